Context: an optimization exercise on an open-source flow, tuned for small area, a short achievable clock period and few clock cycles per item. The choices shown serve that exercise and are no tape-out recipe.
In this exercise RTL edits were held to simulation tests only and were not proved equivalent to the original.
Order is by start time. A run may have started before the one above it ended, and the first run may already hold edits.
Not every run is shown, and edits may drop behaviour that the tests do not exercise.

==> flow/design.v <==
module add(
    input [31:0] A_in,
    input [31:0] B_in,
    input Ctr_in,  
    input en,
    input clk,
    output [31:0] S,
    output Cout,
    output reg done,
    output reg [3:0] flag
);  
    parameter OVERFLOW=3;
    parameter ZERO=2;
    parameter SIGN=1;
    parameter CARRY=0;
    reg [31:0] A;
    reg [31:0] B;
    reg Ctr;
    reg counter;
    always @(posedge clk) begin
        if(en) begin
            if(counter == 0) begin
                A <= A_in;
                Ctr <= Ctr_in;
                if(Ctr_in) begin
                    B <= ~B_in;
                end else begin
                    B <= B_in;
                end
                done <= 0;
                counter <= 1;
            end else begin
                if(Cout) begin
                    flag[CARRY] <= 1;
                    flag[OVERFLOW] <= 1;
                end else begin
                    flag[CARRY] <= 0;
                    flag[OVERFLOW] <= 0;
                end
                if(S[31]) begin
                    flag[SIGN] <= 1;
                end else begin
                    flag[SIGN] <= 0;
                end
                if(S == 0) begin
                    flag[ZERO] <= 1;
                end else begin
                    flag[ZERO] <= 0;
                end
                done <= 1;
                counter <= 0;
            end
        end else begin
            done <= 0;
            counter <= 0;
        end
    end
    genvar i;
    wire [6:0] Cout_temp;
    generate
        for(i = 0; i < 7; i = i + 1) begin : CLA_i_gen
            CLA CLA_i(
                .A(A[4*i+3:4*i]),
                .B(B[4*i+3:4*i]),
                .Cin(i == 0 ? Ctr : Cout_temp[i-1]),
                .S(S[4*i+3:4*i]),
                .Cout(Cout_temp[i])
            );
        end
        CLA CLA_7(
            .A(A[31:28]),
            .B(B[31:28]),
            .Cin(Cout_temp[6]),
            .S(S[31:28])
        );
    endgenerate
    assign Cout = A[31]&B[31]&(~S[31]) | (~A[31])&(~B[31])&S[31];
endmodule
module CLA(
    input [3:0] A,
    input [3:0] B,
    input Cin,
    output [3:0] S,
    output Cout
);  
    wire [3:0] G;
    wire [3:0] P;
    genvar i;
    generate
        for(i = 0; i < 4; i = i + 1) begin : P_G_gen
            assign G[i] = A[i] & B[i];  
            assign P[i] = A[i] | B[i];  
        end
    endgenerate
    wire [3:0] Gi_0;
    wire P3_0 = P[3] & P[2] & P[1] & P[0];
    genvar j;
    generate
        assign Gi_0[0] = G[0];
        for(j = 1; j < 4; j = j + 1) begin : Gi_gen
            assign Gi_0[j] = G[j] | (P[j] & Gi_0[j-1]);
        end
    endgenerate
    assign Cout = Gi_0[3] | (P3_0 & Cin);
    wire [2:0] Cout_temp;
    genvar k;
    generate
        FA Sum_0(
            .A(A[0]),
            .B(B[0]),
            .Cin(Cin),
            .S(S[0]),
            .Cout(Cout_temp[0])
        );
        for(k = 1; k < 3; k = k + 1) begin : Sum_gen
            FA Sum_i(
                .A(A[k]),
                .B(B[k]),
                .Cin(Cout_temp[k-1]),  
                .S(S[k]),
                .Cout(Cout_temp[k])
            );
        end
        FA Sum_3(
            .A(A[3]),
            .B(B[3]),
            .Cin(Cout_temp[2]),
            .S(S[3])
        );
    endgenerate
endmodule  
module FA(
    input A,
    input B,
    input Cin,
    output S,
    output Cout
);
    assign S = A ^ B ^ Cin;
    assign Cout = (A & B) | (A & Cin) | (B & Cin); 
endmodule
module mul(
    input [31:0] M_in,
    input [31:0] Q_in,
    input clk,
    input reset,
    input en,
    output reg done,
    output [63:0] A_out,  
    output reg [3:0] flag  
);
    parameter OVERFLOW=3;
    parameter ZERO=2;
    parameter SIGN=1;
    parameter CARRY=0;
reg [5:0] counter;
reg signed [31:0] M;
reg signed [31:0] Q;
reg signed [66:0] temp;  
wire signed [1:0] temp_s = {temp[66], temp[66]};  
assign A_out = temp[64:1];
wire signed [33:0] b_M;
wire signed [33:0] b_2M;
wire signed [33:0] b_M_in;
wire signed [33:0] b_2M_in;
assign b_2M = -(M<<1);  
assign b_M = - M;  
assign b_2M_in = -(M_in<<1);  
assign b_M_in = - M_in;  
reg signed [33:0] booth_p;  
always @(*) begin  
    if((counter == 0)) begin
        case ({Q_in[1:0],1'b0})  
            3'b000: booth_p <= 0;
            3'b001: booth_p <= {M_in[31], M_in[31], M_in};  
            3'b010: booth_p <= {M_in[31], M_in[31], M_in};
            3'b011: booth_p <= {M_in[31],M_in, 1'b0};  
            3'b100: booth_p <= b_2M_in; 
            3'b101: booth_p <= {b_M_in};  
            3'b110: booth_p <= b_M_in;
            3'b111: booth_p <= 0;
        endcase
    end else begin  
        case (temp[2:0])  
            3'b000: booth_p <= 0;
            3'b001: booth_p <= {M[31], M[31], M};  
            3'b010: booth_p <= {M[31], M[31], M};
            3'b011: booth_p <= {M[31], M, 1'b0};  
            3'b100: booth_p <= b_2M;
            3'b101: booth_p <= b_M;
            3'b110: booth_p <= b_M;
            3'b111: booth_p <= 0;
        endcase
    end
end
parameter MUL_CYCLE = 17;
always @(posedge clk) begin
    if(reset) begin
        M <= 0;
        Q <= 0;
        temp <= 0;
        counter <= 0;
        done <= 0;
    end else begin
        if(en) begin
            if(counter == 0) begin
                M <= M_in;
                Q <= Q_in;
                temp[66:35] <= 0;
                temp[34:0] <= {Q_in[31], Q_in[31],Q_in, 1'b0}; 
                done <= 0;
                counter <= counter + 1;
            end else if(counter == MUL_CYCLE) begin
                temp[66:33] <= {temp_s, temp[66:35]} + booth_p;  
                temp[32:0] <= temp[34:2];
                counter <= 0;
                done <= 1;
            end else begin
                temp[66:33] <= {temp_s, temp[66:35]} + booth_p;
                temp[32:0] <= temp[34:2];
                done <= 0;
                counter <= counter + 1;
            end
        end else begin
            temp <= temp;
            M <= M;
            Q <= Q;
            counter <= 0;
            done <= 0;
        end
    end
end
always @(*) begin
    flag[OVERFLOW] = 0;
    flag[CARRY] = 0;
    if(A_out == 0) begin
        flag[ZERO] = 1;
    end else begin
        flag[ZERO] = 0;
    end
    if(A_out[63]) begin
        flag[SIGN] = 1;
    end else begin
        flag[SIGN] = 0;
    end
end
endmodule
module div #(
        parameter WIDTH = 32
    )(
    input [2*WIDTH-1:0] Z_in,
    input [WIDTH-1:0] D_in,
    input clk,
    input reset,
    input en,
    output reg [WIDTH-1:0] Q,
    output reg [WIDTH-1:0] R,
    output reg done,
    output reg [3:0] flag  
);
    parameter OVERFLOW=3;
    parameter ZERO=2;
    parameter SIGN=1;
    parameter CARRY=0;
    parameter MAX_DIV_CYCLE = WIDTH+1;
    parameter MAX_CORRECT_CYCLE = 2;
    parameter CHECK_OVERFLOW = 2;
    reg [6:0] div_counter;  
    reg [4:0] correct_counter;  
    reg signed [2*WIDTH:0] S;  
    reg signed [WIDTH:0] D;  
    reg signed [WIDTH:0] Q_t;  
    reg signed [WIDTH:0] D_c;  
    reg Z_in_sign;    
    reg overflow;
    wire signed [WIDTH:0] D_abs = (D_in[WIDTH-1] == 1) ? D_c : D;
    wire signed [WIDTH:0] S_abs = (S[2*WIDTH] == 1) ? (~S[2*WIDTH:WIDTH] + 1) : S[2*WIDTH:WIDTH];
    always @(posedge clk) begin
        if(div_counter == 0) begin
            D_c <= ~{D_in[WIDTH-1],D_in}+1;
        end else begin
            D_c <= ~D + 1;
        end
        if(div_counter == 0) begin
            Z_in_sign <= Z_in[2*WIDTH-1];
        end else begin
            Z_in_sign <= Z_in_sign;
        end
    end
    always @(posedge clk) begin
        if(reset) begin
            S <= 0;
            D <= 0;
            Q_t <= 0;
            div_counter <= 0;
            correct_counter <= 0;
            Q <= 0;
            R <= 0;
            done <= 0;
            overflow <= 0;
        end else begin
            if(en) begin
                if(div_counter == 0) begin
                    S <= {Z_in[2*WIDTH-1], Z_in};  
                    D <= {D_in[WIDTH-1], D_in};  
                    Q_t <= 0;
                    div_counter <= div_counter + 1;
                    correct_counter <= 0;
                    Q <= 0;
                    R <= 0;
                    done <= 0;
                    overflow <= 0;
                end else if(correct_counter == MAX_CORRECT_CYCLE) begin  
                    S <= 0;
                    D <= 0;
                    Q_t <= 0;
                    div_counter <= 0;
                    correct_counter <= 0;
                    Q <= Q_t[WIDTH-1:0];
                    R <= S[2*WIDTH-1:WIDTH];
                    done <= 1;
                    overflow <= 0;
                end else if((div_counter == MAX_DIV_CYCLE) && (correct_counter != 0) && (correct_counter != MAX_CORRECT_CYCLE)) begin  
                    if(S[2*WIDTH] ^ D[WIDTH]) begin  
                        Q_t <= Q_t - 1;
                        S[2*WIDTH:WIDTH] <= S[2*WIDTH:WIDTH] + D;
                    end else begin  
                        Q_t <= Q_t + 1;
                        S[2*WIDTH:WIDTH] <= S[2*WIDTH:WIDTH] + D_c;
                    end
                    div_counter <= div_counter;
                    correct_counter <= correct_counter + 1;  
                    Q <= 0;
                    R <= 0;
                    done <= 0;
                    overflow <= 0;
                end else if((div_counter == MAX_DIV_CYCLE) && (correct_counter == 0)) begin  
                    if((S_abs >= D_abs)||(Z_in_sign ^ S[2*WIDTH])) begin  
                        S <= S;
                        D <= D;
                        Q_t[WIDTH] <= ~Q_t[WIDTH-1];  
                        Q_t[WIDTH-1:1] <= Q_t[WIDTH-2:0];  
                        Q_t[0] <= 1;  
                        div_counter <= div_counter;
                        correct_counter <= correct_counter + 1;  
                        Q <= 0;
                        R <= 0;
                        done <= 0;
                        overflow <= 0;  
                    end else begin  
                        S <= S;
                        D <= D;
                        Q_t <= 0;
                        div_counter <= 0;
                        correct_counter <= correct_counter + 1;  
                        Q[WIDTH-1:1] <= Q_t[WIDTH-2:0];  
                        Q[0] <= 1;  
                        R <= S[2*WIDTH-1:WIDTH];
                        done <= 1;
                        overflow <= 0;   
                    end 
                end else if(div_counter == CHECK_OVERFLOW )begin  
                    if(Z_in_sign == S[2*WIDTH]) begin  
                        S <= 0;
                        D <= 0;
                        Q_t <= 0;
                        div_counter <= 0;
                        correct_counter <= 0;
                        Q <= 0;
                        R <= 0;
                        done <= 1;
                        overflow <= 1;
                    end else begin
                        if(S[2*WIDTH] ^ D[WIDTH]) begin  
                            S[2*WIDTH:WIDTH] <= S[2*WIDTH-1:WIDTH-1] + D;  
                            Q_t[0] <= 0; 
                        end else begin
                            S[2*WIDTH:WIDTH] <= S[2*WIDTH-1:WIDTH-1] + D_c;  
                            Q_t[0] <= 1; 
                        end
                        S[WIDTH-1:0] <= {S[WIDTH-2:0],1'b0};  
                        Q_t[WIDTH:1] <= Q_t[WIDTH-1:0];  
                        D <= D; 
                        div_counter <= div_counter + 1;
                        correct_counter <= 0;
                        Q <= 0;
                        R <= 0;
                        done <= 0;
                        overflow <= 0;
                    end
                end else begin  
                    if(S[2*WIDTH] ^ D[WIDTH]) begin  
                        S[2*WIDTH:WIDTH] <= S[2*WIDTH-1:WIDTH-1] + D;  
                        Q_t[0] <= 0; 
                    end else begin
                        S[2*WIDTH:WIDTH] <= S[2*WIDTH-1:WIDTH-1] + D_c;  
                        Q_t[0] <= 1; 
                    end
                    S[WIDTH-1:0] <= {S[WIDTH-2:0],1'b0};  
                    Q_t[WIDTH:1] <= Q_t[WIDTH-1:0];  
                    D <= D; 
                    div_counter <= div_counter + 1;
                    correct_counter <= 0;
                    Q <= 0;
                    R <= 0;
                    done <= 0;
                    overflow <= 0;
                end
            end else begin
                    S <= 0;
                    D <= 0;
                    Q_t <= 0;
                    div_counter <= 0;
                    correct_counter <= 0;
                    Q <= 0;
                    R <= 0;
                    done <= 0;
                    overflow <= 0;
            end
        end
    end
    always @(*) begin
        flag[OVERFLOW] = overflow;
        if(Q[WIDTH-1] == 1) begin
            flag[SIGN] = 1;
        end else begin
            flag[SIGN] = 0;
        end
        if(Q == 0) begin
            flag[ZERO] = 1;
        end else begin
            flag[ZERO] = 0;
        end
        flag[CARRY] = 0;
    end
endmodule
module ALU #(
    parameter WIDTH = 32
)(
    input [WIDTH-1:0] num_1,
    input [WIDTH-1:0] num_2,
    input [WIDTH-1:0] sub_reg_input,
    input [3:0] opcode,  
    input clk,
    output reg [WIDTH-1:0] result,
    output reg [WIDTH-1:0] sub_reg_result,
    output reg done,
    output reg [3:0] flag  
);
    parameter OVERFLOW=3;
    parameter ZERO=2;
    parameter SIGN=1;
    parameter CARRY=0;
    parameter ADD = 4'b0000;
    parameter SUB = 4'b0001;
    parameter MUL = 4'b0010;
    parameter DIV = 4'b0011;  
    parameter NEG = 4'b0100;  
    parameter AND = 4'b0101;
    parameter OR  = 4'b0110;
    parameter XOR = 4'b0111;
    parameter NOT = 4'b1000;  
    parameter ADD_CTR = 1'b0;
    parameter SUB_CTR = 1'b1;
    reg ADD_input_en;
    reg ADD_input_Ctr;
    wire signed [WIDTH-1:0] ADD_output_S;
    wire ADD_output_Cout;
    wire ADD_output_done;
    wire [3:0] ADD_output_flag;
    reg SUB_input_en;
    reg SUB_input_Ctr;
    wire signed [WIDTH-1:0] SUB_output_S;
    wire SUB_output_Cout;
    wire SUB_output_done;
    wire [3:0] SUB_output_flag;
    reg NEG_input_en;
    reg NEG_input_Ctr;
    wire signed [WIDTH-1:0] NEG_output_S;
    wire NEG_output_Cout;
    wire NEG_output_done;
    wire [3:0] NEG_output_flag;
    reg MUL_input_en;
    reg MUL_input_reset;
    wire signed [WIDTH*2-1:0] MUL_output_A;
    wire [3:0] MUL_output_flag;
    wire MUL_done;
    reg DIV_input_en;
    wire signed [WIDTH-1:0] DIV_output_Q;
    wire signed [WIDTH-1:0] DIV_output_R;
    wire DIV_done;
    wire [3:0] DIV_flag;
    reg AND_en;
    reg [WIDTH-1:0] AND_output;
    reg [3:0] AND_flag;
    reg OR_en;
    reg [WIDTH-1:0] OR_output;
    reg [3:0] OR_flag;
    reg XOR_en;
    reg [WIDTH-1:0] XOR_output;
    reg [3:0] XOR_flag;
    reg NOT_en;
    reg [WIDTH-1:0] NOT_output;
    reg [3:0] NOT_flag;
    add ALU_ADD(
        .A_in(num_1),
        .B_in(num_2),
        .Ctr_in(ADD_CTR),
        .en(ADD_input_en),
        .clk(clk),
        .S(ADD_output_S),
        .Cout(ADD_output_Cout),
        .done(ADD_output_done),
        .flag(ADD_output_flag)
    );
    add ALU_SUB(
        .A_in(num_1),
        .B_in(num_2),
        .Ctr_in(SUB_CTR),
        .en(SUB_input_en),
        .clk(clk),
        .S(SUB_output_S),
        .Cout(SUB_output_Cout),
        .done(SUB_output_done),
        .flag(SUB_output_flag)
    );
    add ALU_NEG(
        .A_in(0),
        .B_in(num_1),
        .Ctr_in(SUB_CTR),
        .en(NEG_input_en),
        .clk(clk),
        .S(NEG_output_S),
        .Cout(NEG_output_Cout),
        .done(NEG_output_done),
        .flag(NEG_output_flag)
    );
    mul ALU_MUL(
        .M_in(num_1),
        .Q_in(num_2),
        .clk(clk),
        .reset(0),
        .en(MUL_input_en),
        .done(MUL_done),
        .A_out(MUL_output_A),
        .flag(MUL_output_flag)
    );
    div #(.WIDTH(WIDTH)) ALU_DIV(
        .Z_in({sub_reg_input, num_1}),
        .D_in(num_2),
        .clk(clk),
        .reset(1'b0),
        .en(DIV_input_en),
        .done(DIV_done),
        .Q(DIV_output_Q),
        .R(DIV_output_R),
        .flag(DIV_flag)
    );
    always @(AND_en, num_1, num_2, AND_output) begin : AND_module
        if(AND_en) begin
            AND_output = num_1 & num_2;
            if(AND_output == 0) begin
                AND_flag[ZERO] = 1;  
            end else begin
                AND_flag[ZERO] = 0;
            end
            AND_flag[OVERFLOW] = 0;
            AND_flag[SIGN] = AND_output[WIDTH-1];
            AND_flag[CARRY] = 0;
        end else begin
            AND_flag = 4'b0000;
            AND_output = 0;
        end
    end
    always @(OR_en, num_1, num_2, OR_output) begin : OR_module
        if(OR_en) begin
            OR_output = num_1 | num_2;
            if(OR_output == 0) begin
                OR_flag[ZERO] = 1;  
            end else begin
                OR_flag[ZERO] = 0;
            end
            OR_flag[OVERFLOW] = 0;
            OR_flag[SIGN] = OR_output[WIDTH-1];
            OR_flag[CARRY] = 0;
        end else begin
            OR_flag = 4'b0000;
            OR_output = 0;
        end
    end
    always @(XOR_en, num_1, num_2, XOR_output) begin : XOR_module
        if(XOR_en) begin
            XOR_output = num_1 ^ num_2;
            if(XOR_output == 0) begin
                XOR_flag[ZERO] = 1;  
            end else begin
                XOR_flag[ZERO] = 0;
            end
            XOR_flag[OVERFLOW] = 0;
            XOR_flag[SIGN] = XOR_output[WIDTH-1];
            XOR_flag[CARRY] = 0;
        end else begin
            XOR_flag = 4'b0000;
            XOR_output = 0;
        end
    end
    always @(NOT_en, num_1, NOT_output) begin : NOT_module
        if(NOT_en) begin
            NOT_output = ~num_1;
            if(NOT_output == 0) begin
                NOT_flag[ZERO] = 1;  
            end else begin
                NOT_flag[ZERO] = 0;
            end
            NOT_flag[OVERFLOW] = 0;
            NOT_flag[SIGN] = NOT_output[WIDTH-1];
            NOT_flag[CARRY] = 0;
        end else begin
            NOT_flag = 4'b0000;
            NOT_output = 0;
        end
    end
    always @(*) begin : EN_decode
        ADD_input_en = (opcode == ADD);
        SUB_input_en = (opcode == SUB);
        NEG_input_en = (opcode == NEG);
        MUL_input_en = (opcode == MUL);
        DIV_input_en = (opcode == DIV);
        AND_en = (opcode == AND);
        OR_en  = (opcode == OR);
        XOR_en = (opcode == XOR);
        NOT_en = (opcode == NOT);
    end
    always @(*) begin : OPCODE_drive_output
        sub_reg_result =  0;
        case(opcode)
            ADD: begin
                flag =  ADD_output_flag;
                result =  ADD_output_S;
                done =  ADD_output_done;
            end
            SUB: begin
                flag =  SUB_output_flag;
                result =  SUB_output_S;
                done =  SUB_output_done;
            end
            NEG: begin
                flag =  NEG_output_flag;
                result =  NEG_output_S;
                done =  NEG_output_done;
            end
            MUL: begin
                flag =  MUL_output_flag;
                {sub_reg_result, result} =  MUL_output_A;
                done =  MUL_done;
            end
            DIV: begin
                flag =  DIV_flag;
                result =  DIV_output_Q;
                sub_reg_result =  DIV_output_R;
                done =  DIV_done;
            end
            AND: begin
                flag =  AND_flag;
                result =  AND_output;
                done =  1;
            end
            OR: begin
                flag =  OR_flag;
                result =  OR_output;
                done =  1;
            end
            XOR: begin
                flag =  XOR_flag;
                result =  XOR_output;
                done =  1;
            end
            NOT: begin
                flag =  NOT_flag;
                result =  NOT_output;
                done =  1;
            end 
            default: begin
                result =  0;
                flag =  4'b1111;
                sub_reg_result =  0;
                done =  0;
            end
        endcase
    end
endmodule
==> flow/run.sh <==
#!/bin/bash
# synth_recipe.tcl (not shown) runs the flow's synth.tcl, then flattens the netlist and writes it again
# the make line also repeats each setting of config.mk as NAME=value (left out here)
make -C /OpenROAD-flow-scripts/flow DESIGN_CONFIG=/design/flow/config.mk WORK_HOME=/design/flow/orfs CLKGATE_MAP_FILE= SYNTH_SCRIPT=/design/flow/synth_recipe.tcl finish
==> flow/config.mk <==
export PLATFORM = sky130hd
export DESIGN_NAME = ALU
export DESIGN_NICKNAME = ALU
export VERILOG_FILES = /design/flow/design.v
export SDC_FILE = /design/flow/constraint.sdc
export NUM_CORES = 4
export LEC_CHECK = 0
export CAP_MARGIN = 20
export CORE_MARGIN = 2
export CORE_UTILIZATION = 40
export PLACE_DENSITY = 0.6
export SLEW_MARGIN = 20
==> flow/constraint.sdc <==
create_clock -name core_clock -period 10.0 [get_ports {clk}]
set_input_delay 2.0000 -clock core_clock [delete_from_list [all_inputs] [get_ports {clk}]]
set_output_delay 2.0000 -clock core_clock [all_outputs]
set_load 0.01 [all_outputs]
==> results.toml, run 1 <==
[run_status]
status = "finished clean"

[cells_and_area]
drive_above_1_share_pct = 5.68
fin_util_pct = 46.0
final_nets = 4768
layoutNonFillerInstCount = 5573
nFillCells = 9049
areaGrowthSynthToFinish_pct = 14.1

[critical_path]
path_cells = "ha_1, inv_1, fa_1, o21ba_2, o211ai_1, o211ai_1, nor4_1, nor4_1, nor2_1, a21oi_1, o41a_1, o41a_1, fa_1, fa_1, fa_1, xor2_1, o311ai_0, clkdlybuf4s50_1"
cp.depth = 18
path_buf_inv = 2
cp.arrival_ps = 6960
cp_data_required_time_ps = 8000
slowest_stage = "o311ai_0"
crit_type = "flop to output pin"
startpoint_type = "flop"
cpMostUsedCell = "fa_1"
path_max_fanout = 4
r2r_cells = 19
critPathTopFamily = "compound AO/OA/AOI/OAI gates"
critPathMaxStageDelay_ps = 740
worst_setup_path_end_kind = "output pin"

[grt]
antenna_found_initial = 14
grt_max_degree = 101
grt_pass1_wl_um = 221000
track_usage_pct = 31.5
use_met2_pct = 48.5
grt_most_used_layer = "met2"
grtUsageMet1_pct = 41.8
grt_pass1_vias = 32345
met3_usage_pct = 6.00
overflow = 0

[yosys]
async_flop_share_pct = 0
ys_ff_latch = 522
ys_warn_count = 5
netlist-cell-type-count = 80
syn_nets = 4690
synthFlopType = "edfxtp_1"
synth_seq_area_share_pct = 35.1
synth.top_cells.by_count = "nand2_1, ha_1, nor2_1"
yosys-top-cells-area = "edfxtp_1, dfxtp_1, ha_1"
synth_enable_flop_cells = 269
yosysMostFrequentCell = "nand2_1"
synth_top_area_share_pct = 21.5
yosys.area.top_type = "edfxtp_1"
syn_area_per_cell_um2 = 8.95
syn_inst = 4188
synth_area_um2 = 37500

[placement]
pre_cts_slack_ps = 1910
place_inst = 5452
port_buffers = 169
hpwl_um = 116000
place_congestion = 1.05

[clock_tree]
cts_setup_buffers = 0
root_buffer = "clkbuf_16"
cts_buffers = 66
tritoncts = "built"
h-tree-depth = 3
insertion_delay_ps = 640
clk_path_buf_depth = 3
path_clk_slew_ps = 60
hold_buffers = 0
ctsResizeCount = 0
cts_num_sinks = 522

[floorplan]
die_w_um = 310
rows = 112
start_util_pct = 40.3
die_h_um = 310
die-area_um2 = 96200
core_um2 = 93000
pin_count = 170

[sta]
hold_viol_final = 0
max_freq_mhz = 112
slew_headroom_pct = 18.2
rsz0062_at_grt = "false"
fin_setup_tns_ps = 0
fin_ws_ps = 1040
worst_pin_slew_ps = 1220
fin_crit_sh_pct = 89.6
fin_skew_ps = 20.7
setup_violations = 0
drv_slew = 0
period_minus_slack_ps = 8960

[route]
antenna_left = 0
routedWlPerCell_um = 27.7
totalWireLength_um = 154000
drcViolationCount = 0
vias = 34384
firstDrtPassIters = 9
drt_iter0_markers = 4521
vias_per_cell = 6.17

[run]
max_cap_viol_count = 0

[hold_path]
hold_path_depth = 1
worst_hold_path_type = "flop to flop"
## sequential cells by signal, indices dropped and copies added (netlist names), 6 cells and up
register	flops
ALU_DIV.Q_t	32
ALU_DIV.div_counter	7
ALU_SUB.B	32
ALU_ADD.B	32
ALU_DIV.Q	32
ALU_DIV.D	32
ALU_ADD.A	32
ALU_DIV.R	32
ALU_MUL.M	32
ALU_MUL.counter	6
ALU_DIV.D_c	33
ALU_SUB.A	32
ALU_MUL.temp	67
ALU_DIV.S	65
ALU_NEG.B	32
## final timing paths
check                        from               to  slack [ps]
setup / recovery     ALU_ADD.B[0]       result[31]        1040
hold / removal    ALU_NEG.counter  ALU_NEG.counter         480
setup reg to reg    ALU_DIV.S[34]     ALU_DIV.Q[0]        4020
hold reg to reg   ALU_NEG.counter  ALU_NEG.counter         480
## layout by cell type, fill, tap and decap left out, drive strengths merged, types with 52 or more instances in the layout
| master | synthesis | final |
|---|---|---|
| nor4 | 96 | 96 |
| nand4 | 79 | 79 |
| xnor2 | 207 | 207 |
| o21ai | 226 | 226 |
| o22ai | 52 | 52 |
| ha | 352 | 352 |
| nor3 | 130 | 130 |
| inv | 268 | 272 |
| clkbuf | 211 | 92 |
| a22oi | 63 | 63 |
| xor2 | 83 | 83 |
| a22o | 97 | 97 |
| nand3 | 89 | 89 |
| mux2i | 63 | 63 |
| nor2 | 323 | 323 |
| edfxtp | 269 | 269 |
| a21oi | 212 | 212 |
| clkdlybuf4s50 | 0 | 167 |
| buf | 33 | 87 |
| a21o | 55 | 55 |
| a221oi | 97 | 97 |
| nand2 | 370 | 370 |
| dfxtp | 253 | 253 |
## metrics by stage
step                hold WS (ps)  cell area, um2
floorplan                    417           37500
global placement             461           40600
detailed placement           458           40600
CTS                          473           42800
global route                 509           42800
finish                       479           42800
## kinds of logic after synthesis
family / synth area share (%)
fa+ha+maj: 14.7
buf+inv: 5.16
compound gates: 19.9
simple gates: 16.7
flops: 35.1
xor+xnor: 6.77
mux: 1.77
## area by class of cell
class / instances / area, um2 / area share [%]
antenna: 2 / 5.00 / 0.0117
clock buffer: 92 / 1860 / 4.36
clock inverter: 27 / 298 / 0.696
inverter: 268 / 1010 / 2.36
multi-input combinational: 3154 / 22600 / 52.7
sequential: 522 / 13100 / 30.7
tap: 1254 / 1570 / 3.67
timing repair buffer: 254 / 2340 / 5.48
## layer usage
metal / vias to the layer above / routed length, um
li1: 15611 / -
met1: 16579 / 62700
met2: 1833 / 67200
met3: 361 / 15400
met4: 0 / 8990
met5: - / 0
Testbench counts, summed over its fixed seeds: cycles 32,496, items 4,800.
Power of run 1 is not shown: the default activity estimate is doubtful for this run.
==> inputs of run 2 (changes only) <==
==> flow/design.v (replaced) <==
module alu_addsub (
    input  [31:0] a,
    input  [31:0] b,       
    input         cin,
    output [31:0] s,
    output [3:0]  flag
);
    assign s = a + b + {31'd0, cin};
    wire ovf = (a[31] == b[31]) & (s[31] != a[31]);
    wire [31:0] cz = {a[30:0] | b[30:0], cin};
    wire zero = ~|((a ^ b) ^ cz);
    assign flag = {ovf, zero, s[31], ovf};
endmodule
module mul_group (
    input  [31:0] m,
    input  [8:0]  q9,      
    input  [31:0] acc,     
    output [39:0] s
);
    wire [39:0] r [0:3];
    wire [3:0] ng;
    genvar t;
    generate
        for (t = 0; t < 4; t = t + 1) begin : row
            wire b0 = q9[2*t], b1 = q9[2*t+1], b2 = q9[2*t+2];
            wire one = b0 ^ b1;
            wire two = (b2 & ~b1 & ~b0) | (~b2 & b1 & b0);
            assign ng[t] = b2 & ~(b1 & b0);
            wire [32:0] mag = one ? {m[31], m} : two ? {m, 1'b0} : 33'd0;
            wire [32:0] x = mag ^ {33{ng[t]}};
            wire [39:0] xe = {{7{x[32]}}, x};
            assign r[t] = xe << (2*t);
        end
    endgenerate
    wire [39:0] nv = {33'd0, ng[3], 1'b0, ng[2], 1'b0, ng[1], 1'b0, ng[0]};
    wire [39:0] av = {{8{acc[31]}}, acc};
    wire [39:0] s1 = r[0] ^ r[1] ^ r[2];
    wire [39:0] c1 = ((r[0] & r[1]) | (r[0] & r[2]) | (r[1] & r[2])) << 1;
    wire [39:0] s2 = r[3] ^ av ^ nv;
    wire [39:0] c2 = ((r[3] & av) | (r[3] & nv) | (av & nv)) << 1;
    wire [39:0] s3 = s1 ^ c1 ^ s2;
    wire [39:0] c3 = ((s1 & c1) | (s1 & s2) | (c1 & s2)) << 1;
    wire [39:0] s4 = s3 ^ c3 ^ c2;
    wire [39:0] c4 = ((s3 & c3) | (s3 & c2) | (c3 & c2)) << 1;
    assign s = s4 + c4;
endmodule
module div_step (
    input  [30:0] r,
    input         b,
    input  [32:0] dx,
    input         c0,
    output [30:0] r_out,
    output        q
);
    wire [31:0] x = {r, b};
    wire [32:0] t = {1'b0, x} + dx + {32'd0, c0};
    assign q = ~t[32];
    assign r_out = q ? t[30:0] : x[30:0];
endmodule
module div_lt (
    input  [30:0] y,
    input  [32:0] dx,
    input         c0,
    output        lt
);
    wire [32:0] t = {2'b0, y} + dx + {32'd0, c0};
    assign lt = t[32];
endmodule
module ALU #(
    parameter WIDTH = 32
)(
    input [WIDTH-1:0] num_1,
    input [WIDTH-1:0] num_2,
    input [WIDTH-1:0] sub_reg_input,
    input [3:0] opcode,
    input clk,
    output reg [WIDTH-1:0] result,
    output reg [WIDTH-1:0] sub_reg_result,
    output reg done,
    output reg [3:0] flag  
);
    wire op_mul = (opcode == 4'd2);
    wire op_div = (opcode == 4'd3);
    wire op_arith = (opcode == 4'd0) | (opcode == 4'd1) | (opcode == 4'd4);
    wire op_logic = (opcode == 4'd5) | (opcode == 4'd6) | (opcode == 4'd7) | (opcode == 4'd8);
    wire is_add = ~opcode[0] & ~opcode[2];
    wire is_neg = opcode[2];
    wire [31:0] aa = is_neg ? 32'd0 : num_1;
    wire [31:0] bb = is_add ? num_2 : ~(is_neg ? num_1 : num_2);
    wire [31:0] ar_s;
    wire [3:0]  ar_f;
    alu_addsub u_add (.a(aa), .b(bb), .cin(~is_add), .s(ar_s), .flag(ar_f));
    reg [31:0] lg;
    always @(*) begin
        case (opcode[1:0])
            2'b01:   lg = num_1 & num_2;
            2'b10:   lg = num_1 | num_2;
            2'b11:   lg = num_1 ^ num_2;
            default: lg = ~num_1;
        endcase
    end
    wire [3:0] lg_f = {1'b0, ~|lg, lg[31], 1'b0};
    reg        act;         
    reg        fin;         
    reg        ovf;         
    reg  [5:0] cnt;         
    reg  [31:0] hi;         
    reg  [31:0] lo;         
    wire [1:0] grp = act ? cnt[1:0] : 2'd0;
    reg  [8:0] q9;
    always @(*) begin
        case (grp)
            2'd0: q9 = {num_2[7:0], 1'b0};
            2'd1: q9 = num_2[15:7];
            2'd2: q9 = num_2[23:15];
            default: q9 = num_2[31:23];
        endcase
    end
    wire [39:0] ms;
    mul_group u_mul (.m(num_1), .q9(q9), .acc(act ? hi : 32'd0), .s(ms));
    wire zs = sub_reg_input[31];
    wire ds = num_2[31];
    wire [32:0] dx = ds ? {num_2[31], num_2} : ~{num_2[31], num_2};    
    wire c0 = ~ds;
    wire [63:0] zm = {sub_reg_input, num_1} ^ {64{zs}};
    wire [30:0] r0 = hi[30:0];
    wire [30:0] r1, r2;
    wire q1, q2;
    div_step u_s1 (.r(r0), .b(lo[31]), .dx(dx), .c0(c0), .r_out(r1), .q(q1));
    div_step u_s2 (.r(r1), .b(lo[30]), .dx(dx), .c0(c0), .r_out(r2), .q(q2));
    wire lt16, lt8;
    div_lt u_l16 (.y({r0[14:0], lo[31:16]}), .dx(dx), .c0(c0), .lt(lt16));
    div_lt u_l8  (.y({r0[22:0], lo[31:24]}), .dx(dx), .c0(c0), .lt(lt8));
    wire sk16 = (cnt >= 6'd16) & ~|r0[30:15] & lt16;
    wire sk8  = (cnt >= 6'd8)  & ~|r0[30:23] & lt8;
    always @(posedge clk) begin
        if (!(op_mul | op_div) | fin) begin
            act <= 1'b0;
            fin <= 1'b0;
        end else if (op_mul) begin
            hi  <= ms[39:8];
            lo  <= {ms[7:0], lo[31:8]};
            cnt <= act ? cnt + 6'd1 : 6'd1;
            act <= 1'b1;
            fin <= act & (cnt[1:0] == 2'd3);
        end else if (!act) begin             
            hi  <= {1'b0, zm[62:32]};
            lo  <= zm[31:0];
            cnt <= 6'd32;
            ovf <= 1'b0;
            act <= 1'b1;
        end else if (sk16) begin
            hi  <= {1'b0, r0[14:0], lo[31:16]};
            lo  <= {lo[15:0], 16'd0};
            cnt <= cnt - 6'd16;
            fin <= (cnt == 6'd16);
        end else if (sk8) begin
            hi  <= {1'b0, r0[22:0], lo[31:24]};
            lo  <= {lo[23:0], 8'd0};
            cnt <= cnt - 6'd8;
            fin <= (cnt == 6'd8);
        end else begin
            hi  <= {1'b0, r2};
            lo  <= {lo[29:0], q1, q2};
            cnt <= cnt - 6'd2;
            ovf <= cnt[5] & q1;
            fin <= (cnt == 6'd2) | (cnt[5] & q1);
        end
    end
    wire [31:0] rp = {1'b0, hi[30:0]};
    wire [31:0] qp = lo;
    wire [31:0] ea = ds ? rp : ~rp;
    wire [31:0] ecz = {ea[30:0] | num_2[30:0], ds};
    wire ex = ~|((ea ^ num_2) ^ ecz);
    wire sadj = zs & ex & qp[0];
    wire dneg = zs ^ ds;
    wire [31:0] dq = (qp ^ {32{dneg}}) + {31'd0, dneg ^ sadj};
    wire [31:0] dr = zs ? (sadj ? 32'd0 : ~rp) : rp;
    always @(*) begin
        result = lg;
        sub_reg_result = 32'd0;
        flag = lg_f;
        done = 1'b0;
        if (op_arith) begin
            result = ar_s;
            flag = ar_f;
            done = 1'b1;
        end else if (op_logic) begin
            done = 1'b1;
        end else if (op_mul) begin
            result = lo;
            sub_reg_result = hi;
            flag = {1'b0, ~|{hi, lo}, hi[31], 1'b0};
            done = fin;
        end else if (op_div) begin
            result = ovf ? 32'd0 : dq;
            sub_reg_result = ovf ? 32'd0 : dr;
            flag = ovf ? 4'b1100 : {1'b0, ~|dq, dq[31], 1'b0};
            done = fin;
        end
    end
endmodule
==> results.toml, run 2 <==
[yosys]
ys_ff_latch = 73
synth_seq_area_share_pct = 7.55
synth.top_cells.by_count = "inv_1, nand2_1, ha_1"
syn_nets = 4498
yosysMostFrequentCell = "inv_1"
yosys-top-cells-area = "ha_1, xnor2_1, fa_1"
synth_enable_flop_cells = 71
synthFlopType = "edfxtp_1"
syn_area_per_cell_um2 = 7.34
netlist-cell-type-count = 84
ys_warn_count = 2
synth_top_area_share_pct = 16.0
async_flop_share_pct = 0
yosys.area.top_type = "ha_1"
syn_inst = 3920
synth_area_um2 = 28800

[clock_tree]
cts_buffers = 9
insertion_delay_ps = 370
cts_setup_buffers = 0
cts_num_sinks = 73
h-tree-depth = 3
tritoncts = "built"
hold_buffers = 0
path_clk_slew_ps = 60
root_buffer = "clkbuf_16"
clk_path_buf_depth = 2

[critical_path]
crit_type = "input pin to output pin"
cp.arrival_ps = 7710
worst_setup_path_end_kind = "output pin"
cp_data_required_time_ps = 8000
path_max_fanout = 4
startpoint_type = "input pin"

[floorplan]
die_w_um = 272
pin_count = 170
start_util_pct = 40.3
die_h_um = 272
core_um2 = 71400
rows = 98
die-area_um2 = 74100

[placement]
hpwl_um = 111000
place_congestion = 1.04
port_buffers = 169
placed_cell_area_um2 = 32300

[route]
drt_iter0_markers = 3788
totalWireLength_um = 140000
vias = 30854
firstDrtPassIters = 6
antenna_left = 0
drcViolationCount = 0
vias_per_cell = 6.21
routedWlPerCell_um = 28.1

[cells_and_area]
most-common-layout-cells = "inv_1, nand2_1, ha_1, xnor2_1, a21oi_1"
final_nets = 4592
areaGrowthSynthToFinish_pct = 13.2
fin_util_pct = 45.7
finish.instance_area_um2 = 32600
largest_registers = "hi x32, lo x32, cnt x6"
drive_above_1_share_pct = 7.51
mostFrequentLayoutCell = "inv_1"

[sta]
worst_pin_slew_ps = 1190
fin_crit_sh_pct = 97.1
fin_skew_ps = 16.5
hold_slack_ps = 802
drv_slew = 0
slew_headroom_pct = 18.6
rsz0062_at_grt = "false"
max_freq_mhz = 103
hold_viol_final = 0
setup_violations = 0
period_minus_slack_ps = 9710
fin_setup_tns_ps = 0

[grt]
track_usage_pct = 36.5
grt_max_degree = 95
overflow = 0
antenna_found_initial = 8
grt_pass1_vias = 28404
grt_pass1_wl_um = 199000

[run]
max_cap_viol_count = 0

[run_status]
status = "finished clean"

[hold_path]
worst_hold_path_type = "flop to flop"
## run 2: critical path: stages
cell	delay (ps)
clkdlybuf4s50_1	530
inv_1	160
ha_1	330
xor2_1	280
nand3_1	160
nor4b_1	370
and4_1	340
and3_1	190
or2_1	130
ha_1	170
inv_1	90
a211oi_4	250
and2_1	260
nand2b_4	90
o21a_1	200
a21oi_4	170
xnor2_1	90
nor4_1	330
o2111ai_1	160
or4_1	530
o31ai_2	270
clkdlybuf4s50_1	590
## run 2: cells by family (layout without fill, tap and decap cells)
| kind of cell | Yosys count | count (layout) | synth area share [%] |
|---|---|---|---|
| flops | 73 | 73 | 7.55 |
| fa+ha+maj | 477 | 477 | 23.6 |
| xor+xnor | 487 | 487 | 14.8 |
| mux | 99 | 99 | 4.56 |
| simple gates | 1060 | 1060 | 17.1 |
| other cells | 0 | 3 | 0 |
| compound gates | 1013 | 1013 | 23.1 |
| buf+inv | 711 | 810 | 9.31 |
## run 2: repair_timing
action / CTS / global route
hold endpoints to repair: 0 / 0
resized for setup: 0 / 1
setup endpoints to repair: 0 / 1
## run 2: per-stage QoR
| stage | instances | setup WS (ps) |
|---|---|---|
| floorplan | 3920 | 812 |
| global placement | 4951 | 321 |
| detailed placement | 4951 | 320 |
| CTS | 4967 | 312 |
| global route | 4969 | 17.4 |
| finish | 4972 | 288 |
## run 2: layer usage
| layer | GRT usage [%] | part of all wire [%] | vias up |
|---|---|---|---|
| met3 | 6.83 | 9.9 | 475 |
| li1 | - | - | 13850 |
| met5 | 0 | 0.059 | - |
| met4 | 25.4 | 8.3 | 14 |
| met1 | 47.5 | 39 | 14644 |
| met2 | 54.6 | 42 | 1871 |
## run 2: worst paths after layout
check / cells after the start / slack [ps] / end / startpoint
max: 22 / 290 / flag[2] / num_2[7]
min: 2 / 800 / cnt[4] / cnt[4]
max reg2reg: 27 / 1740 / hi[24] / cnt[1]
min reg2reg: 2 / 800 / cnt[4] / cnt[4]
## run 2: area by class of cell
class	instances	area, um2
sequential	73	2180
inverter	425	1600
antenna	3	7.51
tap	950	1190
clock inverter	7	61.3
clock buffer	9	225
multi-input combinational	3136	24100
timing repair buffer	369	3250
fill	7347	38800
Testbench counts for the RTL of run 2, summed over its fixed seeds: cycles 9,448, items 4,800.
Power of run 2 is not shown: the default activity estimate is doubtful for this run.
==> inputs of run 3 (changes only) <==
--- a/flow/config.mk
+++ b/flow/config.mk
@@ -5,8 +5,10 @@
 export SDC_FILE = /design/flow/constraint.sdc
 export NUM_CORES = 4
 export LEC_CHECK = 0
+export ABC_CLOCK_PERIOD_IN_PS = 6000
 export CAP_MARGIN = 20
 export CORE_MARGIN = 2
 export CORE_UTILIZATION = 40
 export PLACE_DENSITY = 0.6
+export SETUP_SLACK_MARGIN = 3
 export SLEW_MARGIN = 20
==> results.toml, run 3 <==
[sta]
worst_pin_slew_ps = 1280
fin_crit_sh_pct = 85.5
max_freq_mhz = 117
fin_skew_ps = 9.44
drv_slew = 0
fin_setup_tns_ps = 0
setup_violations = 0
rsz0062_at_grt = "true"
slew_headroom_pct = 13.2
period_minus_slack_ps = 8550
hold_viol_final = 0

[grt]
grt_max_degree = 77
antenna_found_initial = 5
track_usage_pct = 39.8
overflow = 0
grt_pass1_vias = 31352
grt_pass1_wl_um = 217000

[placement]
port_buffers = 169
place_inst = 4933
place_congestion = 1.05
hpwl_um = 111000

[yosys]
async_flop_share_pct = 0
syn_inst = 3920
yosysMostFrequentCell = "inv_1"
syn_area_per_cell_um2 = 7.34
synth_top_area_share_pct = 16.0
yosys.area.top_type = "ha_1"
ys_ff_latch = 73
synth_area_um2 = 28800
ys_warn_count = 2
synth.top_cells.by_count = "inv_1, nand2_1, ha_1"
synth_enable_flop_cells = 71
synth_seq_area_share_pct = 7.55
netlist-cell-type-count = 84
synthFlopType = "edfxtp_1"
yosys-top-cells-area = "ha_1, xnor2_1, fa_1"
syn_nets = 4498

[route]
vias = 33286
totalWireLength_um = 154000
routedWlPerCell_um = 29.2
antenna_left = 0
drt_iter0_markers = 4227
wl_met2_um = 65100
wl_met1_um = 58100
routed-wl-met3_um = 17100
firstDrtPassIters = 8
top_layer_used = "met4"
vias_per_cell = 6.32
drcViolationCount = 0

[critical_path]
slowest_stage = "mux4_2"
path_max_fanout = 3
cp.arrival_ps = 6550
r2r_slack_ps = 2730
cpMostUsedCell = "nand4_1"
crit_type = "input pin to output pin"
worst_setup_path_end_kind = "output pin"
r2r_cells = 29
r2r-end = "hi[30]"
path_cells = "clkdlybuf4s50_1, inv_1, ha_1, mux4_2, nor4b_1, nand4_1, or3_1, o21ai_0, nand4_1, nor4_2, o2111ai_1, or4_4, o31ai_4, buf_2"
r2r_start = "act"
path_buf_inv = 3
cp_data_required_time_ps = 8000
critPathTopFamily = "simple AND/OR/NAND/NOR gates"
startpoint_type = "input pin"
critPathMaxStageDelay_ps = 620

[run_status]
status = "finished clean"

[hold_path]
holdCritStartpoint = "cnt[4]"
worst_hold_path_type = "flop to flop"
holdPathEnd = "cnt[4]"
hold_path_depth = 2

[floorplan]
start_util_pct = 40.3
core_um2 = 71400
pin_count = 170
die_w_um = 272
die-area_um2 = 74100
rows = 98
die_h_um = 272

[cells_and_area]
most-common-layout-cells = "nand2_1, inv_1, buf_4, ha_1, xnor2_1"
areaGrowthSynthToFinish_pct = 39.1
mostFrequentLayoutCell = "nand2_1"
drive_above_1_share_pct = 27.1
layoutNonFillerInstCount = 5269
final_nets = 4888
largest_registers = "hi x32, lo x32, cnt x6"

[run]
max_cap_viol_count = 0

[clock_tree]
cts_buffers = 9
clk_path_buf_depth = 2
root_buffer = "clkbuf_16"
path_clk_slew_ps = 60
h-tree-depth = 3
tritoncts = "built"
cts_num_sinks = 73
insertion_delay_ps = 370
## run 3: cell types whose count changed in the layout (fill, tap and decap cells not counted), moves of 50 or more
cell             delta
buf_4             +129
ha_1               -61
o21ai_0            -53
ha_4               +50
buf_6             +102
clkdlybuf4s50_1    -81
a21oi_1            -62
## run 3: worst max-delay path by stage
| stage | startpoint | to | slack (ps) | cells after the start |
|---|---|---|---|---|
| after floorplan | num_2[31] | flag[2] | 1620 | 25 |
| final | num_1[27] | flag[2] | 1450 | 14 |
| after detailed placement | num_2[3] | flag[2] | 430 | 22 |
| after CTS | num_2[31] | flag[2] | 1510 | 22 |
| after global routing | num_2[31] | flag[2] | 1350 | 22 |
| after global placement | num_2[3] | flag[2] | 440 | 22 |
## run 3: area by class of cell
class | instances | area (um2)
fill | 6545 | 31300
clock inverter | 6 | 65.1
multi-input combinational | 3137 | 28000
inverter | 425 | 1610
tap | 950 | 1190
sequential | 73 | 2180
clock buffer | 10 | 229
timing repair buffer | 664 | 6740
antenna | 4 | 10.0
## run 3: repair_timing
item                                    CTS  global route
setup buffers                           239            52
endpoints found under the hold margin     0             0
pin swaps                               234           150
resized for setup                       958           212
endpoints found under the setup margin  119           114
cloned                                   21             4
hold buffers                              0             0
## run 3: worst min-delay path, delay by kind of cell (launching register included)
family	cells	cell delay, ps
flip-flops	1	410
AO/OA/AOI/OAI	2	250
## run 3: through the flow
step / cell area, um2 / hold slack (ps) / worst slack, ps / utilization (%)
2_1_floorplan: 29300 / 582 / 1620 / -
3_3_place_gp: 32400 / 763 / 440 / 45.4
3_5_place_dp: 32400 / 733 / 429 / 45.4
4_1_cts: 38500 / 777 / 1510 / 54.0
5_1_grt: 40000 / 816 / 1350 / 56.1
6_report: 40000 / 784 / 1450 / 56.1
## run 3: cell families (layout without fill, tap and decap cells)
group | Yosys count | after routing | synth area share (%)
simple gates | 1060 | 1061 | 17.1
compound gates | 1013 | 1013 | 23.1
buf+inv | 711 | 1105 | 9.31
xor+xnor | 487 | 487 | 14.8
fa+ha+maj | 477 | 477 | 23.6
mux | 99 | 99 | 4.56
flops | 73 | 73 | 7.55
other cells | 0 | 4 | 0
## run 3: per-layer routing
metal	global-route usage, %	up-vias
li1	-	14453
met1	50.4	15959
met2	59.6	2222
met3	9.20	652
met4	27.8	0
met5	0	-
Power of run 3 is not shown: the default activity estimate is doubtful for this run.
==> inputs of run 4 (changes only) <==
==> flow/design.v (replaced) <==
module bk_add #(parameter N = 32) (
    input  [N-1:0] a,
    input  [N-1:0] b,
    input          cin,
    output [N-1:0] s,
    output         co
);
    localparam TOP = (N > 64) ? 64 : (N > 32) ? 32 : (N > 16) ? 16 : (N > 8) ? 8 : (N > 4) ? 4 : (N > 2) ? 2 : 1;
    wire [N-1:0] p0 = a ^ b;
    wire [N-1:0] g0 = a & b;
    reg  [N-1:0] G, P;
    integer i, d;
    always @(*) begin
        G = g0;
        P = p0;
        G[0] = g0[0] | (p0[0] & cin);
        for (d = 1; d < N; d = d * 2)
            for (i = 2 * d - 1; i < N; i = i + 2 * d) begin
                G[i] = G[i] | (P[i] & G[i - d]);
                P[i] = P[i] & P[i - d];
            end
        for (d = TOP; d >= 1; d = d / 2)
            for (i = 3 * d - 1; i < N; i = i + 2 * d) begin
                G[i] = G[i] | (P[i] & G[i - d]);
                P[i] = P[i] & P[i - d];
            end
    end
    assign s = p0 ^ {G[N-2:0], cin};
    assign co = G[N-1];
endmodule
module alu_addsub (
    input  [31:0] a,
    input  [31:0] b,       
    input         cin,
    output [31:0] s,
    output [3:0]  flag
);
    wire co;
    bk_add #(32) u_add (.a(a), .b(b), .cin(cin), .s(s), .co(co));
    wire ovf = (a[31] == b[31]) & (s[31] != a[31]);
    wire [31:0] cz = {a[30:0] | b[30:0], cin};
    wire zero = ~|((a ^ b) ^ cz);
    assign flag = {ovf, zero, s[31], ovf};
endmodule
module mul_group (
    input  [31:0] m,
    input  [8:0]  q9,      
    input  [31:0] s_in,    
    input  [31:0] c_in,
    input         cl_in,   
    output [31:0] s_out,
    output [31:0] c_out,
    output        cl_out,
    output [7:0]  p        
);
    wire [39:0] r [0:3];
    wire [3:0] ng;
    genvar t;
    generate
        for (t = 0; t < 4; t = t + 1) begin : row
            wire b0 = q9[2*t], b1 = q9[2*t+1], b2 = q9[2*t+2];
            wire one = b0 ^ b1;
            wire two = (b2 & ~b1 & ~b0) | (~b2 & b1 & b0);
            assign ng[t] = b2 & ~(b1 & b0);
            wire [32:0] mag = one ? {m[31], m} : two ? {m, 1'b0} : 33'd0;
            wire [32:0] x = mag ^ {33{ng[t]}};
            wire [39:0] u = {7'd0, ~x[32], x[31:0]};
            assign r[t] = u << (2*t);
        end
    endgenerate
    wire [39:0] nv = {32'd0, 1'b1, ng[3], 1'b1, ng[2], 1'b1, ng[1], 1'b1, ng[0]} ;
    wire [39:0] av = {8'd0, s_in};
    wire [39:0] bv = {8'd0, c_in[31:1], c_in[0] | 1'b0};
    wire [39:0] s1 = r[0] ^ r[1] ^ r[2];
    wire [39:0] c1 = ((r[0] & r[1]) | (r[0] & r[2]) | (r[1] & r[2])) << 1;
    wire [39:0] s2 = r[3] ^ av ^ bv;
    wire [39:0] c2 = ((r[3] & av) | (r[3] & bv) | (av & bv)) << 1;
    wire [39:0] s3 = s1 ^ c1 ^ s2;
    wire [39:0] c3 = ((s1 & c1) | (s1 & s2) | (c1 & s2)) << 1;
    wire [39:0] c2n = c2 | {39'd0, cl_in};           
    wire [39:0] s4 = s3 ^ c2n ^ nv;
    wire [39:0] c4 = ((s3 & c2n) | (s3 & nv) | (c2n & nv)) << 1;
    wire [39:0] s5 = s4 ^ c4 ^ c3;
    wire [39:0] c5 = ((s4 & c4) | (s4 & c3) | (c4 & c3)) << 1;
    wire [8:0] lo = {1'b0, s5[7:0]} + {1'b0, c5[7:0]};
    assign p = lo[7:0];
    assign cl_out = lo[8];
    assign s_out = s5[39:8];
    assign c_out = c5[39:8];
endmodule
module mul_hi (
    input  [31:0] s,
    input  [31:0] c,
    input         cl,
    output [31:0] h
);
    localparam [31:0] K = 32'haaaaaaaa;
    wire [31:0] x = s ^ c ^ K;
    wire [31:0] y = (s & c) | (s & K) | (c & K);
    wire co;
    bk_add #(32) u_cpa (.a(x), .b({y[30:0], cl}), .cin(1'b0), .s(h), .co(co));
endmodule
module div_step (
    input  [30:0] r,
    input         b,
    input  [32:0] dx,
    input         c0,
    output [30:0] r_out,
    output        q
);
    wire [31:0] x = {r, b};
    wire [32:0] t;
    wire co;
    bk_add #(33) u_sub (.a({1'b0, x}), .b(dx), .cin(c0), .s(t), .co(co));
    assign q = ~t[32];
    assign r_out = q ? t[30:0] : x[30:0];
endmodule
module div_lt (
    input  [30:0] y,
    input  [32:0] dx,
    input         c0,
    output        lt
);
    wire [32:0] t;
    wire co;
    bk_add #(33) u_cmp (.a({2'b0, y}), .b(dx), .cin(c0), .s(t), .co(co));
    assign lt = t[32];
endmodule
module ALU #(
    parameter WIDTH = 32
)(
    input [WIDTH-1:0] num_1,
    input [WIDTH-1:0] num_2,
    input [WIDTH-1:0] sub_reg_input,
    input [3:0] opcode,
    input clk,
    output reg [WIDTH-1:0] result,
    output reg [WIDTH-1:0] sub_reg_result,
    output reg done,
    output reg [3:0] flag  
);
    wire op_mul = (opcode == 4'd2);
    wire op_div = (opcode == 4'd3);
    wire op_arith = (opcode == 4'd0) | (opcode == 4'd1) | (opcode == 4'd4);
    wire op_logic = (opcode == 4'd5) | (opcode == 4'd6) | (opcode == 4'd7) | (opcode == 4'd8);
    wire is_add = ~opcode[0] & ~opcode[2];
    wire is_neg = opcode[2];
    wire [31:0] aa = is_neg ? 32'd0 : num_1;
    wire [31:0] bb = is_add ? num_2 : ~(is_neg ? num_1 : num_2);
    wire [31:0] ar_s;
    wire [3:0]  ar_f;
    alu_addsub u_add (.a(aa), .b(bb), .cin(~is_add), .s(ar_s), .flag(ar_f));
    reg [31:0] lg;
    always @(*) begin
        case (opcode[1:0])
            2'b01:   lg = num_1 & num_2;
            2'b10:   lg = num_1 | num_2;
            2'b11:   lg = num_1 ^ num_2;
            default: lg = ~num_1;
        endcase
    end
    wire [3:0] lg_f = {1'b0, ~|lg, lg[31], 1'b0};
    reg        act;         
    reg        fin;         
    reg        ovf;         
    reg  [5:0] cnt;         
    reg  [31:0] hs;         
    reg  [31:0] hc;         
    reg         mcl;        
    reg  [31:0] lo;         
    reg  [32:0] dxr;        
    reg         c0r;
    wire [1:0] grp = act ? cnt[1:0] : 2'd0;
    reg  [8:0] q9;
    always @(*) begin
        case (grp)
            2'd0: q9 = {num_2[7:0], 1'b0};
            2'd1: q9 = num_2[15:7];
            2'd2: q9 = num_2[23:15];
            default: q9 = num_2[31:23];
        endcase
    end
    wire [31:0] ms_s, ms_c;
    wire ms_cl;
    wire [7:0] ms_p;
    mul_group u_mul (.m(num_1), .q9(q9), .s_in(act ? hs : 32'h55555556), .c_in(act ? hc : 32'd0),
                     .cl_in(act & mcl), .s_out(ms_s), .c_out(ms_c), .cl_out(ms_cl), .p(ms_p));
    wire [31:0] mh;
    mul_hi u_mh (.s(hs), .c(hc), .cl(mcl), .h(mh));
    wire zs = sub_reg_input[31];
    wire ds = num_2[31];
    wire [32:0] dx = ds ? {num_2[31], num_2} : ~{num_2[31], num_2};    
    wire c0 = ~ds;
    wire [63:0] zm = {sub_reg_input, num_1} ^ {64{zs}};
    wire [30:0] r0 = act ? hs[30:0] : zm[62:32];    
    wire [31:0] l0 = act ? lo : zm[31:0];
    wire [5:0]  cn = act ? cnt : 6'd32;
    wire [30:0] r1, r2;
    wire q1, q2;
    div_step u_s1 (.r(hs[30:0]), .b(lo[31]), .dx(dxr), .c0(c0r), .r_out(r1), .q(q1));
    div_step u_s2 (.r(r1), .b(lo[30]), .dx(dxr), .c0(c0r), .r_out(r2), .q(q2));
    wire lt16, lt8;
    div_lt u_l16 (.y({r0[14:0], l0[31:16]}), .dx(dx), .c0(c0), .lt(lt16));
    div_lt u_l8  (.y({r0[22:0], l0[31:24]}), .dx(dx), .c0(c0), .lt(lt8));
    wire sk16 = cn[5] | cn[4];
    wire sk8  = cn[5] | cn[4] | cn[3];
    wire do16 = sk16 & ~|r0[30:15] & lt16;
    wire do8  = sk8 & ~|r0[30:23] & lt8;
    always @(posedge clk) begin
        dxr <= dx;
        c0r <= c0;
        hc  <= ms_c;
        mcl <= ms_cl;
        if (!opcode[0]) begin                
            hs  <= ms_s;
            lo  <= {ms_p, lo[31:8]};
        end else if (do16) begin
            hs  <= {1'b0, r0[14:0], l0[31:16]};
            lo  <= {l0[15:0], 16'd0};
        end else if (do8) begin
            hs  <= {1'b0, r0[22:0], l0[31:24]};
            lo  <= {l0[23:0], 8'd0};
        end else if (!act) begin
            hs  <= {1'b0, r0};
            lo  <= l0;
        end else begin
            hs  <= {1'b0, r2};
            lo  <= {lo[29:0], q1, q2};
        end
        if (!(op_mul | op_div) | fin) begin
            act <= 1'b0;
            fin <= 1'b0;
        end else if (op_mul) begin
            cnt <= act ? cnt + 6'd1 : 6'd1;
            act <= 1'b1;
            fin <= act & (cnt[1:0] == 2'd3);
        end else begin
            act <= 1'b1;
            if (!act) ovf <= 1'b0;
            if (do16) begin
                cnt <= cn - 6'd16;
                fin <= (cn == 6'd16);
            end else if (do8) begin
                cnt <= cn - 6'd8;
                fin <= (cn == 6'd8);
            end else if (!act) begin
                cnt <= 6'd32;
            end else begin
                cnt <= cnt - 6'd2;
                ovf <= cnt[5] & q1;
                fin <= (cnt == 6'd2) | (cnt[5] & q1);
            end
        end
    end
    wire [31:0] rp = {1'b0, hs[30:0]};
    wire [31:0] qp = lo;
    wire [31:0] ea = ds ? rp : ~rp;
    wire [31:0] ecz = {ea[30:0] | num_2[30:0], ds};
    wire ex = ~|((ea ^ num_2) ^ ecz);
    wire sadj = zs & ex & qp[0];
    wire dneg = zs ^ ds;
    wire dcin = dneg ^ sadj;
    wire [31:0] dx_q = qp ^ {32{dneg}};
    reg  [31:0] dpre;                     
    integer k;
    always @(*) begin
        dpre[0] = 1'b1;
        for (k = 1; k < 32; k = k + 1) dpre[k] = dpre[k-1] & dx_q[k-1];
    end
    wire [31:0] dq = dx_q ^ (dpre & {32{dcin}});
    wire [31:0] dr = zs ? (sadj ? 32'd0 : ~rp) : rp;
    wire qz = ~|qp;
    wire dzero = qz;
    wire dsign = dneg ? ~qz : (&qp[30:0] & sadj);
    always @(*) begin
        result = lg;
        sub_reg_result = 32'd0;
        flag = lg_f;
        done = 1'b0;
        if (op_arith) begin
            result = ar_s;
            flag = ar_f;
            done = 1'b1;
        end else if (op_logic) begin
            done = 1'b1;
        end else if (op_mul) begin
            result = lo;
            sub_reg_result = mh;
            flag = {1'b0, ~|{mh, lo}, mh[31], 1'b0};
            done = fin;
        end else if (op_div) begin
            result = ovf ? 32'd0 : dq;
            sub_reg_result = ovf ? 32'd0 : dr;
            flag = ovf ? 4'b1100 : {1'b0, dzero, dsign, 1'b0};
            done = fin;
        end
    end
endmodule
==> flow/config.mk (replaced) <==
export PLATFORM = sky130hd
export DESIGN_NAME = ALU
export DESIGN_NICKNAME = ALU
export VERILOG_FILES = /design/flow/design.v
export SDC_FILE = /design/flow/constraint.sdc
export NUM_CORES = 4
export LEC_CHECK = 0
export ABC_AREA = 1
export CAP_MARGIN = 20
export CORE_MARGIN = 2
export CORE_UTILIZATION = 40
export PLACE_DENSITY = 0.6
export SLEW_MARGIN = 20
==> results.toml, run 4 <==
[run_status]
status = "finished clean"

[route]
totalWireLength_um = 145000
drt_iter0_markers = 3912
drcViolationCount = 0
firstDrtPassIters = 19
antenna_left = 0
vias_per_cell = 5.72
routedWlPerCell_um = 26.4
vias = 31553

[grt]
track_usage_pct = 37.3
grt_pass1_wl_um = 208000
overflow = 0
antenna_found_initial = 11
grt_max_degree = 76
grt_pass1_vias = 29576

[placement]
port_buffers = 169
place_inst = 5479
pre_cts_slack_ps = 463
hpwl_um = 119000
place_congestion = 1.06

[critical_path]
crit_type = "input pin to output pin"
r2r_start = "cnt[0]"
worst_setup_path_end_kind = "output pin"
r2r_slack_ps = 2390
path_max_fanout = 6
r2r_cells = 26
r2r-end = "lo[31]"
startpoint_type = "input pin"
crit_start = "num_2[0]"
cp_data_required_time_ps = 8000
cp.arrival_ps = 7450

[hold_path]
holdCritStartpoint = "fin"
holdPathEnd = "ovf"
hold_path_depth = 1
worst_hold_path_type = "flop to flop"

[clock_tree]
insertion_delay_ps = 460
cts_num_sinks = 136
path_clk_slew_ps = 70
h-tree-depth = 4
cts_buffers = 17
hold_buffers = 0
root_buffer = "clkbuf_16"
tritoncts = "built"
clk_path_buf_depth = 2

[yosys]
synth_seq_area_share_pct = 9.43
netlist-cell-type-count = 63
synthFlopType = "dfxtp_1"
ys_warn_count = 4
syn_area_per_cell_um2 = 6.61
yosys-top-cells-area = "ha_1, nand2_1, fa_1"
async_flop_share_pct = 0
synth_top_area_share_pct = 16.8
yosys.area.top_type = "ha_1"
synth_enable_flop_cells = 7
synth_area_um2 = 29600
syn_nets = 5171
yosysMostFrequentCell = "nand2_1"
syn_inst = 4483
synth.top_cells.by_count = "nand2_1, inv_1, o21ai_0"
ys_ff_latch = 136

[cells_and_area]
ff_latch_area_um2 = 2800
largest_reg_flops = 32
final_nets = 5227
largest-register = "lo"
mostFrequentLayoutCell = "nand2_1"
areaGrowthSynthToFinish_pct = 11.5
fin_util_pct = 45.2
drive_above_1_share_pct = 4.28
most-common-layout-cells = "nand2_1, inv_1, o21ai_0, ha_1, nor2_1"
nFillCells = 7719
layoutNonFillerInstCount = 5516
multi_input_area_um2 = 23500

[sta]
setup_violations = 0
period_minus_slack_ps = 9450
fin_setup_tns_ps = 0
fin_ws_ps = 547
hold_viol_final = 0
slew_headroom_pct = 17.6
rsz0062_at_grt = "false"
fin_skew_ps = 11.4
worst_pin_slew_ps = 1220
max_freq_mhz = 106
drv_slew = 0
fin_crit_sh_pct = 94.5

[floorplan]
die-area_um2 = 76200
rows = 99
die_w_um = 276
start_util_pct = 40.5
core_um2 = 73100
die_h_um = 276
pin_count = 170

[run]
max_cap_viol_count = 0
## run 4: worst max-delay path by stage
| stage | cells past startpoint | endpoint | slack (ps) |
|---|---|---|---|
| CTS | 25 | result[30] | 430 |
| detailed placement | 25 | result[30] | 460 |
| floorplan | 26 | flag[3] | 1750 |
| finish | 25 | result[30] | 550 |
| global placement | 25 | result[30] | 550 |
| global route | 25 | result[30] | 40 |
## run 4: logic make-up after synthesis
kind of cell | Yosys count | synth area share, %
simple gates | 1593 | 22.1
compound gates | 977 | 18.4
buf+inv | 887 | 11.5
fa+ha+maj | 587 | 29.6
xor+xnor | 303 | 8.96
flops | 136 | 9.43
## run 4: final cells by class
type | instances | share of cell area [%]
clock buffers | 22 | 1.50
repair buffers | 272 | 7.41
flip-flops and latches | 136 | 8.47
inverters | 652 | 7.41
well taps | 959 | 3.63
diodes | 6 | 0.0455
multi-input cells | 3460 | 71.1
clock inverters | 9 | 0.421
## run 4: metrics by stage
stage                     cell area, um2  hold slack [ps]
final                              33000              607
after global routing               33000              643
after CTS                          33000              603
after detailed placement           32400              591
after global placement             32400              582
after floorplan                    29600              503
## run 4: layer usage
metal | vias up | GRT usage [%] | part of all wire (%)
met5 | - | 0 | 0.034
met4 | 8 | 22.9 | 7.4
met3 | 425 | 8.15 | 11
met2 | 1837 | 56.3 | 42
met1 | 14666 | 48.5 | 40
li1 | 14617 | - | -
## run 4: what timing repair did
item / 4_1_cts / 5_1_grt
setup endpoints to repair: 0 / 1
buffers inserted: 0 / 0
resized for setup: 0 / 1
## run 4: worst max-delay path, stage by stage
cell and delay, ps:
clkdlybuf4s50_1 610, inv_1 180, o21ai_0 180, nand2_1 60, o21ai_0 120, inv_1 100
fa_1 430, inv_1 90, fa_1 230, inv_1 60, a31oi_1 310, inv_1 110
a221o_1 350, a21oi_1 260, o21a_1 210, o21ai_0 200, nand3_1 120, nand2_1 90
inv_1 110, o21bai_1 90, a21boi_1 220, fa_1 420, or2_2 290, nand2_1 80
clkdlybuf4s50_1 530
Testbench counts for the RTL of run 4, summed over its fixed seeds: cycles 9,075, items 4,800.
Power of run 4 is not shown: the default activity estimate is doubtful for this run.
==> inputs of run 5 (changes only) <==
==> flow/flow/run.sh (new file) <==
#!/bin/bash
set -euo pipefail
export BUFFER_PORTS_ARGS="-buffer_cell sky130_fd_sc_hd__buf_2"
bash standard.sh > flow.log 2>&1
==> flow/standard.sh (new file) <==
#!/bin/bash
# synth_recipe.tcl (not shown) runs the flow's synth.tcl, then flattens the netlist and writes it again
# the make line also repeats each setting of config.mk as NAME=value (left out here)
make -C /OpenROAD-flow-scripts/flow DESIGN_CONFIG=/design/flow/config.mk WORK_HOME=/design/flow/orfs CLKGATE_MAP_FILE= SYNTH_SCRIPT=/design/flow/synth_recipe.tcl "${@:-finish}"
removed: flow/run.sh
==> results.toml, run 5 <==
[floorplan]
die_w_um = 276
die-area_um2 = 76200
core_um2 = 73100
start_util_pct = 40.5
rows = 99
pin_count = 170
die_h_um = 276

[grt]
overflow = 0
track_usage_pct = 36.6
grt_pass1_vias = 29087
grt_max_degree = 77
antenna_found_initial = 8
grt_pass1_wl_um = 205000

[critical_path]
r2r_slack_ps = 2410
r2r_cells = 31
cp.arrival_ps = 7080
startpoint_type = "flop"
worst_setup_path_end_kind = "output pin"
cp_data_required_time_ps = 8000
path_max_fanout = 7
critPathMaxStageDelay_ps = 770
slowest_stage = "xor2_1"
crit_type = "flop to output pin"
r2r-end = "lo[31]"
cpMostUsedCell = "nand2_1"
r2r_start = "cnt[0]"

[route]
antenna_left = 0
vias = 31534
routedWlPerCell_um = 26.2
vias_per_cell = 5.75
totalWireLength_um = 144000
firstDrtPassIters = 21
drcViolationCount = 0
drt_iter0_markers = 4009

[yosys]
netlist-cell-type-count = 63
synthAdderAreaFrac_pct = 29.6
synth_top_family_by_area = "adder cells"
synth-simple-area-share_pct = 22.1
synth_top_area_share_pct = 16.8
syn_inst = 4483
yosys-top-cells-area = "ha_1, nand2_1, fa_1"
ys_ff_latch = 136
ys_warn_count = 4
syn_nets = 5171
synth_area_um2 = 29600
synth_compound_area_share_pct = 18.4
yosysMostFrequentCell = "nand2_1"
synthFlopType = "dfxtp_1"
async_flop_share_pct = 0
yosys.area.top_type = "ha_1"
synth_seq_area_share_pct = 9.43
synthMuxAreaShare_pct = 0
synth.top_cells.by_count = "nand2_1, inv_1, o21ai_0"
synth-xor-area-share_pct = 8.96
syn_area_per_cell_um2 = 6.61
synth_enable_flop_cells = 7

[sta]
fin_crit_sh_pct = 90.8
drv_slew = 0
rsz0062_at_grt = "false"
period_minus_slack_ps = 9080
hold_slack_ps = 626
hold_viol_final = 0
setup_violations = 0
fin_setup_tns_ps = 0
worst_pin_slew_ps = 1220
max_freq_mhz = 110
slew_headroom_pct = 18.9
fin_skew_ps = 19.4

[run]
max_cap_viol_count = 0

[hold_path]
holdCritStartpoint = "lo[28]"
hold_path_depth = 2
worst_hold_path_type = "flop to flop"
holdPathEnd = "lo[20]"

[cells_and_area]
most-common-layout-cells = "nand2_1, inv_1, o21ai_0, ha_1, nor2_1"
largest_reg_flops = 32
finish.instance_area_um2 = 31900
mostFrequentLayoutCell = "nand2_1"
ff_latch_area_um2 = 2800
areaGrowthSynthToFinish_pct = 7.74
largest-register = "lo"
final_nets = 5194
drive_above_1_share_pct = 7.28
nFillCells = 7837
multi_input_area_um2 = 23500

[run_status]
status = "finished clean"

[clock_tree]
clk_path_buf_depth = 2
insertion_delay_ps = 460
tritoncts = "built"
root_buffer = "clkbuf_16"
cts_setup_buffers = 0
hold_buffers = 0
h-tree-depth = 4
cts_buffers = 17
path_clk_slew_ps = 80
cts_num_sinks = 136
ctsResizeCount = 0

[placement]
placed_cell_area_um2 = 31300
port_buffers = 169
hpwl_um = 116000
place_congestion = 1.04
run 5: cell type report:
type | count | share of cell area (%)
Multi-Input combinational cell | 3460 | 73.6
Sequential cell | 136 | 8.76
Inverter | 652 | 7.67
Timing Repair Buffer | 239 | 4.31
Tap cell | 959 | 3.76
Clock buffer | 18 | 1.38
Clock inverter | 14 | 0.502
Antenna cell | 7 | 0.0549
run 5: how the worst max path moves through the flow:
stage / depth (start not counted) / slack (ps) / end / startpoint
after CTS: 28 / 1050 / flag[2] / hs[3]
after floorplan: 26 / 1750 / flag[3] / opcode[2]
final: 28 / 920 / flag[2] / hs[3]
after global placement: 24 / 1090 / result[30] / opcode[0]
after global routing: 28 / 540 / flag[2] / hs[3]
after detailed placement: 24 / 1060 / result[30] / opcode[0]
run 5: cell families (layout without fill, tap and decap cells):
logic type / Yosys count / after routing
AO/OA/AOI/OAI: 977 / 977
XOR/XNOR: 303 / 303
adder cells (fa/ha/maj): 587 / 587
buffers and inverters: 887 / 923
flip-flops: 136 / 136
other: 0 / 7
AND/OR/NAND/NOR: 1593 / 1593
run 5: through the flow:
step	cells	setup WS, ps	utilization, %
5_1_grt	5478	544	43.6
6_report	5485	923	43.7
3_5_place_dp	5446	1060	42.8
3_3_place_gp	5446	1090	42.8
2_1_floorplan	4483	1750	-
4_1_cts	5478	1050	43.6
run 5: layer usage:
layer	routed length (um)	track usage, %	share of wire [%]	up-vias
met5	57	0	0.040	-
met4	11300	23.3	7.9	8
met3	15300	7.44	11	412
met2	58700	54.3	41	1876
met1	58200	48.4	41	14673
li1	-	-	-	14565
run 5: critical path, delay by kind of cell (launching register included):
kind / cells / cell delay, ps
compound gates: 10 / 2700
fa+ha+maj: 3 / 1030
buf+inv: 6 / 830
xor+xnor: 1 / 770
simple gates: 8 / 720
flops: 1 / 570
Power of run 5 is not shown: the default activity estimate is doubtful for this run.
==> inputs of run 6 (changes only) <==
--- a/flow/design.v
+++ b/flow/design.v
@@ -35,8 +35,7 @@
     output [31:0] s,
     output [3:0]  flag
 );
-    wire co;
-    bk_add #(32) u_add (.a(a), .b(b), .cin(cin), .s(s), .co(co));
+    assign s = a + b + {31'd0, cin};      
     wire ovf = (a[31] == b[31]) & (s[31] != a[31]);
     wire [31:0] cz = {a[30:0] | b[30:0], cin};
     wire zero = ~|((a ^ b) ^ cz);
@@ -103,28 +102,29 @@
 module div_step (
     input  [30:0] r,
     input         b,
-    input  [32:0] dx,
-    input         c0,
+    input         zs,
+    input  [32:0] y,
+    input         cin,
     output [30:0] r_out,
     output        q
 );
-    wire [31:0] x = {r, b};
     wire [32:0] t;
     wire co;
-    bk_add #(33) u_sub (.a({1'b0, x}), .b(dx), .cin(c0), .s(t), .co(co));
-    assign q = ~t[32];
-    assign r_out = q ? t[30:0] : x[30:0];
+    bk_add #(33) u_sub (.a({zs, r, b}), .b(y), .cin(cin), .s(t), .co(co));
+    assign q = t[32] ^ ~zs;
+    assign r_out = q ? t[30:0] : {r[29:0], b};
 endmodule
 module div_lt (
-    input  [30:0] y,
-    input  [32:0] dx,
-    input         c0,
+    input  [30:0] v,
+    input         zs,
+    input  [32:0] y,
+    input         cin,
     output        lt
 );
     wire [32:0] t;
     wire co;
-    bk_add #(33) u_cmp (.a({2'b0, y}), .b(dx), .cin(c0), .s(t), .co(co));
-    assign lt = t[32];
+    bk_add #(33) u_cmp (.a({zs, zs, v}), .b(y), .cin(cin), .s(t), .co(co));
+    assign lt = t[32] ^ zs;
 endmodule
 module ALU #(
     parameter WIDTH = 32
@@ -168,8 +168,8 @@
     reg  [31:0] hc;         
     reg         mcl;        
     reg  [31:0] lo;         
-    reg  [32:0] dxr;        
-    reg         c0r;
+    reg  [32:0] yr;         
+    reg         cr;
     wire [1:0] grp = act ? cnt[1:0] : 2'd0;
     reg  [8:0] q9;
     always @(*) begin
@@ -189,26 +189,24 @@
     mul_hi u_mh (.s(hs), .c(hc), .cl(mcl), .h(mh));
     wire zs = sub_reg_input[31];
     wire ds = num_2[31];
-    wire [32:0] dx = ds ? {num_2[31], num_2} : ~{num_2[31], num_2};    
-    wire c0 = ~ds;
-    wire [63:0] zm = {sub_reg_input, num_1} ^ {64{zs}};
-    wire [30:0] r0 = act ? hs[30:0] : zm[62:32];    
-    wire [31:0] l0 = act ? lo : zm[31:0];
+    wire dneg = zs ^ ds;
+    wire [32:0] y = {num_2[31], num_2} ^ {33{~dneg}};    
+    wire cin = ~dneg;
+    wire [30:0] r0 = act ? hs[30:0] : sub_reg_input[30:0];    
+    wire [31:0] l0 = act ? lo : num_1;
     wire [5:0]  cn = act ? cnt : 6'd32;
     wire [30:0] r1, r2;
     wire q1, q2;
-    div_step u_s1 (.r(hs[30:0]), .b(lo[31]), .dx(dxr), .c0(c0r), .r_out(r1), .q(q1));
-    div_step u_s2 (.r(r1), .b(lo[30]), .dx(dxr), .c0(c0r), .r_out(r2), .q(q2));
+    div_step u_s1 (.r(hs[30:0]), .b(lo[31]), .zs(zs), .y(yr), .cin(cr), .r_out(r1), .q(q1));
+    div_step u_s2 (.r(r1), .b(lo[30]), .zs(zs), .y(yr), .cin(cr), .r_out(r2), .q(q2));
     wire lt16, lt8;
-    div_lt u_l16 (.y({r0[14:0], l0[31:16]}), .dx(dx), .c0(c0), .lt(lt16));
-    div_lt u_l8  (.y({r0[22:0], l0[31:24]}), .dx(dx), .c0(c0), .lt(lt8));
-    wire sk16 = cn[5] | cn[4];
-    wire sk8  = cn[5] | cn[4] | cn[3];
-    wire do16 = sk16 & ~|r0[30:15] & lt16;
-    wire do8  = sk8 & ~|r0[30:23] & lt8;
+    div_lt u_l16 (.v({r0[14:0], l0[31:16]}), .zs(zs), .y(y), .cin(cin), .lt(lt16));
+    div_lt u_l8  (.v({r0[22:0], l0[31:24]}), .zs(zs), .y(y), .cin(cin), .lt(lt8));
+    wire do16 = (cn[5] | cn[4]) & (r0[30:15] == {16{zs}}) & lt16;
+    wire do8  = (cn[5] | cn[4] | cn[3]) & (r0[30:23] == {8{zs}}) & lt8;
     always @(posedge clk) begin
-        dxr <= dx;
-        c0r <= c0;
+        yr <= y;
+        cr <= cin;
         hc  <= ms_c;
         mcl <= ms_cl;
         if (!opcode[0]) begin                
@@ -216,16 +214,16 @@
             lo  <= {ms_p, lo[31:8]};
         end else if (do16) begin
             hs  <= {1'b0, r0[14:0], l0[31:16]};
-            lo  <= {l0[15:0], 16'd0};
+            lo  <= {l0[15:0], {16{dneg}}};
         end else if (do8) begin
             hs  <= {1'b0, r0[22:0], l0[31:24]};
-            lo  <= {l0[23:0], 8'd0};
+            lo  <= {l0[23:0], {8{dneg}}};
         end else if (!act) begin
             hs  <= {1'b0, r0};
             lo  <= l0;
         end else begin
             hs  <= {1'b0, r2};
-            lo  <= {lo[29:0], q1, q2};
+            lo  <= {lo[29:0], q1 ^ dneg, q2 ^ dneg};
         end
         if (!(op_mul | op_div) | fin) begin
             act <= 1'b0;
@@ -252,26 +250,22 @@
             end
         end
     end
-    wire [31:0] rp = {1'b0, hs[30:0]};
-    wire [31:0] qp = lo;
-    wire [31:0] ea = ds ? rp : ~rp;
-    wire [31:0] ecz = {ea[30:0] | num_2[30:0], ds};
-    wire ex = ~|((ea ^ num_2) ^ ecz);
-    wire sadj = zs & ex & qp[0];
-    wire dneg = zs ^ ds;
+    wire [31:0] ea = {~ds, hs[30:0] ^ {31{~dneg}}};
+    wire [31:0] eb = num_2;
+    wire [31:0] ecz = {ea[30:0] | eb[30:0], ds};
+    wire ex = ~|((ea ^ eb) ^ ecz);
+    wire sadj = zs & ex & (lo[0] ^ dneg);         
     wire dcin = dneg ^ sadj;
-    wire [31:0] dx_q = qp ^ {32{dneg}};
-    reg  [31:0] dpre;                     
+    reg  [31:0] dpre;                             
     integer k;
     always @(*) begin
         dpre[0] = 1'b1;
-        for (k = 1; k < 32; k = k + 1) dpre[k] = dpre[k-1] & dx_q[k-1];
-    end
-    wire [31:0] dq = dx_q ^ (dpre & {32{dcin}});
-    wire [31:0] dr = zs ? (sadj ? 32'd0 : ~rp) : rp;
-    wire qz = ~|qp;
-    wire dzero = qz;
-    wire dsign = dneg ? ~qz : (&qp[30:0] & sadj);
+        for (k = 1; k < 32; k = k + 1) dpre[k] = dpre[k-1] & lo[k-1];
+    end
+    wire [31:0] dq = lo ^ (dpre & {32{dcin}});
+    wire [31:0] dr = sadj ? 32'd0 : {zs, hs[30:0]};
+    wire qz = (lo == {32{dneg}});
+    wire dsign = dneg ? ~qz : (&lo[30:0] & sadj);
     always @(*) begin
         result = lg;
         sub_reg_result = 32'd0;
@@ -291,7 +285,7 @@
         end else if (op_div) begin
             result = ovf ? 32'd0 : dq;
             sub_reg_result = ovf ? 32'd0 : dr;
-            flag = ovf ? 4'b1100 : {1'b0, dzero, dsign, 1'b0};
+            flag = ovf ? 4'b1100 : {1'b0, qz, dsign, 1'b0};
             done = fin;
         end
     end
==> flow/run.sh (new file) <==
#!/bin/bash
# synth_recipe.tcl (not shown) runs the flow's synth.tcl, then flattens the netlist and writes it again
# the make line also repeats each setting of config.mk as NAME=value (left out here)
make -C /OpenROAD-flow-scripts/flow DESIGN_CONFIG=/design/flow/config.mk WORK_HOME=/design/flow/orfs CLKGATE_MAP_FILE= SYNTH_SCRIPT=/design/flow/synth_recipe.tcl finish
removed: flow/flow/run.sh
removed: flow/standard.sh
==> results.toml, run 6 <==
[clock_tree]
tritoncts = "built"
insertion_delay_ps = 480
path_clk_slew_ps = 70
ctsResizeCount = 0
cts_buffers = 17
cts_setup_buffers = 0
h-tree-depth = 4
cts_num_sinks = 137
hold_buffers = 0
clk_path_buf_depth = 2
root_buffer = "clkbuf_16"

[yosys]
synthFlopType = "dfxtp_1"
ys_ff_latch = 137
syn_area_per_cell_um2 = 6.46
yosys.area.top_type = "ha_1"
synth_area_um2 = 29900
ys_warn_count = 4
yosysMostFrequentCell = "nand2_1"
netlist-cell-type-count = 61
synth_seq_area_share_pct = 9.41
synth.top_cells.by_count = "nand2_1, inv_1, ha_1"
synth_enable_flop_cells = 7
async_flop_share_pct = 0
syn_nets = 5303
synth_top_area_share_pct = 16.8
yosys-top-cells-area = "ha_1, nand2_1, fa_1"
syn_inst = 4626

[sta]
rsz0062_at_grt = "false"
worst_pin_slew_ps = 1190
hold_viol_final = 0
fin_skew_ps = 14.0
slew_headroom_pct = 20.0
period_minus_slack_ps = 9630
fin_crit_sh_pct = 96.3
max_freq_mhz = 104
fin_setup_tns_ps = 0
setup_violations = 0
drv_slew = 0

[cells_and_area]
final_nets = 5390
mostFrequentLayoutCell = "nand2_1"
most-common-layout-cells = "nand2_1, inv_1, ha_1, o21ai_0, a21oi_1"
largest_registers = "lo x32, yr x32"
finish.instance_area_um2 = 33500
areaGrowthSynthToFinish_pct = 12.0
drive_above_1_share_pct = 4.47
nFillCells = 8007
ff_latch_area_um2 = 2820
multi_input_area_um2 = 23500

[route]
routedWlPerCell_um = 26.5
totalWireLength_um = 151000
vias_per_cell = 5.75
vias = 32770
antenna_left = 0
drt_iter0_markers = 4199
firstDrtPassIters = 8
drcViolationCount = 0

[critical_path]
critPathMaxStageDelay_ps = 650
cpMostUsedCell = "nand2_1"
startpoint_type = "flop"
worst_setup_path_end_kind = "output pin"
cp.arrival_ps = 7630
slowest_stage = "nor4_1"
r2r_cells = 36
path_max_fanout = 6
crit_type = "flop to output pin"
cp_data_required_time_ps = 8000

[run]
max_cap_viol_count = 0

[grt]
overflow = 0
grt_pass1_wl_um = 217000
track_usage_pct = 38.6
grt_max_degree = 98
grt_pass1_vias = 30837
antenna_found_initial = 7

[hold_path]
hold_path_depth = 2
worst_hold_path_type = "flop to flop"

[placement]
place_congestion = 1.05
placed_cell_area_um2 = 32800
port_buffers = 169
hpwl_um = 124000

[floorplan]
die_h_um = 277
die_w_um = 277
die-area_um2 = 76900
core_um2 = 74200
start_util_pct = 40.3
pin_count = 170
rows = 100

[run_status]
status = "finished clean"
## run 6: logic make-up after synthesis
kind of cell / share of synthesized area, %
flops: 9.41
simple gates: 25.7
xor+xnor: 8.18
mux: 0.0335
buf+inv: 12.1
compound gates: 16.1
fa+ha+maj: 28.5
## run 6: routing by layer
layer	track usage (%)	share of wire [%]
met5	0	0.026
met4	20.4	6.1
met1	51.6	41
met2	57.8	42
met3	8.72	11
## run 6: path summary, 6_finish.rpt
kind / from / endpoint / slack, ps
hold / removal: lo[11] / lo[3] / 580
hold reg to reg: lo[11] / lo[3] / 580
setup / recovery: hs[3] / flag[2] / 370
setup reg to reg: lo[31] / hs[21] / 2510
## run 6: final cells by class
type / instances / share of cell area [%]
antenna: 1 / 0.00748
clock buffer: 20 / 1.34
clock inverter: 11 / 0.662
inverter: 708 / 7.94
multi-input combinational: 3564 / 70.3
sequential: 137 / 8.42
tap: 969 / 3.62
timing repair buffer: 285 / 7.68
## run 6: per-stage QoR
| step | hold WS (ps) | worst slack (ps) | utilization, % | std cells |
|---|---|---|---|---|
| after floorplan | 486 | 2670 | - | 4626 |
| after global placement | 542 | 803 | 44.2 | 5662 |
| after detailed placement | 554 | 892 | 44.2 | 5663 |
| after CTS | 576 | 541 | 45.1 | 5694 |
| after global routing | 589 | 222 | 45.1 | 5694 |
| final | 581 | 367 | 45.1 | 5695 |
## run 6: worst max-delay path: cells and delay by family (launching register included)
family | cells | cell delay, ps
AO/OA/AOI/OAI | 5 | 1690
flip-flops | 1 | 540
XOR/XNOR | 1 | 270
AND/OR/NAND/NOR | 12 | 2070
buffers and inverters | 6 | 1450
adder cells (fa/ha/maj) | 3 | 1110
Testbench counts for the RTL of run 6, summed over its fixed seeds: cycles 9,075, items 4,800.
Power of run 6 is not shown: the default activity estimate is doubtful for this run.
==> inputs of run 7 (changes only) <==
--- a/flow/design.v
+++ b/flow/design.v
@@ -61,8 +61,8 @@
             wire one = b0 ^ b1;
             wire two = (b2 & ~b1 & ~b0) | (~b2 & b1 & b0);
             assign ng[t] = b2 & ~(b1 & b0);
-            wire [32:0] mag = one ? {m[31], m} : two ? {m, 1'b0} : 33'd0;
-            wire [32:0] x = mag ^ {33{ng[t]}};
+            wire [32:0] mn = {m[31], m} ^ {33{ng[t]}};      
+            wire [32:0] x = ({33{one}} & mn) | ({33{two}} & {mn[31:0], ng[t]});
             wire [39:0] u = {7'd0, ~x[32], x[31:0]};
             assign r[t] = u << (2*t);
         end
@@ -199,11 +199,11 @@
     wire q1, q2;
     div_step u_s1 (.r(hs[30:0]), .b(lo[31]), .zs(zs), .y(yr), .cin(cr), .r_out(r1), .q(q1));
     div_step u_s2 (.r(r1), .b(lo[30]), .zs(zs), .y(yr), .cin(cr), .r_out(r2), .q(q2));
-    wire lt16, lt8;
-    div_lt u_l16 (.v({r0[14:0], l0[31:16]}), .zs(zs), .y(y), .cin(cin), .lt(lt16));
-    div_lt u_l8  (.v({r0[22:0], l0[31:24]}), .zs(zs), .y(y), .cin(cin), .lt(lt8));
-    wire do16 = (cn[5] | cn[4]) & (r0[30:15] == {16{zs}}) & lt16;
-    wire do8  = (cn[5] | cn[4] | cn[3]) & (r0[30:23] == {8{zs}}) & lt8;
+    wire ltA, ltB;
+    div_lt u_la (.v({r0[0], l0[31:2]}), .zs(zs), .y(y), .cin(cin), .lt(ltA));
+    div_lt u_lb (.v({r0[18:0], l0[31:20]}), .zs(zs), .y(y), .cin(cin), .lt(ltB));
+    wire doA = (cn >= 6'd30) & (r0[30:1] == {30{zs}}) & ltA;
+    wire doB = (cn >= 6'd12) & (r0[30:19] == {12{zs}}) & ltB;
     always @(posedge clk) begin
         yr <= y;
         cr <= cin;
@@ -212,12 +212,12 @@
         if (!opcode[0]) begin                
             hs  <= ms_s;
             lo  <= {ms_p, lo[31:8]};
-        end else if (do16) begin
-            hs  <= {1'b0, r0[14:0], l0[31:16]};
-            lo  <= {l0[15:0], {16{dneg}}};
-        end else if (do8) begin
-            hs  <= {1'b0, r0[22:0], l0[31:24]};
-            lo  <= {l0[23:0], {8{dneg}}};
+        end else if (doA) begin
+            hs  <= {1'b0, r0[0], l0[31:2]};
+            lo  <= {l0[1:0], {30{dneg}}};
+        end else if (doB) begin
+            hs  <= {1'b0, r0[18:0], l0[31:20]};
+            lo  <= {l0[19:0], {12{dneg}}};
         end else if (!act) begin
             hs  <= {1'b0, r0};
             lo  <= l0;
@@ -235,12 +235,12 @@
         end else begin
             act <= 1'b1;
             if (!act) ovf <= 1'b0;
-            if (do16) begin
-                cnt <= cn - 6'd16;
-                fin <= (cn == 6'd16);
-            end else if (do8) begin
-                cnt <= cn - 6'd8;
-                fin <= (cn == 6'd8);
+            if (doA) begin
+                cnt <= cn - 6'd30;
+                fin <= (cn == 6'd30);
+            end else if (doB) begin
+                cnt <= cn - 6'd12;
+                fin <= (cn == 6'd12);
             end else if (!act) begin
                 cnt <= 6'd32;
             end else begin
==> flow/flow/run.sh (new file) <==
#!/bin/bash
set -euo pipefail
export BUFFER_PORTS_ARGS="-buffer_cell sky130_fd_sc_hd__buf_2"
bash standard.sh > flow.log 2>&1
==> flow/standard.sh (new file) <==
#!/bin/bash
# synth_recipe.tcl (not shown) runs the flow's synth.tcl, then flattens the netlist and writes it again
# the make line also repeats each setting of config.mk as NAME=value (left out here)
make -C /OpenROAD-flow-scripts/flow DESIGN_CONFIG=/design/flow/config.mk WORK_HOME=/design/flow/orfs CLKGATE_MAP_FILE= SYNTH_SCRIPT=/design/flow/synth_recipe.tcl "${@:-finish}"
removed: flow/run.sh
==> results.toml, run 7 <==
[critical_path]
path_max_fanout = 4
r2r_slack_ps = 2440
r2r_start = "act"
r2r-end = "lo[30]"
crit_start = "hs[1]"
startpoint_type = "flop"
r2r_cells = 19
worst_setup_path_end_kind = "output pin"
cp_data_required_time_ps = 8000
crit_path_end = "flag[2]"
crit_type = "flop to output pin"
cp.arrival_ps = 6790

[floorplan]
rows = 100
core_um2 = 74100
start_util_pct = 40.3
die_w_um = 277
die_h_um = 277
pin_count = 170
die-area_um2 = 76700

[clock_tree]
h-tree-depth = 4
cts_setup_buffers = 0
hold_buffers = 0
path_clk_slew_ps = 80
cts_buffers = 17
cts_num_sinks = 137
tritoncts = "built"
clk_path_buf_depth = 2
insertion_delay_ps = 520
root_buffer = "clkbuf_16"
ctsResizeCount = 0

[grt]
overflow = 0
track_usage_pct = 38.4
grt_pass1_vias = 30639
grt_pass1_wl_um = 213000
grt_max_degree = 74
antenna_found_initial = 13

[yosys]
ys_warn_count = 4
ys_ff_latch = 137
syn_area_per_cell_um2 = 6.58
yosys-top-cells-area = "ha_1, nand2_1, fa_1"
synth_enable_flop_cells = 7
async_flop_share_pct = 0
synthFlopType = "dfxtp_1"
synth_seq_area_share_pct = 9.43
synth_area_um2 = 29800
syn_inst = 4532
syn_nets = 5208
synth.top_cells.by_count = "nand2_1, inv_1, ha_1"
netlist-cell-type-count = 63
synth_top_area_share_pct = 16.8
yosysMostFrequentCell = "nand2_1"
yosys.area.top_type = "ha_1"

[cells_and_area]
final_nets = 5269
multi_input_area_um2 = 23200
nFillCells = 8088
ff_latch_area_um2 = 2820
most-common-layout-cells = "nand2_1, inv_1, ha_1, o21ai_0, a21oi_1"
mostFrequentLayoutCell = "nand2_1"
areaGrowthSynthToFinish_pct = 7.42
largest_registers = "lo x32, yr x32"
drive_above_1_share_pct = 7.53

[route]
vias_per_cell = 5.84
antenna_left = 0
drt_iter0_markers = 3873
vias = 32555
routedWlPerCell_um = 26.9
firstDrtPassIters = 6
drcViolationCount = 0
totalWireLength_um = 150000

[run_status]
status = "finished clean"

[hold_path]
worst_hold_path_type = "flop to flop"

[sta]
max_freq_mhz = 114
hold_viol_final = 0
fin_crit_sh_pct = 87.9
setup_violations = 0
worst_pin_slew_ps = 1060
fin_skew_ps = 24.3
fin_ws_ps = 1210
rsz0062_at_grt = "false"
drv_slew = 0
fin_setup_tns_ps = 0
slew_headroom_pct = 29.0
period_minus_slack_ps = 8790

[placement]
place_congestion = 1.09
hpwl_um = 124000
port_buffers = 169
pre_cts_slack_ps = 1700

[run]
max_cap_viol_count = 0
run 7: cell count changes in the layout (fill, tap and decap cells not counted), moves of 52 or more:
cell and change:
o21ai_0 -129, o22ai_1 +101, nand2_1 -150, clkdlybuf4s50_1 -167
buf_4 -52, buf_2 +167, inv_1 +59
run 7: cell type report:
cell class              instances  area share [%]
multi-input cells            3422            72.3
clock inverters                15           0.484
inverters                     784            9.19
well taps                     969            3.79
clock buffers                  17            1.33
diodes                          2          0.0156
repair buffers                231            4.09
flip-flops and latches        137            8.79
run 7: per-stage QoR:
step | area (um2) | std cells | util [%] | hold WS, ps
detailed placement | 31400 | 5543 | 42.4 | 616
CTS | 32000 | 5575 | 43.2 | 626
finish | 32000 | 5577 | 43.2 | 640
global placement | 31400 | 5543 | 42.4 | 615
global route | 32000 | 5575 | 43.2 | 647
floorplan | 29800 | 4532 | - | 480
run 7: worst min path at each step:
stage,endpoint,slack (ps),from,depth (start not counted)
after floorplan,lo[11],480,lo[19],2
after global placement,ovf,620,fin,1
after detailed placement,ovf,620,fin,1
after CTS,ovf,630,fin,1
after global routing,ovf,650,fin,1
final,ovf,640,fin,1
run 7: logic make-up (layout without fill, tap and decap cells):
| group | Yosys count | count (layout) | synth area share [%] |
|---|---|---|---|
| AO/OA/AOI/OAI | 855 | 855 | 16.7 |
| XOR/XNOR | 269 | 269 | 7.93 |
| adder cells (fa/ha/maj) | 575 | 575 | 28.5 |
| buffers and inverters | 973 | 1047 | 13.0 |
| flip-flops | 137 | 137 | 9.43 |
| multiplexers | 2 | 2 | 0.0671 |
| other | 0 | 2 | 0 |
| AND/OR/NAND/NOR | 1721 | 1721 | 24.4 |
run 7: critical path, stage by stage, from the launching register on:
cell	delay [ps]
dfxtp_1	550
inv_1	280
ha_1	360
inv_1	50
fa_1	380
a31oi_1	270
inv_1	110
a221o_1	340
nand3_1	80
nand4_1	230
nand3_1	150
nand2_1	110
nand3_1	100
nand2_1	80
nand2_1	80
nand2_1	80
fa_1	440
xor2_1	810
inv_1	90
nor4_1	180
nand3_1	360
o41ai_1	370
o21ai_0	290
o22ai_1	280
buf_2	190
run 7: per-layer routing:
metal,track usage (%),vias to the layer above,share of wire (%)
li1,-,14819,-
met1,49.6,15233,40
met2,56.9,2043,41
met3,9.84,448,12
met4,24.4,12,7.4
met5,0,-,0.059
Testbench counts for the RTL of run 7, summed over its fixed seeds: cycles 8,810, items 4,800.
Power of run 7 is not shown: the default activity estimate is doubtful for this run.
==> inputs of run 8 (changes only) <==
--- a/flow/design.v
+++ b/flow/design.v
@@ -91,13 +91,15 @@
     input  [31:0] s,
     input  [31:0] c,
     input         cl,
-    output [31:0] h
+    output [31:0] h,
+    output        hz
 );
     localparam [31:0] K = 32'haaaaaaaa;
     wire [31:0] x = s ^ c ^ K;
-    wire [31:0] y = (s & c) | (s & K) | (c & K);
+    wire [31:0] y = {((s[30:0] & c[30:0]) | (s[30:0] & K[30:0]) | (c[30:0] & K[30:0])), cl};
     wire co;
-    bk_add #(32) u_cpa (.a(x), .b({y[30:0], cl}), .cin(1'b0), .s(h), .co(co));
+    bk_add #(32) u_cpa (.a(x), .b(y), .cin(1'b0), .s(h), .co(co));
+    assign hz = ~|((x ^ y) ^ {x[30:0] | y[30:0], 1'b0});
 endmodule
 module div_step (
     input  [30:0] r,
@@ -169,7 +171,8 @@
     reg         mcl;        
     reg  [31:0] lo;         
     reg  [32:0] yr;         
-    reg         cr;
+    reg         cr;         
+    reg         zr;         
     wire [1:0] grp = act ? cnt[1:0] : 2'd0;
     reg  [8:0] q9;
     always @(*) begin
@@ -186,7 +189,8 @@
     mul_group u_mul (.m(num_1), .q9(q9), .s_in(act ? hs : 32'h55555556), .c_in(act ? hc : 32'd0),
                      .cl_in(act & mcl), .s_out(ms_s), .c_out(ms_c), .cl_out(ms_cl), .p(ms_p));
     wire [31:0] mh;
-    mul_hi u_mh (.s(hs), .c(hc), .cl(mcl), .h(mh));
+    wire mhz;
+    mul_hi u_mh (.s(hs), .c(hc), .cl(mcl), .h(mh), .hz(mhz));
     wire zs = sub_reg_input[31];
     wire ds = num_2[31];
     wire dneg = zs ^ ds;
@@ -207,6 +211,7 @@
     always @(posedge clk) begin
         yr <= y;
         cr <= cin;
+        zr <= zs;
         hc  <= ms_c;
         mcl <= ms_cl;
         if (!opcode[0]) begin                
@@ -250,12 +255,13 @@
             end
         end
     end
-    wire [31:0] ea = {~ds, hs[30:0] ^ {31{~dneg}}};
-    wire [31:0] eb = num_2;
-    wire [31:0] ecz = {ea[30:0] | eb[30:0], ds};
+    wire rneg = ~cr;
+    wire [31:0] ea = {1'b1, hs[30:0]};
+    wire [31:0] eb = yr[31:0];
+    wire [31:0] ecz = {ea[30:0] | eb[30:0], cr};
     wire ex = ~|((ea ^ eb) ^ ecz);
-    wire sadj = zs & ex & (lo[0] ^ dneg);         
-    wire dcin = dneg ^ sadj;
+    wire sadj = zr & ex & (lo[0] ^ rneg);         
+    wire dcin = rneg ^ sadj;
     reg  [31:0] dpre;                             
     integer k;
     always @(*) begin
@@ -263,9 +269,9 @@
         for (k = 1; k < 32; k = k + 1) dpre[k] = dpre[k-1] & lo[k-1];
     end
     wire [31:0] dq = lo ^ (dpre & {32{dcin}});
-    wire [31:0] dr = sadj ? 32'd0 : {zs, hs[30:0]};
-    wire qz = (lo == {32{dneg}});
-    wire dsign = dneg ? ~qz : (&lo[30:0] & sadj);
+    wire [31:0] dr = sadj ? 32'd0 : {zr, hs[30:0]};
+    wire qz = (lo == {32{rneg}});
+    wire dsign = rneg ? ~qz : (&lo[30:0] & sadj);
     always @(*) begin
         result = lg;
         sub_reg_result = 32'd0;
@@ -280,7 +286,7 @@
         end else if (op_mul) begin
             result = lo;
             sub_reg_result = mh;
-            flag = {1'b0, ~|{mh, lo}, mh[31], 1'b0};
+            flag = {1'b0, mhz & ~|lo, mh[31], 1'b0};
             done = fin;
         end else if (op_div) begin
             result = ovf ? 32'd0 : dq;
==> results.toml, run 8 <==
[clock_tree]
hold_buffers = 0
tritoncts = "built"
clk_path_buf_depth = 2
ctsResizeCount = 0
insertion_delay_ps = 470
cts_buffers = 17
cts_num_sinks = 138
root_buffer = "clkbuf_16"
h-tree-depth = 4
cts_setup_buffers = 0
path_clk_slew_ps = 70

[yosys]
async_flop_share_pct = 0
ys_warn_count = 4
synth.top_cells.by_count = "nand2_1, inv_1, ha_1"
synth_area_um2 = 30500
yosysMostFrequentCell = "nand2_1"
synth_enable_flop_cells = 7
netlist-cell-type-count = 64
yosys.area.top_type = "ha_1"
synthFlopType = "dfxtp_1"
syn_area_per_cell_um2 = 6.56
syn_inst = 4642
synth_top_area_share_pct = 17.8
yosys-top-cells-area = "ha_1, nand2_1, fa_1"
synth_seq_area_share_pct = 9.30
ys_ff_latch = 138
syn_nets = 5350

[sta]
rsz0062_at_grt = "false"
drv_slew = 0
setup_violations = 0
hold_viol_final = 0
period_minus_slack_ps = 8370
fin_skew_ps = 17.7
slew_headroom_pct = 17.2
fin_setup_tns_ps = 0
hold_slack_ps = 580
fin_crit_sh_pct = 83.7
worst_pin_slew_ps = 1240
max_freq_mhz = 119

[critical_path]
path_max_fanout = 63
startpoint_type = "input pin"
cp.arrival_ps = 6370
cp_data_required_time_ps = 8000
worst_setup_path_end_kind = "output pin"
path_cells = "buf_2, inv_2, nand2_1, buf_4, nand2_1, o21ai_0, inv_1, fa_1, inv_1, fa_1, nand3b_1, nand2_1, nand2_1, nand2_1, a21oi_1, o21ai_1, a21oi_1, o21ai_1, a21boi_0, and2_1, o21ai_0, nand2_1, buf_2"
critPathMaxStageDelay_ps = 530
r2r_start = "lo[31]"
crit_type = "input pin to output pin"
r2r_slack_ps = 2390
slowest_stage = "inv_2"
r2r_cells = 39
r2r-end = "hs[6]"
cpMostUsedCell = "nand2_1"

[placement]
port_buffers = 169
hpwl_um = 120000
place_congestion = 1.05

[grt]
grt_max_degree = 97
track_usage_pct = 36.1
antenna_found_initial = 4
grt_pass1_vias = 30627
overflow = 0
grt_pass1_wl_um = 207000

[run_status]
status = "finished clean"

[cells_and_area]
most-common-layout-cells = "nand2_1, inv_1, ha_1, o21ai_0, nor2_1"
largest_registers = "lo x32, yr x32"
areaGrowthSynthToFinish_pct = 6.99
mostFrequentLayoutCell = "nand2_1"
num_antenna_cells = 0
nFillCells = 8178
fin_util_pct = 43.0
drive_above_1_share_pct = 6.95
final_nets = 5385

[floorplan]
start_util_pct = 40.2
pin_count = 170
die_w_um = 280
rows = 101
core_um2 = 75700
die_h_um = 280
die-area_um2 = 78400

[route]
drt_iter0_markers = 3958
totalWireLength_um = 144000
firstDrtPassIters = 6
drcViolationCount = 0
routedWlPerCell_um = 25.5
vias = 32809
vias_per_cell = 5.79
antenna_left = 0

[hold_path]
worst_hold_path_type = "flop to flop"
holdPathEnd = "lo[17]"
holdCritStartpoint = "lo[25]"
hold_path_depth = 2

[run]
max_cap_viol_count = 0
[run 8: changes by cell type in the layout (fill, tap and decap cells not counted), moves of 20 or more]
cell     previous run  this run
a21oi_1           247       212
ha_1              401       433
inv_1             744       764
nand2_1          1054      1093
nor2_1            239       265
o21ai_0           257       282
xor2_1            221       200
[run 8: cells by family (layout without fill, tap and decap cells)]
kind of cell               count (synthesis)  count (layout)  synth area share [%]
and+or+nand+nor                         1811            1811                  25.1
muxes                                      1               1                0.0329
DFF                                      138             138                  9.30
xor gates and xnor gates                 251             251                  7.22
AOI/OAI and AO/OA                        833             833                  16.1
adders and majority gates                607             607                  29.2
buffers and inverters                   1001            1049                  13.0
[run 8: critical path: cells and delay by family]
kind                       cells  cell delay (ps)
and+or+nand+nor                8             1010
adders and majority gates      2              660
buffers and inverters          6             1330
AOI/OAI and AO/OA              7             1320
[run 8: final cells by class]
class	instances	area (um2)	share of cell area, %
Inverter	803	3020	9.25
Sequential cell	138	2840	8.71
Multi-Input combinational cell	3503	23700	72.7
Clock inverter	10	139	0.426
Clock buffer	22	474	1.46
Tap cell	978	1220	3.76
Timing Repair Buffer	214	1200	3.67
[run 8: metal layers]
metal,up-vias,GRT usage (%),part of all wire (%)
li1,15056,-,-
met1,15266,48.1,40
met2,2053,53.4,41
met3,430,7.31,12
met4,4,22.6,7.6
met5,-,0,0.019
[run 8: worst max path at each step]
stage / endpoint / from / slack [ps] / cells past startpoint
2_1_floorplan: result[18] / opcode[0] / 2970 / 21
6_report: result[16] / opcode[0] / 1630 / 23
5_1_grt: result[16] / opcode[0] / 1320 / 23
4_1_cts: result[16] / opcode[0] / 1780 / 23
3_5_place_dp: result[16] / opcode[0] / 1790 / 23
3_3_place_gp: result[16] / opcode[0] / 1770 / 23
[run 8: through the flow]
step | setup slack, ps | cells | instance area [um2]
final | 1630 | 5668 | 32600
after CTS | 1780 | 5667 | 32600
after global routing | 1320 | 5668 | 32600
after floorplan | 2970 | 4642 | 30500
after global placement | 1770 | 5635 | 32000
after detailed placement | 1790 | 5635 | 32000
Testbench counts for the RTL of run 8, summed over its fixed seeds: cycles 8,810, items 4,800.
Power of run 8 is not shown: the default activity estimate is doubtful for this run.
==> inputs of run 9 (changes only) <==
--- a/flow/design.v
+++ b/flow/design.v
@@ -170,7 +170,6 @@
     reg  [31:0] hc;         
     reg         mcl;        
     reg  [31:0] lo;         
-    reg  [32:0] yr;         
     reg         cr;         
     reg         zr;         
     wire [1:0] grp = act ? cnt[1:0] : 2'd0;
@@ -201,6 +200,7 @@
     wire [5:0]  cn = act ? cnt : 6'd32;
     wire [30:0] r1, r2;
     wire q1, q2;
+    wire [32:0] yr = {hc[31], hc};       
     div_step u_s1 (.r(hs[30:0]), .b(lo[31]), .zs(zs), .y(yr), .cin(cr), .r_out(r1), .q(q1));
     div_step u_s2 (.r(r1), .b(lo[30]), .zs(zs), .y(yr), .cin(cr), .r_out(r2), .q(q2));
     wire ltA, ltB;
@@ -209,10 +209,9 @@
     wire doA = (cn >= 6'd30) & (r0[30:1] == {30{zs}}) & ltA;
     wire doB = (cn >= 6'd12) & (r0[30:19] == {12{zs}}) & ltB;
     always @(posedge clk) begin
-        yr <= y;
         cr <= cin;
         zr <= zs;
-        hc  <= ms_c;
+        hc  <= opcode[0] ? y[31:0] : ms_c;
         mcl <= ms_cl;
         if (!opcode[0]) begin                
             hs  <= ms_s;
--- a/flow/config.mk
+++ b/flow/config.mk
@@ -10,4 +10,5 @@
 export CORE_MARGIN = 2
 export CORE_UTILIZATION = 40
 export PLACE_DENSITY = 0.6
+export SETUP_SLACK_MARGIN = 3.0
 export SLEW_MARGIN = 20
==> results.toml, run 9 <==
[yosys]
async_flop_share_pct = 0
synth.top_cells.by_count = "nand2_1, inv_1, ha_1"
ys_warn_count = 4
synth_enable_flop_cells = 7
syn_inst = 4589
yosys-top-cells-area = "ha_1, nand2_1, fa_1"
yosysMostFrequentCell = "nand2_1"
synth_top_area_share_pct = 17.7
ys_ff_latch = 107
yosys.area.top_type = "ha_1"
netlist-cell-type-count = 64
synthFlopType = "dfxtp_1"
syn_area_per_cell_um2 = 6.44
synth_area_um2 = 29600
synth_seq_area_share_pct = 7.48
syn_nets = 5284

[route]
routedWlPerCell_um = 25.9
drt_iter0_markers = 3877
totalWireLength_um = 146000
firstDrtPassIters = 26
drcViolationCount = 0
vias = 32841
vias_per_cell = 5.80
antenna_left = 0

[run_status]
status = "finished clean"

[clock_tree]
insertion_delay_ps = 410
hold_buffers = 0
tritoncts = "built"
cts_buffers = 9
root_buffer = "clkbuf_16"
h-tree-depth = 3
clk_path_buf_depth = 2
cts_num_sinks = 107
path_clk_slew_ps = 80

[sta]
max_freq_mhz = 142
worst_pin_slew_ps = 1210
drv_slew = 0
fin_crit_sh_pct = 70.4
rsz0062_at_grt = "true"
fin_skew_ps = 14.0
setup_violations = 0
slew_headroom_pct = 18.4
hold_viol_final = 0
fin_setup_tns_ps = 0
period_minus_slack_ps = 7040

[floorplan]
die_w_um = 276
pin_count = 170
start_util_pct = 40.5
die-area_um2 = 76100
die_h_um = 276
core_um2 = 73100
rows = 99

[placement]
port_buffers = 169
place_congestion = 1.06
hpwl_um = 119000

[grt]
overflow = 0
grt_pass1_vias = 30133
grt_max_degree = 75
grt_pass1_wl_um = 208000
track_usage_pct = 37.7
antenna_found_initial = 5

[critical_path]
crit_type = "input pin to output pin"
path_buf_inv = 3
critPathTopFamily = "compound AO/OA/AOI/OAI gates"
cp.arrival_ps = 5040
worst_setup_path_end_kind = "output pin"
cp_data_required_time_ps = 8000
path_max_fanout = 6
cpMostUsedCell = "a21oi_1"
startpoint_type = "input pin"
critPathMaxStageDelay_ps = 550
slowest_stage = "inv_1"
path_cells = "buf_2, inv_1, ha_1, nand2_1, o21ai_0, a21oi_1, o21ai_1, nand2_1, a21oi_1, a21oi_1, o21ai_0, buf_2"

[cells_and_area]
most-common-layout-cells = "nand2_1, inv_1, ha_1, o21ai_0, nand3_1"
final_nets = 5388
drive_above_1_share_pct = 9.75
multi_input_area_um2 = 23600
mostFrequentLayoutCell = "nand2_1"
areaGrowthSynthToFinish_pct = 9.79
nFillCells = 7942
largest_registers = "hc x32, lo x32, hs x31"
ff_latch_area_um2 = 2230

[run]
max_cap_viol_count = 0

[hold_path]
worst_hold_path_type = "flop to flop"
run 9: cell count changes after synthesis, sizes merged, moves of 17 or more:
cell,delta
nand2,+62
dfxtp,-31
nor2,-53
nor3,-17
run 9: cells by family after synthesis:
logic type / after synthesis / synth area share, %
AOI/OAI and AO/OA: 820 / 16.2
xor gates and xnor gates: 265 / 7.85
adders and majority gates: 594 / 29.6
buffers and inverters: 1010 / 13.5
DFF: 107 / 7.48
muxes: 1 / 0.0339
and+or+nand+nor: 1792 / 25.3
run 9: layout make-up:
| class | instances | share of cell area (%) |
|---|---|---|
| Multi-Input combinational cell | 3473 | 72.7 |
| Sequential cell | 107 | 6.88 |
| Antenna cell | 4 | 0.0308 |
| Inverter | 808 | 9.61 |
| Timing Repair inverter | 2 | 0.0308 |
| Timing Repair Buffer | 292 | 6.10 |
| Clock buffer | 9 | 0.694 |
| Clock inverter | 6 | 0.227 |
| Tap cell | 959 | 3.70 |
run 9: through the flow:
step,area [um2],instances,util (%),hold slack (ps),setup WS (ps)
2_1_floorplan,29600,4589,-,475,3040
3_3_place_gp,31200,5578,42.7,578,2110
3_5_place_dp,31200,5578,42.7,587,2040
4_1_cts,31800,5601,43.5,602,2930
5_1_grt,32500,5656,44.4,606,2830
6_report,32500,5660,44.4,607,2960
run 9: final timing paths:
kind | from | to | slack [ps] | cells after the start
min reg2reg | lo[19] | lo[11] | 610 | 2
max | num_1[3] | result[3] | 2960 | 12
max reg2reg | cnt[1] | lo[30] | 3340 | 24
min | lo[19] | lo[11] | 610 | 2
run 9: repair_timing:
action	4_1_cts	5_1_grt
buffers inserted	4	52
setup endpoints to repair	65	84
endpoints found under the hold margin	0	0
gates cloned	4	3
gates resized for setup	61	76
pin swaps	4	11
run 9: layer usage:
layer / vias up / GRT usage (%) / share of wire (%)
li1: 14964 / - / -
met1: 15509 / 52.8 / 42
met2: 2008 / 54.8 / 41
met3: 354 / 7.35 / 11
met4: 6 / 19.0 / 6.0
met5: - / 0 / 0.029
run 9: worst min-delay path: cells and delay by family, from the launching register on:
family / cells / cell delay (ps)
buffers and inverters: 1 / 120
AO/OA/AOI/OAI: 1 / 80
flip-flops: 1 / 370
Testbench counts for the RTL of run 9, summed over its fixed seeds: cycles 8,810, items 4,800.
Power of run 9 is not shown: the default activity estimate is doubtful for this run.
==> inputs of run 10 (changes only) <==
--- a/flow/config.mk
+++ b/flow/config.mk
@@ -8,7 +8,7 @@
 export ABC_AREA = 1
 export CAP_MARGIN = 20
 export CORE_MARGIN = 2
-export CORE_UTILIZATION = 40
-export PLACE_DENSITY = 0.6
-export SETUP_SLACK_MARGIN = 3.0
+export CORE_UTILIZATION = 55
+export PLACE_DENSITY = 0.7
+export SETUP_SLACK_MARGIN = 3.2
 export SLEW_MARGIN = 20
==> results.toml, run 10 <==
[run_status]
status = "finished clean"

[sta]
drv_slew = 0
fin_setup_tns_ps = 0
slew_headroom_pct = 23.2
worst_pin_slew_ps = 1140
hold_viol_final = 0
fin_crit_sh_pct = 68.4
setup_violations = 0
period_minus_slack_ps = 6840
max_freq_mhz = 146
rsz0062_at_grt = "true"
fin_skew_ps = 26.1

[route]
totalWireLength_um = 142000
firstDrtPassIters = 9
vias_per_cell = 6.22
vias = 33861
drcViolationCount = 0
routedWlPerCell_um = 26.1
drt_iter0_markers = 4914
antenna_left = 0

[yosys]
netlist-cell-type-count = 64
syn_area_per_cell_um2 = 6.44
yosys-top-cells-area = "ha_1, nand2_1, fa_1"
async_flop_share_pct = 0
yosys.area.top_type = "ha_1"
synth_top_area_share_pct = 17.7
syn_inst = 4589
synth_seq_area_share_pct = 7.48
ys_ff_latch = 107
synth_enable_flop_cells = 7
yosysMostFrequentCell = "nand2_1"
synth_area_um2 = 29600
syn_nets = 5284
ys_warn_count = 4
synthFlopType = "dfxtp_1"
synth.top_cells.by_count = "nand2_1, inv_1, ha_1"

[critical_path]
r2r-end = "lo[31]"
crit_type = "input pin to output pin"
r2r_cells = 26
worst_setup_path_end_kind = "output pin"
r2r_start = "cnt[1]"
startpoint_type = "input pin"
path_max_fanout = 6
r2r_slack_ps = 3420
cp.arrival_ps = 4840
cp_data_required_time_ps = 8000

[placement]
port_buffers = 169
hpwl_um = 112000
place_congestion = 1.12

[floorplan]
core_um2 = 52900
die_h_um = 236
rows = 84
start_util_pct = 55.9
die-area_um2 = 55600
pin_count = 170
die_w_um = 236

[clock_tree]
path_clk_slew_ps = 90
clk_path_buf_depth = 2
h-tree-depth = 3
tritoncts = "built"
insertion_delay_ps = 410
cts_num_sinks = 107
cts_buffers = 9
root_buffer = "clkbuf_16"

[cells_and_area]
mostFrequentLayoutCell = "nand2_1"
areaGrowthSynthToFinish_pct = 13.2
final_nets = 5442
most-common-layout-cells = "nand2_1, inv_1, ha_1, nand3_1, o21ai_0"
nFillCells = 5178
drive_above_1_share_pct = 13.9
largest_registers = "hc x32, lo x32, hs x31"

[grt]
overflow = 0
track_usage_pct = 48.6
grt_max_degree = 92
grt_pass1_wl_um = 200000
antenna_found_initial = 1
grt_pass1_vias = 29817

[hold_path]
holdCritStartpoint = "lo[12]"
worst_hold_path_type = "flop to flop"
holdPathEnd = "lo[4]"
hold_path_depth = 2

[run]
max_cap_viol_count = 0
## run 10: cell count changes in the layout (fill, tap and decap cells not counted), moves of 12 or more
cell     before  now
ha_1        416  388
o21ai_2       7   26
buf_4       112  155
dfxtp_1      89   75
ha_2          2   17
inv_1       759  745
o21ai_0     240  209
ha_4          1   14
nor2_1      206  194
a21oi_1     215  200
a21oi_2       5   17
dfxtp_2       8   22
## run 10: worst max-delay path, stage by stage
cell	delay (ps)
buf_16	130
buf_16	140
o21ai_4	140
nand2_2	90
o21ai_2	90
inv_2	60
fa_2	370
inv_2	70
fa_2	190
inv_2	40
nand3_2	50
nand2_2	90
a21oi_4	170
o21ai_4	100
a21oi_2	160
inv_2	60
a21oi_2	140
or2_4	150
a21oi_4	60
buf_4	140
o21ai_4	160
nand2_1	70
buf_2	150
## run 10: logic make-up after synthesis
kind of cell	share of synthesized area [%]
and+or+nand+nor	25.3
buffers and inverters	13.5
AOI/OAI and AO/OA	16.2
adders and majority gates	29.6
xor gates and xnor gates	7.85
DFF	7.48
muxes	0.0339
## run 10: cell type report
class                      instances  area, um2  share of cell area, %
timing repair buffer             342       2530                   7.55
tap                              688        861                   2.57
inverter                         808       3190                   9.51
clock inverter                     6       56.3                  0.168
clock buffer                      10        229                  0.684
sequential                       107       2250                   6.72
antenna                            1       2.50                0.00747
multi-input combinational       3475      24400                   72.7
timing repair inverter             4       20.0                 0.0598
## run 10: stage by stage
stage	cells	utilization, %	cell area [um2]	hold WS [ps]	setup slack (ps)
3_5_place_dp	5297	58.2	30800	563	1880
6_report	5441	63.3	33500	575	3160
5_1_grt	5440	63.3	33500	605	3070
3_3_place_gp	5297	58.2	30800	566	1920
2_1_floorplan	4589	-	29600	475	3210
4_1_cts	5350	60.4	31900	553	3100
## run 10: worst max path at each step
stage | startpoint | slack (ps) | end
after floorplan | opcode[2] | 3210 | result[14]
after global placement | opcode[2] | 1920 | result[14]
after detailed placement | opcode[2] | 1880 | result[14]
after CTS | num_1[2] | 3100 | result[27]
after global routing | num_2[0] | 3070 | result[14]
final | opcode[2] | 3160 | result[14]
## run 10: metal layers
layer,vias up,share of wire (%),track usage [%]
met1,15632,38,64.8
met5,-,0.0078,0
met4,2,7.8,29.8
met2,2634,39,66.9
met3,499,16,16.6
li1,15094,-,-
## run 10: timing repair
item	4_1_cts	5_1_grt
setup endpoints to repair	91	86
cloned	8	6
resized for setup	140	252
pin swaps	16	68
setup buffers	29	84
hold endpoints to repair	0	0
hold buffers	0	0
Power of run 10 is not shown: the default activity estimate is doubtful for this run.
==> inputs of run 11 (changes only) <==
--- a/flow/config.mk
+++ b/flow/config.mk
@@ -8,7 +8,7 @@
 export ABC_AREA = 1
 export CAP_MARGIN = 20
 export CORE_MARGIN = 2
-export CORE_UTILIZATION = 55
-export PLACE_DENSITY = 0.7
-export SETUP_SLACK_MARGIN = 3.2
+export CORE_UTILIZATION = 70
+export PLACE_DENSITY = 0.85
+export SETUP_SLACK_MARGIN = 3.0
 export SLEW_MARGIN = 20
==> results.toml, run 11 <==
[run_status]
status = "finished clean"

[clock_tree]
h-tree-depth = 3
cts_buffers = 9
hold_buffers = 0
insertion_delay_ps = 400
tritoncts = "built"
path_clk_slew_ps = 90
root_buffer = "clkbuf_16"
cts_num_sinks = 107
clk_path_buf_depth = 2

[sta]
fin_setup_tns_ps = 0
drv_slew = 0
max_freq_mhz = 142
period_minus_slack_ps = 7040
fin_skew_ps = 16.1
worst_pin_slew_ps = 1310
slew_headroom_pct = 11.4
hold_viol_final = 0
hold_slack_ps = 557
fin_crit_sh_pct = 70.4
setup_violations = 0
rsz0062_at_grt = "true"

[route]
wl_met1_um = 44800
drt_iter0_markers = 6310
routed-wl-met3_um = 25800
routedWlPerCell_um = 26.0
firstDrtPassIters = 10
drcViolationCount = 0
wl_met2_um = 49900
top_layer_used = "met5"
antenna_left = 0
vias = 34950
totalWireLength_um = 136000
vias_per_cell = 6.68

[yosys]
syn_nets = 5284
synth_seq_area_share_pct = 7.48
yosys-top-cells-area = "ha_1, nand2_1, fa_1"
synth_top_area_share_pct = 17.7
synth_enable_flop_cells = 7
synth.top_cells.by_count = "nand2_1, inv_1, ha_1"
synth_area_um2 = 29600
yosys.area.top_type = "ha_1"
yosysMostFrequentCell = "nand2_1"
syn_inst = 4589
async_flop_share_pct = 0
synthFlopType = "dfxtp_1"
ys_warn_count = 4
ys_ff_latch = 107
syn_area_per_cell_um2 = 6.44
netlist-cell-type-count = 64

[grt]
grt_max_degree = 91
overflow = 0
grt_pass1_vias = 31445
antenna_found_initial = 9
grt_pass1_wl_um = 195000
track_usage_pct = 59.7

[critical_path]
r2r_start = "cnt[1]"
worst_setup_path_end_kind = "output pin"
cpMostUsedCell = "nand2_1"
path_buf_inv = 3
r2r-end = "lo[31]"
cp.arrival_ps = 5040
slowest_stage = "dfxtp_1"
path_cells = "inv_1, ha_1, ha_1, nor2_1, nand3b_1, nor2_1, nand4_1, nor2_1, nand2_2, nand2_1, nand2_1, nor2_1, nand3_1, inv_1, nand2_1, nand2_1, nand3_1, nand2_1, o211ai_1, nand2_1, buf_2"
path_max_fanout = 16
crit_type = "flop to output pin"
critPathTopFamily = "simple AND/OR/NAND/NOR gates"
startpoint_type = "flop"
r2r_cells = 26
cp_data_required_time_ps = 8000
r2r_slack_ps = 3050
critPathMaxStageDelay_ps = 670

[floorplan]
pin_count = 170
die-area_um2 = 43900
die_w_um = 210
core_um2 = 41900
die_h_um = 210
start_util_pct = 70.7
rows = 75

[cells_and_area]
largest_registers = "hc x32, lo x32, hs x31"
mostFrequentLayoutCell = "nand2_1"
most-common-layout-cells = "nand2_1, inv_1, ha_1, nand3_1, o21ai_0"
areaGrowthSynthToFinish_pct = 8.68
drive_above_1_share_pct = 10.5
final_nets = 5377
nFillCells = 3346

[hold_path]
holdCritStartpoint = "lo[21]"
holdPathEnd = "lo[13]"
hold_path_depth = 2
worst_hold_path_type = "flop to flop"

[placement]
port_buffers = 169
place_congestion = 1.14
hpwl_um = 106000

[run]
max_cap_viol_count = 0
[run 11: cell counts after synthesis]
Identical to the previous run, type by type.
[run 11: cells by family (layout without fill, tap and decap cells)]
family | count (synthesis) | in the layout | share of synthesized area (%)
and+or+nand+nor | 1792 | 1793 | 25.3
buffers and inverters | 1010 | 1107 | 13.5
AOI/OAI and AO/OA | 820 | 820 | 16.2
adders and majority gates | 594 | 594 | 29.6
xor gates and xnor gates | 265 | 265 | 7.85
DFF | 107 | 107 | 7.48
muxes | 1 | 1 | 0.0339
other | 0 | 6 | 0
[run 11: routing by layer]
layer / global-route usage, % / vias to the layer above
li1: - / 14958
met1: 71.4 / 15625
met2: 80.5 / 3368
met3: 29.4 / 989
met4: 47.7 / 10
met5: 2.56 / -
[run 11: area by class of cell]
class / instances / area, um2 / share of cell area, %
Clock inverter: 6 / 56.3 / 0.175
Inverter: 808 / 3110 / 9.69
Tap cell: 539 / 674 / 2.10
Timing Repair inverter: 3 / 15.0 / 0.0467
Sequential cell: 107 / 2230 / 6.93
Multi-Input combinational cell: 3473 / 23800 / 74.2
Clock buffer: 10 / 229 / 0.712
Antenna cell: 6 / 15.0 / 0.0467
Timing Repair Buffer: 280 / 1970 / 6.13
[run 11: worst max path at each step]
| stage | depth (start not counted) | to | start | slack, ps |
|---|---|---|---|---|
| after floorplan | 20 | result[22] | opcode[2] | 3040 |
| after global placement | 21 | result[14] | opcode[0] | 1980 |
| after detailed placement | 21 | result[14] | opcode[2] | 1960 |
| after CTS | 24 | result[14] | opcode[2] | 2950 |
| after global routing | 22 | result[4] | hc[6] | 2860 |
| final | 21 | result[6] | hc[4] | 2960 |
[run 11: timing repair]
action / CTS / global route
pin swaps: 4 / 44
setup buffers: 14 / 49
gates resized for setup: 63 / 146
endpoints found under the setup margin: 83 / 106
gates cloned: 6 / 3
[run 11: through the flow]
stage | area (um2) | cells | setup WS, ps | utilization (%)
final | 32100 | 5232 | 2960 | 76.8
after global routing | 32100 | 5227 | 2860 | 76.8
after CTS | 31200 | 5174 | 2950 | 74.7
after detailed placement | 30500 | 5138 | 1960 | 72.8
after global placement | 30500 | 5138 | 1980 | 72.8
after floorplan | 29600 | 4589 | 3040 | -
[run 11: tightest hold or removal path, cell delays in order (launching register included)]
cell	delay [ps]
dfxtp_1	370
nor2_1	100
a21oi_1	40
Power of run 11 is not shown: the default activity estimate is doubtful for this run.
==> inputs of run 12 (changes only) <==
--- a/flow/design.v
+++ b/flow/design.v
@@ -70,17 +70,16 @@
     wire [39:0] nv = {32'd0, 1'b1, ng[3], 1'b1, ng[2], 1'b1, ng[1], 1'b1, ng[0]} ;
     wire [39:0] av = {8'd0, s_in};
     wire [39:0] bv = {8'd0, c_in[31:1], c_in[0] | 1'b0};
+    wire [39:0] sa = av ^ bv ^ nv;
+    wire [39:0] ca = (((av & bv) | (av & nv) | (bv & nv)) << 1) | {39'd0, cl_in};    
     wire [39:0] s1 = r[0] ^ r[1] ^ r[2];
     wire [39:0] c1 = ((r[0] & r[1]) | (r[0] & r[2]) | (r[1] & r[2])) << 1;
-    wire [39:0] s2 = r[3] ^ av ^ bv;
-    wire [39:0] c2 = ((r[3] & av) | (r[3] & bv) | (av & bv)) << 1;
+    wire [39:0] s2 = r[3] ^ sa ^ ca;
+    wire [39:0] c2 = ((r[3] & sa) | (r[3] & ca) | (sa & ca)) << 1;
     wire [39:0] s3 = s1 ^ c1 ^ s2;
     wire [39:0] c3 = ((s1 & c1) | (s1 & s2) | (c1 & s2)) << 1;
-    wire [39:0] c2n = c2 | {39'd0, cl_in};           
-    wire [39:0] s4 = s3 ^ c2n ^ nv;
-    wire [39:0] c4 = ((s3 & c2n) | (s3 & nv) | (c2n & nv)) << 1;
-    wire [39:0] s5 = s4 ^ c4 ^ c3;
-    wire [39:0] c5 = ((s4 & c4) | (s4 & c3) | (c4 & c3)) << 1;
+    wire [39:0] s5 = s3 ^ c3 ^ c2;
+    wire [39:0] c5 = ((s3 & c3) | (s3 & c2) | (c3 & c2)) << 1;
     wire [8:0] lo = {1'b0, s5[7:0]} + {1'b0, c5[7:0]};
     assign p = lo[7:0];
     assign cl_out = lo[8];
--- a/flow/config.mk
+++ b/flow/config.mk
@@ -8,7 +8,7 @@
 export ABC_AREA = 1
 export CAP_MARGIN = 20
 export CORE_MARGIN = 2
-export CORE_UTILIZATION = 70
-export PLACE_DENSITY = 0.85
+export CORE_UTILIZATION = 40
+export PLACE_DENSITY = 0.6
 export SETUP_SLACK_MARGIN = 3.0
 export SLEW_MARGIN = 20
==> results.toml, run 12 <==
[run_status]
status = "finished clean"

[critical_path]
cp_data_required_time_ps = 8000
worst_setup_path_end_kind = "output pin"
path_max_fanout = 6
r2r_cells = 23
crit_start = "num_1[12]"
r2r_start = "cnt[1]"
startpoint_type = "input pin"
cp.arrival_ps = 4920
crit_type = "input pin to output pin"

[cells_and_area]
nFillCells = 7815
drive_above_1_share_pct = 10.3
multi_input_area_um2 = 24200
most-common-layout-cells = "nand2_1, inv_1, ha_1, o21ai_0, nor2_1"
largest_registers = "hc x32, lo x32, hs x31"
areaGrowthSynthToFinish_pct = 9.76
mostFrequentLayoutCell = "nand2_1"
ff_latch_area_um2 = 2230
final_nets = 5325

[placement]
hpwl_um = 113000
place_congestion = 1.07
port_buffers = 169

[route]
antenna_left = 0
vias = 32026
drcViolationCount = 0
vias_per_cell = 5.72
wl_met2_um = 59000
totalWireLength_um = 138000
routedWlPerCell_um = 24.7
firstDrtPassIters = 6
top_layer_used = "met5"
wl_met1_um = 57200
routed-wl-met3_um = 12800
drt_iter0_markers = 3866

[clock_tree]
root_buffer = "clkbuf_16"
insertion_delay_ps = 410
tritoncts = "built"
path_clk_slew_ps = 80
cts_buffers = 9
hold_buffers = 0
cts_num_sinks = 107
h-tree-depth = 3
clk_path_buf_depth = 2

[floorplan]
core_um2 = 73200
die_w_um = 276
die-area_um2 = 76400
start_util_pct = 40.5
die_h_um = 276
rows = 99
pin_count = 170

[yosys]
synth_seq_area_share_pct = 7.45
syn_inst = 4573
yosys-top-cells-area = "ha_1, nand2_1, fa_1"
synth_enable_flop_cells = 7
synth.top_cells.by_count = "nand2_1, inv_1, ha_1"
synth_top_area_share_pct = 17.6
ys_ff_latch = 107
synth_area_um2 = 29700
async_flop_share_pct = 0
synthFlopType = "dfxtp_1"
yosysMostFrequentCell = "nand2_1"
syn_nets = 5266
syn_area_per_cell_um2 = 6.49
yosys.area.top_type = "ha_1"
netlist-cell-type-count = 63
ys_warn_count = 4

[sta]
hold_viol_final = 0
drv_slew = 0
period_minus_slack_ps = 6920
max_freq_mhz = 145
worst_pin_slew_ps = 1220
fin_setup_tns_ps = 0
slew_headroom_pct = 18.0
setup_violations = 0
fin_crit_sh_pct = 69.2
rsz0062_at_grt = "true"
fin_skew_ps = 25.8

[hold_path]
holdCritStartpoint = "lo[12]"
hold_path_depth = 2
worst_hold_path_type = "flop to flop"

[grt]
track_usage_pct = 35.3
grt_pass1_wl_um = 202000
grt_max_degree = 110
grt_pass1_vias = 30185
overflow = 0
antenna_found_initial = 5

[run]
max_cap_viol_count = 0
## run 12: changes by cell type in the layout (fill, tap and decap cells not counted), sizes merged, moves of 21 or more
cell,before,now
buf,273,238
o22ai,111,50
nand3,242,221
a22oi,5,52
inv,781,747
nor2,219,252
## run 12: worst paths after layout
| check | endpoint | slack (ps) |
|---|---|---|
| setup / recovery | flag[2] | 3080 |
| setup reg to reg | lo[30] | 3560 |
| hold reg to reg | lo[4] | 610 |
| hold / removal | lo[4] | 610 |
## run 12: logic make-up (layout without fill, tap and decap cells)
group | after synthesis | in the layout | share of synthesized area [%]
other cells | 0 | 1 | 0
simple gates | 1795 | 1795 | 25.1
flops | 107 | 107 | 7.45
xor+xnor | 263 | 263 | 7.76
fa+ha+maj | 592 | 592 | 29.4
buf+inv | 964 | 1027 | 13.0
compound gates | 852 | 853 | 17.3
## run 12: worst max-delay path, cell delays in order
cell and delay [ps]:
buf_2 260, clkinv_2 330, ha_1 380, nand2_1 60, o2111ai_1 550, nor4_1 440
nand4_1 110, nor2_1 140, a21oi_1 70, o21ai_0 350, buf_2 200
## run 12: through the flow
step,hold WS [ps],utilization [%],cell area (um2),setup WS (ps),instances
detailed placement,591,42.5,31100,1950,5542
global placement,593,42.5,31100,1930,5542
CTS,605,43.5,31900,3000,5567
finish,615,44.5,32600,3080,5597
floorplan,491,-,29700,3020,4573
global route,627,44.5,32600,2940,5597
## run 12: routing by layer
layer | track usage [%] | vias up
met1 | 46.9 | 15097
met2 | 54.7 | 1696
met4 | 19.2 | 4
met3 | 5.52 | 370
met5 | 0 | -
li1 | - | 14859
## run 12: timing repair
action / 4_1_cts / 5_1_grt
setup buffers: 3 / 24
resized for setup: 75 / 150
cloned: 6 / 4
endpoints found under the setup margin: 100 / 101
pin swaps: 3 / 24
## run 12: area by class of cell
type / count / share of cell area [%]
clock buffer: 11 / 0.745
sequential: 107 / 6.83
inverter: 762 / 9.01
tap: 959 / 3.68
multi-input combinational: 3503 / 74.1
antenna: 1 / 0.00768
clock inverter: 5 / 0.142
timing repair buffer: 249 / 5.44
Testbench counts for the RTL of run 12, summed over its fixed seeds: cycles 8,810, items 4,800.
Power of run 12 is not shown: the default activity estimate is doubtful for this run.
==> inputs of run 13 (changes only) <==
--- a/flow/config.mk
+++ b/flow/config.mk
@@ -10,5 +10,5 @@
 export CORE_MARGIN = 2
 export CORE_UTILIZATION = 40
 export PLACE_DENSITY = 0.6
-export SETUP_SLACK_MARGIN = 3.0
+export SETUP_SLACK_MARGIN = 3.2
 export SLEW_MARGIN = 20
==> results.toml, run 13 <==
[sta]
hold_slack_ps = 617
fin_skew_ps = 18.3
drv_slew = 0
hold_viol_final = 0
worst_pin_slew_ps = 1140
rsz0062_at_grt = "true"
fin_crit_sh_pct = 68.6
setup_violations = 0
max_freq_mhz = 146
fin_setup_tns_ps = 0
slew_headroom_pct = 23.1
period_minus_slack_ps = 6860

[route]
vias = 32464
antenna_left = 0
drcViolationCount = 0
drt_iter0_markers = 3874
vias_per_cell = 5.76
totalWireLength_um = 143000
routedWlPerCell_um = 25.3
firstDrtPassIters = 7

[placement]
port_buffers = 169
hpwl_um = 115000
place_inst = 5545
placed_cell_area_um2 = 31100
place_congestion = 1.07

[yosys]
async_flop_share_pct = 0
yosys-top-cells-area = "ha_1, nand2_1, fa_1"
syn_nets = 5266
synthFlopType = "dfxtp_1"
netlist-cell-type-count = 63
synth_top_area_share_pct = 17.6
ys_warn_count = 4
syn_area_per_cell_um2 = 6.49
ys_ff_latch = 107
synth_enable_flop_cells = 7
syn_inst = 4573
yosys.area.top_type = "ha_1"
synth_seq_area_share_pct = 7.45
yosysMostFrequentCell = "nand2_1"
synth_area_um2 = 29700
synth.top_cells.by_count = "nand2_1, inv_1, ha_1"

[critical_path]
r2r_slack_ps = 3430
startpoint_type = "input pin"
path_max_fanout = 41
crit_start = "opcode[0]"
worst_setup_path_end_kind = "output pin"
cp.arrival_ps = 4860
slowest_stage = "o2111ai_1"
r2r_cells = 23
path_cells = "buf_16, inv_16, clkbuf_8, nor2_4, buf_4, nand2_1, o2111ai_1, nor4_1, nand4_1, nor2_1, a21oi_1, o21ai_1, buf_2"
r2r-end = "lo[30]"
cp_data_required_time_ps = 8000
crit_type = "input pin to output pin"
crit_path_end = "flag[2]"
r2r_start = "cnt[1]"
critPathMaxStageDelay_ps = 420

[grt]
grt_pass1_wl_um = 205000
overflow = 0
antenna_found_initial = 2
grt_max_degree = 68
grt_pass1_vias = 30383
track_usage_pct = 36.0

[clock_tree]
hold_buffers = 0
insertion_delay_ps = 400
clk_path_buf_depth = 2
root_buffer = "clkbuf_16"
cts_buffers = 9
h-tree-depth = 3
cts_num_sinks = 107
tritoncts = "built"
path_clk_slew_ps = 90

[cells_and_area]
num_antenna_cells = 0
largest_registers = "hc x32, lo x32, hs x31"
finish.instance_area_um2 = 33300
most-common-layout-cells = "nand2_1, inv_1, ha_1, nor2_1, o21ai_0"
mostFrequentLayoutCell = "nand2_1"
areaGrowthSynthToFinish_pct = 12.3
nFillCells = 7772
drive_above_1_share_pct = 12.7
layoutNonFillerInstCount = 5640
final_nets = 5369

[floorplan]
die_h_um = 276
die-area_um2 = 76400
core_um2 = 73200
die_w_um = 276
pin_count = 170
start_util_pct = 40.5
rows = 99

[run]
max_cap_viol_count = 0

[hold_path]
worst_hold_path_type = "flop to flop"

[run_status]
status = "finished clean"
==> run 13: cell families after synthesis <==
group,after synthesis,synth area share [%]
AOI/OAI and AO/OA,852,17.3
buffers and inverters,964,13.0
and+or+nand+nor,1795,25.1
xor gates and xnor gates,263,7.76
DFF,107,7.45
adders and majority gates,592,29.4
==> run 13: how the worst min path moves through the flow <==
| stage | start | end | slack (ps) | cells after the start |
|---|---|---|---|---|
| finish | lo[12] | lo[4] | 620 | 2 |
| global route | lo[12] | lo[4] | 630 | 2 |
| CTS | lo[12] | lo[4] | 620 | 2 |
| detailed placement | lo[12] | lo[4] | 610 | 2 |
| global placement | lo[12] | lo[4] | 610 | 2 |
| floorplan | lo[25] | lo[17] | 490 | 2 |
==> run 13: timing repair <==
| action | in CTS | in global routing |
|---|---|---|
| pin swaps | 14 | 52 |
| endpoints found under the setup margin | 132 | 120 |
| buffers inserted | 24 | 37 |
| gates cloned | 10 | 7 |
| gates resized for setup | 160 | 185 |
==> run 13: metrics by stage <==
stage                     util, %  setup WS [ps]
after floorplan                 -           3210
after global placement       42.5           1750
after detailed placement     42.5           1780
after CTS                    44.2           3120
after global routing         45.5           3030
final                        45.5           3140
==> run 13: cell type report <==
cell class              instances  area, um2  share of cell area (%)
multi-input cells            3511      24600                    73.8
inverters                     762       2980                    8.93
flip-flops and latches        107       2250                    6.76
well taps                     959       1200                    3.60
clock buffers                   9        225                   0.676
clock inverters                 7       58.8                   0.176
repair inverters                2       13.8                  0.0413
repair buffers                283       2020                    6.06
==> run 13: worst max-delay path: cells and delay by family <==
family	cells	cell delay, ps
AO/OA/AOI/OAI	3	840
AND/OR/NAND/NOR	5	820
buffers and inverters	5	1090
==> run 13: layer usage <==
layer / wire length [um] / track usage (%)
met5: 13 / 0
met4: 9660 / 20.4
met3: 14000 / 6.11
met2: 59900 / 54.9
met1: 59100 / 48.1
Power of run 13 is not shown: the default activity estimate is doubtful for this run.

==> re-timing with driven ports <==
How much do the figures lean on ideal ports? The routed layouts below were timed once more, with nothing changed but the port constraints.
Step 1 (the two cells are an assumption about what drives the block):
set clk [get_ports {clk}]
set_driving_cell -lib_cell sky130_fd_sc_hd__clkbuf_16 $clk
set_driving_cell -lib_cell sky130_fd_sc_hd__buf_2 [delete_from_list [all_inputs] $clk]
Step 2 adds t to the input delays and takes it off the output delays; t is the mean of the earliest and latest rising clock arrival at the registers after step 1. Input paths then give back, and output paths get back, about the clock's delay inside the block.
a / b / c = ideal ports / drivers / drivers and shift; a / b = the first two.
run	t (ns)	setup slack, ns	hold slack, ns	latest minus earliest clock arrival (ns)
run 1	0.687	1.035 / 0.971 / 1.658	0.479 / 0.479 / 0.479	0.023 / 0.024
run 2	0.416	0.288 / 0.246 / 0.117	0.802 / 0.802 / 0.802	0.016 / 0.017
run 3	0.428	1.449 / 1.163 / 1.163	0.784 / 0.784 / 0.784	0.010 / 0.010
run 4	0.517	0.547 / 0.462 / 0.462	0.607 / 0.607 / 0.607	0.012 / 0.012
run 5	0.518	0.923 / 0.860 / 1.029	0.626 / 0.626 / 0.626	0.019 / 0.020
run 6	0.537	0.367 / 0.307 / 0.633	0.581 / 0.581 / 0.581	0.014 / 0.014
run 7	0.555	1.214 / 1.164 / 1.522	0.640 / 0.640 / 0.640	0.025 / 0.025
run 8	0.528	1.630 / 1.612 / 1.609	0.580 / 0.580 / 0.580	0.018 / 0.018
run 9	0.464	2.959 / 2.820 / 2.790	0.607 / 0.607 / 0.607	0.014 / 0.014
run 10	0.452	3.156 / 2.962 / 2.936	0.575 / 0.575 / 0.575	0.026 / 0.026
run 11	0.448	2.955 / 2.823 / 2.664	0.557 / 0.557 / 0.557	0.016 / 0.017
run 12	0.457	3.082 / 2.909 / 2.798	0.615 / 0.615 / 0.615	0.026 / 0.026
run 13	0.451	3.143 / 3.014 / 2.885	0.617 / 0.617 / 0.617	0.018 / 0.018
After both steps every run listed still meets setup and hold. For run 11, which loses most, drivers alone change the setup slack by -0.132 ns; drivers and shift together by -0.291 ns.
